Background: an optimization exercise with open tools, aiming at small area. Do not read the settings as production practice.
Function was checked by simulation only, so behaviour that the tests miss may differ from the original.
Order is by start time. A run may have started before the one above it ended, and the first run may already hold edits.
The series may have gaps, and a smaller design here may also do less where the tests do not look.
Power figures rest on the tool's default switching activity, not on a simulated workload.

==> flow/design.v <==
localparam[3:0] AND_OP = 4'b0000;
localparam[3:0] OR_OP = 4'b0001;
localparam[3:0] ADD_OP = 4'b0010;
localparam[3:0] SUB_OP = 4'b0110;
localparam[3:0] LESS_OP = 4'b0111;
localparam[3:0] RIGHT_L_OP = 4'b1000;
localparam[3:0] LEFT_L_OP = 4'b1001;
localparam[3:0] RIGHT_AR_OP = 4'b1010;
localparam[3:0] XOR_OP = 4'b1101;
`timescale 1 ns / 1 ps 
module OneShot(clk, rst, in, os);
	input wire logic clk;        
	input wire logic rst;        
	input wire logic in;         
	output logic os;             
	logic [1:0] state, next_state;
	localparam ZERO = 2'b00;
	localparam INC = 2'b01;
	localparam ONE = 2'b10;
	always_ff@(posedge clk)
		if (rst)
			state <= ZERO;
		else
			state <= next_state;
	always_comb begin
		next_state = state;
		case(state)
			ZERO:
				if (in)
					next_state = INC;
			INC:
				if (in)
					next_state = ONE;
				else
					next_state = ZERO;
			ONE:
				if (!in)
					next_state = ZERO;			         
		endcase
	end
	assign os = (state == INC);
endmodule
`timescale 1 ns / 1 ps 
module alu(op1, op2, alu_op, zero, result);
	input wire logic [31:0] op1, op2;
	input wire logic [3:0] alu_op;
	output logic zero;
	output logic [31:0] result;
	always_comb 
	begin
	   case (alu_op)
	   	   default : result = op1 + op2;
	       ADD_OP :  result = op1 + op2;
	       SUB_OP :  result = op1 - op2;
	       AND_OP :  result = op1 & op2;
	       OR_OP : result = op1 | op2;
	       XOR_OP : result = op1 ^ op2;
	       LESS_OP : result = $signed(op1) < $signed(op2);
	       LEFT_L_OP : result = op1 << op2[4:0];
	       RIGHT_L_OP : result = op1 >> op2[4:0];
	       RIGHT_AR_OP : result = $unsigned($signed(op1) >>> op2[4:0]);
	   endcase
	   if(!result)
	       zero = 1;
	   else
	       zero = 0;
	end
endmodule
`timescale 1 ns / 1 ps 
module regfile(clk, readReg1, readReg2, writeReg, writeData, write, readData1, readData2);
	input wire logic clk, write;
	input wire logic [4:0] readReg1, readReg2, writeReg;
	input wire logic [31:0] writeData;
	output logic [31:0] readData1, readData2;
	logic [31:0] register[31:0];
	localparam registerSize = 32;
	 always_ff@ (posedge clk) begin
	   readData1 <= (readReg1 == 0) ? 32'd0 : register[readReg1];
	   readData2 <= (readReg2 == 0) ? 32'd0 : register[readReg2];
	   if (write && writeReg != 0) begin
	     register[writeReg] <= writeData;
	     if (readReg1 == writeReg)
	         readData1 <= writeData;
	     if (readReg2 == writeReg)
	         readData2 <= writeData;
	   end
	 end	
endmodule
`timescale 1 ns / 1 ps 
module regfile_top(clk, btnc, btnl, btnu, btnd, sw, led);
	input wire logic clk, btnc, btnl, btnu, btnd;
	input wire logic [15:0] sw;
	output logic [15:0] led;
	logic [14:0] Address_register;
	logic btnc_d, btnc_one;
	logic [31:0] regReadDataA, regReadDataB, writeData_in;
	logic zero_throw;
	logic [31:0] result;
    always_ff@ (posedge clk) begin
        btnc_d <= btnc;
        if(btnu) 
            Address_register <= 0;
        else if(btnl)
            Address_register <= sw[14:0];
        else
            Address_register <= Address_register;       
    end
    OneShot osc (.clk(clk), .rst(btnu), .in(btnc_d), .os(btnc_one));
    always_comb begin
        if(sw[15])
            writeData_in = {{17{sw[14]}}, sw[14:0]};
        else
            writeData_in = result;
    end
    regfile masterReg (.clk(clk), .readReg1(Address_register[4:0]), 
    .readReg2(Address_register[9:5]), .writeReg(Address_register[14:10]), 
    .writeData(writeData_in), .write(btnc_one), .readData1(regReadDataA), 
    .readData2(regReadDataB));
    alu ALU1 (.op1(regReadDataA), .op2(regReadDataB), .alu_op(sw[3:0]), 
    .zero(zero_throw), .result(result));
    always_comb begin
        if(!btnd)
            led = regReadDataA[15:0];
        else
            led = regReadDataA[31:16];
    end
endmodule
==> flow/run.sh <==
#!/bin/bash
# synth_recipe.tcl (not shown) runs the flow's synth.tcl, then flattens the netlist and writes it again
# the make line also repeats each setting of config.mk as NAME=value (left out here)
make -C /OpenROAD-flow-scripts/flow DESIGN_CONFIG=/design/flow/config.mk WORK_HOME=/design/flow/orfs CLKGATE_MAP_FILE= SYNTH_SCRIPT=/design/flow/synth_recipe.tcl finish
==> flow/config.mk <==
export PLATFORM = sky130hd
export DESIGN_NAME = regfile_top
export DESIGN_NICKNAME = regfile_top
export VERILOG_FILES = /design/flow/design.v
export SDC_FILE = /design/flow/constraint.sdc
export NUM_CORES = 4
export LEC_CHECK = 0
export CAP_MARGIN = 20
export CORE_MARGIN = 2
export CORE_UTILIZATION = 40
export SLEW_MARGIN = 20
==> flow/constraint.sdc <==
create_clock -name core_clock -period 5.0 [get_ports {clk}]
set_input_delay 1.0000 -clock core_clock [delete_from_list [all_inputs] [get_ports {clk}]]
set_output_delay 1.0000 -clock core_clock [all_outputs]
set_load 0.01 [all_outputs]
==> reports/metrics.cfg, run 1 <==
[status]
status = timing/DRC/antenna clean

[floorplanning]
die_width_um = 389
core-area_um2 = 147000
die_y_um = 389
row_count = 141
die_area_um2 = 151000
io_pins = 37
start_util = 0.402

[finish]
final_cell_mix = 1024 x edfxtp_1, 699 x mux4_2, 186 x buf_4
areaGrowthSynthToFinish_pct = 13.3
drive_gt1_frac = 0.315
nFillCells = 12686
final_nets = 3800
seq_area_um2 = 32600
layout.cells.most_common = edfxtp_1
multi_input_area_um2 = 25500

[place]
globalplace.congestion = 0.996
hpwl_mm = 125
io_buffers = 36

[synthesis]
synth_edf_count = 1024
synth_area_um2 = 59200
syn-mean-instance-area_um2 = 16.6
yosys_register_bits = 1116
yosysSeqAreaShare = 0.550
yosys.cell_types.count = 91
yosys_warnings = 4
ys_async_sr_fraction = 0
netlist_instances = 3568
synth_ff_type = edfxtp_1

[detailed_routing]
drtPass1Iterations = 9
drt_first_iter_violations = 4778
wl_mm = 195
via_count = 37245
via_per_inst = 6.54
detail_route.wl_per_cell_um = 34.2
drc = 0
postRouteAntennaNets = 0

[timing]
max_freq_mhz = 218
holdWs_ns = 0.521
finalSetupViolCount = 0
hold_violations = 0
fin_crit_ns = 4.58
slew_viol_final = 0
relSlewSlack = 0.252
finalCritPeriodShare = 0.916
setup_tns_ns = 0
rsz0062_at_grt = false
skew_ns = 0.0601
worst_pin_slew_ns = 1.09

[global_route]
antenna_found_initial = 4
grt.overflow.total = 0
first_global_vias = 37133
grt_max_degree = 84
grt_pass1_wl_mm = 278
track_usage = 0.257

[flow_run]
maxCapViolations = 0

[critical_path]
end_kind = register
worst_setup_path_start_kind = register
r2r-start = masterReg.readData1[0]
r2r_cells = 13
cp_cell_sequence = inv_1, ha_1, fa_1, or2_2, a221oi_1, o211ai_1, a21oi_1, o21ai_0, a31oi_1, mux2i_1, nor3_2, nor2_2, buf_4
cp_data_arrival_time_ns = 5.03
required_ns = 5.45
worst_path_max_delay_cell = nor3_2
cp_max_fo = 32
cp_slowest_stage_delay_ns = 0.48
r2r-end = masterReg.register[7][26]
ff2ff_setup_slack_ns = 0.42
critPathKind = register to register

[clock_network]
clkSinkCount = 1116
clkTransAtPathRegs_ns = 0.06
clk_path_buf_depth = 3
root_buffer = clkbuf_16
clk_latency_ns = 0.76
htree_levels = 3
cts_tree = built
cts_setup_buffers = 0
cts_made_buffers = 113

[hold_path]
min_path_cells = 2
min_to = osc.state[1]
hold_class = register to register
hold_start = btnc_d

[pwr]
power.switching_mw = 8.54
power_frac_comb = 0.264
power.density_nw_per_um2 = 404
power_switching_share = 0.315
p_seq_frac = 0.421
irDropWorstVdd_v = 0.000289
clockPowerShare = 0.315
p_leak_nw = 21.1
intPower_mw = 18.6

==> metrics by stage <==
stage	utilization	cells	total power [mW]	setup slack (ns)	instance area, um^2
floorplan	-	3599	15.8	0.339	59400
global placement	0.430	5491	18.7	0.0208	63400
detailed placement	0.430	5491	18.6	0.0306	63400
CTS	0.455	5696	27.1	0.331	67100
global route	0.455	5696	28.0	0.237	67100
finish	0.455	5697	27.1	0.422	67100
==> layout make-up <==
type	count	area share
Clock buffer	144	0.0452
Tap cell	1930	0.0360
Sequential cell	1116	0.486
Multi-Input combinational cell	2080	0.380
Timing Repair Buffer	252	0.0351
Clock inverter	61	0.0106
Inverter	113	0.00632
Antenna cell	1	0.0000373
==> registers in the layout, indices dropped and copies added (netlist names), named ones only <==
| signal | flops |
|---|---|
| masterReg.register | 1024 |
| masterReg.readData1 | 32 |
| masterReg.readData2 | 32 |
| Address_register | 15 |
| osc.state | 2 |
| btnc_d | 1 |
==> worst max-delay path: cells and delay by family, from the launching register on <==
kind	cells	cell delay [ns]
fa+ha+maj	2	0.62
simple gates	3	0.86
mux	1	0.14
buf+inv	2	0.36
compound gates	5	1.82
flops	1	0.44
==> repair_timing <==
item | in CTS | in global routing
resized for setup | 0 | 1
hold buffers | 0 | 0
setup endpoints to repair | 0 | 20
==> cell families (layout without fill, tap and decap cells) <==
| group | Yosys count | count (layout) | share of synthesized area |
|---|---|---|---|
| compound gates | 589 | 589 | 0.0669 |
| flops | 1116 | 1116 | 0.550 |
| simple gates | 492 | 492 | 0.0387 |
| buf+inv | 403 | 570 | 0.0267 |
| mux | 844 | 844 | 0.293 |
| fa+ha+maj | 103 | 103 | 0.0220 |
| xor+xnor | 20 | 20 | 0.00296 |
| other cells | 1 | 33 | 0.0000633 |
==> synth_stat cells, types with 17 or more instances <==
library cell | number | share of area
edfxtp_1 | 1024 | 0.52
mux4_2 | 699 | 0.27
clkbuf_1 | 197 | 0.012
nor2_1 | 182 | 0.012
a21oi_1 | 131 | 0.011
nand2_1 | 128 | 0.0081
mux2i_1 | 126 | 0.021
o21ai_0 | 111 | 0.0094
inv_1 | 108 | 0.0068
ha_1 | 101 | 0.021
dfxtp_1 | 92 | 0.031
buf_1 | 64 | 0.0041
o22ai_1 | 50 | 0.0053
nor3_1 | 44 | 0.0037
nand3_1 | 32 | 0.0027
o211ai_1 | 29 | 0.0037
a211oi_1 | 24 | 0.0030
a22oi_1 | 21 | 0.0027
buf_2 | 21 | 0.0018
a21o_1 | 17 | 0.0022
o2bb2ai_1 | 17 | 0.0025
==> layer usage <==
layer | part of all wire | global-route usage | up-vias
li1 | - | - | 15173
met1 | 0.39 | 0.353 | 19699
met2 | 0.48 | 0.416 | 2004
met3 | 0.088 | 0.0414 | 365
met4 | 0.038 | 0.0942 | 4
met5 | 0.00013 | 0 | -
==> power by group through the flow <==
stage	logic [mW]	clock network (mW)	registers (mW)
6_report	7.14	8.54	11.4
5_1_grt	7.56	9.05	11.4
4_1_cts	7.03	8.69	11.4
3_5_place_dp	7.00	0	11.6
3_3_place_gp	7.06	0	11.6
2_1_floorplan	4.45	0	11.4
==> how the worst max path moves through the flow <==
| stage | start | cells after the start | to | slack, ns |
|---|---|---|---|---|
| final | masterReg.readData1[0] | 13 | masterReg.register[7][26] | 0.42 |
| after global routing | masterReg.readData1[0] | 13 | masterReg.register[10][26] | 0.24 |
| after CTS | masterReg.readData1[0] | 12 | masterReg.register[4][20] | 0.33 |
| after detailed placement | sw[1] | 9 | masterReg.register[12][3] | 0.03 |
| after global placement | sw[1] | 9 | masterReg.register[14][3] | 0.02 |
| after floorplan | masterReg.readData2[2] | 16 | masterReg.register[0][27] | 0.34 |
==> run 2: changes to the inputs <==
==> flow/design.v (replaced) <==
localparam[3:0] AND_OP = 4'b0000;
localparam[3:0] OR_OP = 4'b0001;
localparam[3:0] ADD_OP = 4'b0010;
localparam[3:0] SUB_OP = 4'b0110;
localparam[3:0] LESS_OP = 4'b0111;
localparam[3:0] RIGHT_L_OP = 4'b1000;
localparam[3:0] LEFT_L_OP = 4'b1001;
localparam[3:0] RIGHT_AR_OP = 4'b1010;
localparam[3:0] XOR_OP = 4'b1101;
`timescale 1 ns / 1 ps
module OneShot(clk, rst, in, os);
	input wire logic clk;
	input wire logic rst;
	input wire logic in;
	output logic os;
	logic nz;
	always_ff @(posedge clk) begin
		nz <= !rst && in;
		os <= !rst && in && !nz;
	end
endmodule
`timescale 1 ns / 1 ps
module alu(op1, op2, alu_op, zero, result);
	input wire logic [31:0] op1, op2;
	input wire logic [3:0] alu_op;
	output logic zero;
	output logic [31:0] result;
	logic sub, left, arith;
	logic [31:0] bx, sum, ain, sh, shrev;
	logic slt;
	assign sub   = (alu_op == SUB_OP) || (alu_op == LESS_OP);
	assign left  = (alu_op == LEFT_L_OP);
	assign arith = (alu_op == RIGHT_AR_OP);
	assign bx  = op2 ^ {32{sub}};
	assign sum = op1 + bx + {31'd0, sub};
	assign slt = (op1[31] ^ op2[31]) ? op1[31] : sum[31];
	always_comb begin
		for (int i = 0; i < 32; i++) ain[i] = left ? op1[31-i] : op1[i];
	end
	assign sh = $unsigned($signed({arith & op1[31], ain}) >>> op2[4:0]);
	always_comb begin
		for (int i = 0; i < 32; i++) shrev[i] = sh[31-i];
	end
	always_comb begin
		case (alu_op)
			AND_OP:      result = op1 & op2;
			OR_OP:       result = op1 | op2;
			XOR_OP:      result = op1 ^ op2;
			LESS_OP:     result = {31'd0, slt};
			RIGHT_L_OP:  result = sh;
			RIGHT_AR_OP: result = sh;
			LEFT_L_OP:   result = shrev;
			default:     result = sum;
		endcase
		zero = (result == 32'd0);
	end
endmodule
`timescale 1 ns / 1 ps
module regfile(clk, readReg1, readReg2, writeReg, writeData, write, readData1, readData2);
	input wire logic clk, write;
	input wire logic [4:0] readReg1, readReg2, writeReg;
	input wire logic [31:0] writeData;
	output logic [31:0] readData1, readData2;
	function automatic logic [4:0] add31(input logic [4:0] a, input logic [4:0] b);
		logic [5:0] s;
		s = {1'b0, a} + {1'b0, b};
		add31 = s[4:0] + {4'd0, s[5]};
	endfunction
	logic [31:0] row[0:30];         
	logic [4:0] z;                  
	logic wr;                       
	logic pv;                       
	logic [4:0] pa;                 
	logic [31:0] pd;                
	logic [4:0] prow;               
	logic commit;                   
	logic [15:0] en;                
	logic [31:0] rd1, rd2;          
	logic fw1, fw2;                 
	assign wr = write && writeReg != 5'd0;
	assign prow = add31(pa, z);
	assign commit = pv && prow[0];
	always_comb
		for (int k = 0; k < 16; k++)
			en[k] = commit && prow[4:1] == k;
	always_ff @(posedge clk) begin
		z <= add31(z, 5'd30);
		pv <= wr || (pv && !prow[0]);
		if (wr) begin
			pa <= writeReg;
			pd <= ~writeData;
		end
		for (int k = 0; k < 31; k++) begin
			if (k % 2 == 0)
				row[k] <= en[k/2] ? pd : row[(k + 1) % 31];
			else
				row[k] <= row[k + 1];
		end
		rd1 <= rdport(readReg1);
		rd2 <= rdport(readReg2);
		fw1 <= wr && writeReg == readReg1;
		fw2 <= wr && writeReg == readReg2;
	end
	assign readData1 = fw1 ? ~pd : rd1;
	assign readData2 = fw2 ? ~pd : rd2;
	function automatic logic [31:0] rdport(input logic [4:0] r);
		logic [4:0] rr;
		logic hit;
		logic [31:0] acc;
		rr = add31(r, z);
		hit = pv && pa == r;
		acc = {32{hit}} & ~pd;
		for (int k = 0; k < 31; k++)
			acc = acc | ({32{r != 5'd0 && !hit && rr == (k == 0 ? 5'd31 : k)}} & ~row[k]);
		rdport = acc;
	endfunction
endmodule
`timescale 1 ns / 1 ps
module regfile_top(clk, btnc, btnl, btnu, btnd, sw, led);
	input wire logic clk, btnc, btnl, btnu, btnd;
	input wire logic [15:0] sw;
	output logic [15:0] led;
	logic [14:0] Address_register;
	logic btnc_d, btnc_one;
	logic [31:0] regReadDataA, regReadDataB, writeData_in;
	logic zero_throw;
	logic [31:0] result;
	always_ff @(posedge clk) begin
		btnc_d <= btnc;
		if (btnu)
			Address_register <= 0;
		else if (btnl)
			Address_register <= sw[14:0];
	end
	OneShot osc (.clk(clk), .rst(btnu), .in(btnc_d), .os(btnc_one));
	assign writeData_in = sw[15] ? {{17{sw[14]}}, sw[14:0]} : result;
	regfile masterReg (.clk(clk), .readReg1(Address_register[4:0]), .readReg2(Address_register[9:5]),
		.writeReg(Address_register[14:10]), .writeData(writeData_in),
		.write(btnc_one), .readData1(regReadDataA), .readData2(regReadDataB));
	alu ALU1 (.op1(regReadDataA), .op2(regReadDataB), .alu_op(sw[3:0]),
		.zero(zero_throw), .result(result));
	assign led = btnd ? regReadDataA[31:16] : regReadDataA[15:0];
endmodule
==> run 2 against run 1 <==
Sequential share of layout area decreased by 10 points. Via count increased by 33%. Sequential power decreased by 9%. Wire length increased by 39%. Global-route usage increased by 15 points. Cell area decreased by 12%. Critical path type unchanged.
==> reports/metrics.cfg, run 2 <==
[global_route]
first_global_vias = 46973
grt.overflow.total = 0
antenna_found_initial = 16
grt_max_degree = 49
track_usage = 0.411
grt_pass1_wl_mm = 370

[detailed_routing]
detail_route.wl_per_cell_um = 38.5
drtPass1Iterations = 8
via_count = 49709
drt_first_iter_violations = 8062
drc = 0
wl_mm = 270
postRouteAntennaNets = 0
via_per_inst = 7.09

[synthesis]
netlist_instances = 5096
synth.most_common_cell = dfxtp_1
synth_edf_count = 37
yosysSeqAreaShare = 0.457
yosys_register_bits = 1119
yosys_warnings = 5
synth_ff_type = dfxtp_1
yosys.cell_types.count = 89
synth_top_area_frac = 0.435
syn-mean-instance-area_um2 = 9.77
synth_area_um2 = 49800
ys_async_sr_fraction = 0
synth_top_area_cell = dfxtp_1
synth_area_leaders = dfxtp_1 43%, mux2_2 12%, o22ai_1 11%
yosys-top-cells-count = 1082 x dfxtp_1, 847 x o22ai_1, 533 x mux2_2

[clock_network]
htree_levels = 3
cts_tree = built
ctsHoldBuffers = 0
cts_made_buffers = 115
clk_latency_ns = 0.77
clk_path_buf_depth = 3
root_buffer = clkbuf_16
clkSinkCount = 1119
clkTransAtPathRegs_ns = 0.06

[finish]
seq_area_um2 = 22800
largest_reg_flops = 992
final_nets = 5412
layout.cells.most_common = dfxtp_1
drive_gt1_frac = 0.235
final_core_util = 0.480
nFillCells = 11551
final_cell_mix = 1080 x dfxtp_1, 847 x o22ai_1, 533 x mux2_2
largest_register = masterReg.row
areaGrowthSynthToFinish_pct = 19.2
multi_input_area_um2 = 25600

[critical_path]
required_ns = 5.65
cp_max_fo = 10
critPathKind = register to register
end_kind = register
worst_setup_path_start_kind = register
cp_data_arrival_time_ns = 5.46

[floorplanning]
row_count = 129
io_pins = 37
die_y_um = 357
die_area_um2 = 127000
core-area_um2 = 124000
die_width_um = 357
start_util = 0.403

[pwr]
p_leak_nw = 24.5
irDropWorstVdd_v = 0.000313
power.density_nw_per_um2 = 421

[timing]
setup_tns_ns = 0
slew_viol_final = 0
skew_ns = 0.0425
finalCritPeriodShare = 0.962
fin_crit_ns = 4.81
rsz0062_at_grt = false
worst_pin_slew_ns = 1.16
relSlewSlack = 0.218
max_freq_mhz = 208
hold_violations = 0
finalSetupViolCount = 0

[place]
io_buffers = 36
globalplace.congestion = 1.09
hpwl_mm = 179

[hold_path]
hold_class = register to register

[flow_run]
maxCapViolations = 0

[status]
status = timing/DRC/antenna clean

run 2: cell types whose count changed after synthesis, sizes merged, moves of 51 or more:
cell    delta
dfxtp    +990
edfxtp   -987
o22ai    +797
mux4     -703
mux2     +522
nor2     +156
clkbuf   +109
nor4     +109
nand3     +78
xnor2     +58
o221ai    +52
nand2b    +51
o22a      +51
run 2: worst max-delay path, stage by stage, from the launching register on:
cell and delay, ns:
dfxtp_1 0.40, ha_1 0.49, o21ai_0 0.18, nor2_1 0.30, o21ai_0 0.13, nand2b_1 0.09, ha_1 0.23, ha_1 0.29
nand4_1 0.19, o221ai_1 0.81, nand2_2 0.53, buf_4 0.35, buf_4 0.23, o22ai_1 0.17, nor4_1 0.07, nand3_1 0.24
run 2: repair_timing:
item	in CTS	in global routing
setup endpoints to repair	0	21
resized for setup	0	9
setup buffers	0	11
run 2: final cells by class:
class                   count  area share
diodes                      7    0.000295
clock buffers             168      0.0562
multi-input cells        3458       0.431
clock inverters            45     0.00992
flip-flops and latches   1119       0.384
inverters                 120     0.00759
repair buffers            454      0.0773
well taps                1637      0.0345
run 2: path summary, 6_finish.rpt:
path,startpoint,endpoint,slack [ns],depth (start not counted)
max,masterReg.z[3],masterReg.rd1[14],0.19,15
max reg2reg,masterReg.z[3],masterReg.rd1[14],0.19,15
min reg2reg,masterReg.row[26][12],masterReg.row[25][12],0.36,0
min,masterReg.row[26][12],masterReg.row[25][12],0.36,0
run 2: routing by layer:
metal | global-route usage | routed length, um | up-vias
met4 | 0.320 | 27000 | 16
li1 | - | - | 19771
met1 | 0.490 | 95000 | 23554
met3 | 0.179 | 41500 | 1611
met5 | 0 | 284 | -
met2 | 0.575 | 106000 | 4757
run 2: power breakdown:
group          leakage (nW)  internal, mW  switching, mW
Combinational          13.3          2.01           3.52
Clock                  1.92          5.16           3.93
Sequential             9.32          9.65          0.711
run 2: cell families after synthesis:
kind of cell    after synthesis  share of synthesized area
fa+ha+maj                   123                     0.0315
compound gates             1506                      0.201
mux                         654                      0.146
simple gates               1078                      0.107
flops                      1119                      0.457
buf+inv                     519                     0.0406
xor+xnor                     97                     0.0172
run 2: through the flow:
stage | std cells | setup slack [ns] | area (um^2) | power, mW | hold slack [ns]
finish | 7008 | 0.190 | 59400 | 25.0 | 0.356
global placement | 6777 | 0.153 | 55300 | 15.7 | 0.354
CTS | 6990 | 0.129 | 59200 | 24.5 | 0.357
global route | 7001 | 0.00172 | 59400 | 25.5 | 0.358
detailed placement | 6777 | 0.145 | 55300 | 15.6 | 0.356
floorplan | 5096 | 0.139 | 49800 | 13.1 | 0.344
==> run 3: changes to the inputs <==
--- a/flow/config.mk
+++ b/flow/config.mk
@@ -9,3 +9,5 @@
 export CORE_MARGIN = 2
 export CORE_UTILIZATION = 40
+export CTS_CLUSTER_DIAMETER = 100
+export CTS_CLUSTER_SIZE = 30
 export SLEW_MARGIN = 20
==> run 3 against run 2 <==
Critical endpoint is now masterReg.rd1[21]. Wire length down 0.92%. Die area unchanged. Combinational power about the same.
==> reports/metrics.cfg, run 3 <==
[status]
status = timing/DRC/antenna clean

[detailed_routing]
drc = 0
postRouteAntennaNets = 0
via_per_inst = 7.18
drt_first_iter_violations = 8025
drtPass1Iterations = 9
detail_route.wl_per_cell_um = 39.0
via_count = 49295
wl_mm = 268

[global_route]
first_global_vias = 46184
grt.overflow.total = 0
grt_max_degree = 49
track_usage = 0.406
grt_pass1_wl_mm = 366
antenna_found_initial = 15

[hold_path]
hold_class = register to register

[critical_path]
crit_top_cell = ha_1
end_kind = register
cp_cell_sequence = ha_1, o21ai_0, nor2_1, o21ai_0, nand2b_1, ha_1, ha_1, xnor2_1, nor3_2, buf_4, nand3_2, buf_4, o22ai_1, nor4_1, o211ai_1, or4_1
worst_setup_path_start_kind = register
required_ns = 5.52
worst_path_max_delay_cell = or4_1
critPathKind = register to register
critPathBufInv = 2
cp_data_arrival_time_ns = 5.37
cp_slowest_stage_delay_ns = 0.60
cp_max_fo = 14
crit_family = simple AND/OR/NAND/NOR gates

[clock_network]
clkSinkCount = 1119
htree_levels = 2
cts_tree = built
clk_path_buf_depth = 3
clkTransAtPathRegs_ns = 0.12
cts_made_buffers = 48
clk_latency_ns = 0.73
ctsHoldBuffers = 0
root_buffer = clkbuf_16

[place]
hpwl_mm = 179
io_buffers = 36
globalplace.congestion = 1.09

[pwr]
power.density_nw_per_um2 = 367
p_leak_nw = 23.3
irDropWorstVdd_v = 0.000291
power.total_mw = 20.9

[floorplanning]
row_count = 129
start_util = 0.403
core-area_um2 = 124000
die_width_um = 357
io_pins = 37
die_y_um = 357
die_area_um2 = 127000

[timing]
skew_ns = 0.0436
finalCritPeriodShare = 0.970
setup_tns_ns = 0
hold_violations = 0
finalSetupViolCount = 0
worst_pin_slew_ns = 1.20
relSlewSlack = 0.199
rsz0062_at_grt = false
max_freq_mhz = 206
slew_viol_final = 0
fin_crit_ns = 4.85

[finish]
nFillCells = 11777
seq_area_um2 = 22800
final_cell_mix = 1080 x dfxtp_1, 847 x o22ai_1, 533 x mux2_2
largest_reg_flops = 992
final_nets = 5347
drive_gt1_frac = 0.218
areaGrowthSynthToFinish_pct = 14.2
multi_input_area_um2 = 25600
largest_register = masterReg.row
layout.cells.most_common = dfxtp_1

[flow_run]
maxCapViolations = 0

[synthesis]
yosys_register_bits = 1119
yosys-top-cells-count = 1082 x dfxtp_1, 847 x o22ai_1, 533 x mux2_2
synth_top_area_frac = 0.435
synth_area_leaders = dfxtp_1 43%, mux2_2 12%, o22ai_1 11%
synth_area_um2 = 49800
yosysSeqAreaShare = 0.457
synth_edf_count = 37
yosys.cell_types.count = 89
ys_async_sr_fraction = 0
netlist_instances = 5096
syn-mean-instance-area_um2 = 9.77
synth.most_common_cell = dfxtp_1
yosys_warnings = 5
synth_top_area_cell = dfxtp_1
synth_ff_type = dfxtp_1

[run 3: cells by family after synthesis]
family / count (synthesis) / synth area share
AO/OA/AOI/OAI: 1506 / 0.201
flip-flops: 1119 / 0.457
AND/OR/NAND/NOR: 1078 / 0.107
multiplexers: 654 / 0.146
buffers and inverters: 519 / 0.0406
adder cells (fa/ha/maj): 123 / 0.0315
XOR/XNOR: 97 / 0.0172
[run 3: repair_timing]
item / 4_1_cts / 5_1_grt
endpoints found under the setup margin: 0 / 22
hold endpoints to repair: 0 / 0
buffers inserted: 0 / 13
gates resized for setup: 0 / 7
[run 3: layout make-up]
type                    count  share of cell area
flip-flops and latches   1119               0.400
clock inverters            12             0.00400
clock buffers              50              0.0216
multi-input cells        3458               0.449
diodes                      9            0.000396
repair buffers            456              0.0807
inverters                 120             0.00792
well taps                1637              0.0360
[run 3: layer usage]
layer | GRT usage | wire length, um | up-vias
met5 | 0 | 193 | -
met1 | 0.488 | 94900 | 23375
met4 | 0.314 | 27700 | 20
met3 | 0.171 | 40200 | 1602
li1 | - | - | 19574
met2 | 0.569 | 105000 | 4724
[run 3: report_power, final]
part / switching, mW / leakage, nW / internal, mW
clock network: 3.16 / 0.702 / 1.87
registers: 0.709 / 9.32 / 9.64
logic: 3.51 / 13.3 / 2.00
[run 3: final timing paths]
| check | from | endpoint | slack, ns | cells past startpoint |
|---|---|---|---|---|
| hold / removal | masterReg.row[28][26] | masterReg.row[27][26] | 0.36 | 0 |
| hold reg to reg | masterReg.row[28][26] | masterReg.row[27][26] | 0.36 | 0 |
| setup reg to reg | masterReg.z[3] | masterReg.rd1[21] | 0.15 | 16 |
| setup / recovery | masterReg.z[3] | masterReg.rd1[21] | 0.15 | 16 |
[run 3: stage by stage]
step	setup WS [ns]	hold WS [ns]	util	cells	cell area (um^2)
floorplan	0.139	0.344	-	5096	49800
global placement	0.153	0.354	0.447	6777	55300
detailed placement	0.145	0.356	0.447	6777	55300
CTS	0.131	0.355	0.459	6839	56700
global route	0.00162	0.362	0.460	6852	56900
finish	0.150	0.360	0.460	6861	56900
==> run 4: changes to the inputs <==
--- a/flow/config.mk
+++ b/flow/config.mk
@@ -8,6 +8,5 @@
 export CAP_MARGIN = 20
 export CORE_MARGIN = 2
-export CORE_UTILIZATION = 40
-export CTS_CLUSTER_DIAMETER = 100
-export CTS_CLUSTER_SIZE = 30
+export CORE_UTILIZATION = 60
+export GPL_TIMING_DRIVEN = 0
 export SLEW_MARGIN = 20
==> run 4 against run 3 <==
The flow now stops in global routing (5_1_grt). Synthesized area unchanged. Synthesized cell count unchanged.
==> reports/metrics.cfg, run 4 <==
[clock_network]
root_buffer = clkbuf_16
cts_made_buffers = 110
clkSinkCount = 1119
htree_levels = 3
clk_path_buf_depth = 3
ctsHoldBuffers = 0

[floorplanning]
start_util = 0.607
row_count = 105
io_pins = 37
die_y_um = 292
die_width_um = 292

[synthesis]
yosysSeqAreaShare = 0.457
synth_top_area_frac = 0.435
synth_top_area_cell = dfxtp_1
synth.most_common_cell = dfxtp_1
yosys_warnings = 5
synth_area_um2 = 49800
synth_mux_area_frac = 0.146
synth_simple_gate_area_share = 0.107
synth_ff_type = dfxtp_1
synth_edf_count = 37
ys_async_sr_fraction = 0
syn-mean-instance-area_um2 = 9.77
netlist_instances = 5096
synth_fa_ha_area_frac = 0.0315
yosys.area_share.xor_xnor = 0.0172
yosys-top-cells-count = 1082 x dfxtp_1, 847 x o22ai_1, 533 x mux2_2
yosys.cell_types.count = 89
yosys_register_bits = 1119
synth_top_family_by_area = compound AO/OA/AOI/OAI gates
synth_compound_area_frac = 0.201
synth_area_leaders = dfxtp_1 43%, mux2_2 12%, o22ai_1 11%

[place]
globalplace.congestion = 1.27
dp_slack_ns = -1.92
hpwl_mm = 216
dp_cells = 6227
io_buffers = 33

[status]
status = stopped before the end
stop_stage = global routing (5_1_grt)
error = [ERROR GRT-0116] Global routing finished with congestion. Check the congestion regions in the DRC Viewer.

[global_route]
grt_max_degree = 22
first_global_vias = 54420
grt_pass1_wl_mm = 465
grt.overflow.total = 4
track_usage = 0.784

-- run 4: cell counts after synthesis --
No cell type changed its count.
-- run 4: metal layers --
metal,GRT usage,GRT overflow
met2,0.916,2
met1,0.793,0
met3,0.657,0
met4,0.754,2
met5,0.466,0
-- run 4: how the worst max path moves through the flow --
stage / from / end / slack, ns / cells after the start
after floorplan: sw[3] / masterReg.pd[29] / 0.14 / 15
after global placement: masterReg.z[1] / masterReg.rd1[13] / -3.11 / 16
after detailed placement: masterReg.z[1] / masterReg.rd2[17] / -1.92 / 17
after CTS: Address_register[7] / masterReg.rd2[17] / -0.03 / 18
-- run 4: timing repair --
action	4_1_cts
resized for setup	398
setup endpoints to repair	99
pin swaps	16
buffers inserted	22
-- run 4: cell families after synthesis --
| logic type | after synthesis |
|---|---|
| buffers and inverters | 519 |
| DFF | 1119 |
| AOI/OAI and AO/OA | 1506 |
| and+or+nand+nor | 1078 |
| xor gates and xnor gates | 97 |
| muxes | 654 |
| adders and majority gates | 123 |
-- run 4: power by group through the flow --
stage / logic [mW] / registers, mW / clock network, mW
after global placement: 4.96 / 10.4 / 0
after detailed placement: 5.02 / 10.4 / 0
after CTS: 5.18 / 10.2 / 8.86
after floorplan: 3.01 / 10.1 / 0
-- run 4: through the flow --
step                area (um^2)   util  setup TNS [ns]  hold slack (ns)
CTS                       57700  0.703         -0.0335            0.355
detailed placement        52200  0.636         -119.54            0.357
global placement          51500  0.627         -190.77            0.354
floorplan                 49800      -               0            0.344
==> run 5: changes to the inputs <==
--- a/flow/config.mk
+++ b/flow/config.mk
@@ -8,5 +8,6 @@
 export CAP_MARGIN = 20
 export CORE_MARGIN = 2
-export CORE_UTILIZATION = 60
-export GPL_TIMING_DRIVEN = 0
+export CORE_UTILIZATION = 40
+export CTS_CLUSTER_DIAMETER = 80
+export CTS_CLUSTER_SIZE = 24
 export SLEW_MARGIN = 20
==> run 5 against run 4 <==
The run now finishes clean. Synthesized cell count unchanged. Synthesized area unchanged.
==> reports/metrics.cfg, run 5 <==
[status]
status = timing/DRC/antenna clean

[critical_path]
cp_max_fo = 12
worst_path_max_delay_cell = o21ai_4
crit_path_end = masterReg.rd2[9]
critPathBufInv = 1
cp_data_arrival_time_ns = 5.35
end_kind = register
r2r-start = Address_register[7]
critPathKind = register to register
critPathLaunch = Address_register[7]
r2r-end = masterReg.rd2[9]
worst_setup_path_start_kind = register
crit_family = compound AO/OA/AOI/OAI gates
required_ns = 5.52
ff2ff_setup_slack_ns = 0.17
r2r_cells = 15
cp_slowest_stage_delay_ns = 0.80
worstSetupPathDepth = 15
cp_cell_sequence = ha_1, o21ai_0, nor2_1, o21ai_0, nand2b_1, ha_1, and2_1, nand2_1, a311oi_1, nor3_2, o21ai_4, buf_4, o22ai_1, nor4_1, nand2_1

[floorplanning]
core-area_um2 = 124000
start_util = 0.403
die_width_um = 357
die_y_um = 357
row_count = 129
die_area_um2 = 127000
io_pins = 37

[clock_network]
clkSinkCount = 1119
cts_made_buffers = 59
cts_tree = built
clk_path_buf_depth = 3
clkTransAtPathRegs_ns = 0.10
clk_latency_ns = 0.75
htree_levels = 2
ctsHoldBuffers = 0
root_buffer = clkbuf_16

[global_route]
grt_max_degree = 49
grt_pass1_wl_mm = 367
grt.overflow.total = 0
antenna_found_initial = 22
track_usage = 0.407
first_global_vias = 46272

[pwr]
intPower_mw = 13.9
power_switching_share = 0.350
power.switching_mw = 7.52
p_leak_nw = 23.5
clockPowerShare = 0.260
irDropWorstVdd_v = 0.000304
power.density_nw_per_um2 = 375
p_seq_frac = 0.482
power_frac_comb = 0.257

[timing]
slew_viol_final = 0
hold_violations = 0
fin_crit_ns = 4.83
finalCritPeriodShare = 0.967
finalSetupViolCount = 0
max_freq_mhz = 207
setup_tns_ns = 0
skew_ns = 0.0541
worst_pin_slew_ns = 1.16
relSlewSlack = 0.222

[synthesis]
synth_top_area_frac = 0.435
synth.most_common_cell = dfxtp_1
synth_top_area_cell = dfxtp_1
synth_area_leaders = dfxtp_1 43%, mux2_2 12%, o22ai_1 11%
yosys_warnings = 5
syn-mean-instance-area_um2 = 9.77
synth_area_um2 = 49800
ys_async_sr_fraction = 0
yosys-top-cells-count = 1082 x dfxtp_1, 847 x o22ai_1, 533 x mux2_2
synth_ff_type = dfxtp_1
yosysSeqAreaShare = 0.457
netlist_instances = 5096
yosys_register_bits = 1119
synth_edf_count = 37
yosys.cell_types.count = 89

[detailed_routing]
postRouteAntennaNets = 0
via_count = 49521
drtPass1Iterations = 10
via_per_inst = 7.20
wl_mm = 269
drc = 0
drt_first_iter_violations = 8445
detail_route.wl_per_cell_um = 39.1

[flow_run]
maxCapViolations = 0

[hold_path]
hold_class = register to register
min_path_cells = 0

[finish]
largest_register = masterReg.row
final_core_util = 0.463
areaGrowthSynthToFinish_pct = 14.9
drive_gt1_frac = 0.220
final_nets = 5356
final_cell_mix = 1080 x dfxtp_1, 847 x o22ai_1, 533 x mux2_2
layout.cells.most_common = dfxtp_1
final_cells = 6882
largest_reg_flops = 992

[place]
globalplace.congestion = 1.09
dp_cells = 6777
hpwl_mm = 179
io_buffers = 36

[run 5: cell counts after synthesis]
No cell type changed its count.
[run 5: cell type report]
| type | instances | area [um^2] |
|---|---|---|
| tap | 1637 | 2050 |
| clock inverter | 14 | 248 |
| multi-input combinational | 3458 | 25600 |
| clock buffer | 66 | 1510 |
| timing repair buffer | 454 | 4580 |
| inverter | 120 | 450 |
| antenna | 14 | 35.0 |
| sequential | 1119 | 22800 |
| fill | 11721 | 66400 |
[run 5: power groups by stage]
stage,Clock [mW],Combinational (mW),Sequential (mW)
floorplan,0,3.01,10.1
global placement,0,5.19,10.5
detailed placement,0,5.17,10.5
CTS,5.56,5.21,10.3
global route,5.86,5.73,10.4
finish,5.58,5.52,10.3
[run 5: what timing repair did]
action / in CTS / in global routing
gates resized for setup: 0 / 8
buffers inserted: 0 / 11
setup endpoints to repair: 0 / 20
hold endpoints to repair: 0 / 0
[run 5: worst min path at each step]
| stage | to | from |
|---|---|---|
| after floorplan | masterReg.row[13][3] | masterReg.row[14][3] |
| after CTS | masterReg.row[23][2] | masterReg.row[24][2] |
| final | masterReg.row[23][2] | masterReg.row[24][2] |
| after global placement | masterReg.row[1][24] | masterReg.row[2][24] |
| after detailed placement | masterReg.row[5][14] | masterReg.row[6][14] |
| after global routing | masterReg.row[23][2] | masterReg.row[24][2] |
[run 5: kinds of logic after synthesis]
group,share of synthesized area
XOR/XNOR,0.0172
flip-flops,0.457
multiplexers,0.146
AO/OA/AOI/OAI,0.201
AND/OR/NAND/NOR,0.107
adder cells (fa/ha/maj),0.0315
buffers and inverters,0.0406
[run 5: metal layers]
metal  global-route usage  share of wire  vias up
met2                0.571           0.39     4769
li1                     -              -    19602
met3                0.168           0.15     1625
met4                0.316           0.10       18
met5                    0        0.00062        -
met1                0.493           0.35    23507
[run 5: per-stage QoR]
stage                     area (um^2)  hold slack (ns)  worst slack, ns  power, mW
after detailed placement        55300            0.356            0.145       15.6
after global routing            57200            0.358          -0.0150       22.0
after global placement          55300            0.354            0.153       15.7
after floorplan                 49800            0.344            0.139       13.1
after CTS                       57000            0.354            0.149       21.0
final                           57200            0.356            0.165       21.5
==> run 6: changes to the inputs <==
--- a/flow/design.v
+++ b/flow/design.v
@@ -57,8 +57,11 @@
 endmodule
 `timescale 1 ns / 1 ps
-module regfile(clk, readReg1, readReg2, writeReg, writeData, write, readData1, readData2);
+module regfile(clk, readReg1, readReg2, writeReg, writeData, write, readData1, readData2,
+	loadReg, newReg1, newReg2);
 	input wire logic clk, write;
 	input wire logic [4:0] readReg1, readReg2, writeReg;
 	input wire logic [31:0] writeData;
+	input wire logic loadReg;               
+	input wire logic [4:0] newReg1, newReg2;
 	output logic [31:0] readData1, readData2;
 	function automatic logic [4:0] add31(input logic [4:0] a, input logic [4:0] b);
@@ -77,4 +80,5 @@
 	logic [15:0] en;                
 	logic [31:0] rd1, rd2;          
+	logic [4:0] rrow1, rrow2;       
 	logic fw1, fw2;                 
 	assign wr = write && writeReg != 5'd0;
@@ -97,6 +101,8 @@
 				row[k] <= row[k + 1];
 		end
-		rd1 <= rdport(readReg1);
-		rd2 <= rdport(readReg2);
+		rd1 <= rdport(readReg1, rrow1);
+		rd2 <= rdport(readReg2, rrow2);
+		rrow1 <= loadReg ? add31(newReg1, add31(z, 5'd30)) : add31(rrow1, 5'd30);
+		rrow2 <= loadReg ? add31(newReg2, add31(z, 5'd30)) : add31(rrow2, 5'd30);
 		fw1 <= wr && writeReg == readReg1;
 		fw2 <= wr && writeReg == readReg2;
@@ -104,9 +110,7 @@
 	assign readData1 = fw1 ? ~pd : rd1;
 	assign readData2 = fw2 ? ~pd : rd2;
-	function automatic logic [31:0] rdport(input logic [4:0] r);
-		logic [4:0] rr;
+	function automatic logic [31:0] rdport(input logic [4:0] r, input logic [4:0] rr);
 		logic hit;
 		logic [31:0] acc;
-		rr = add31(r, z);
 		hit = pv && pa == r;
 		acc = {32{hit}} & ~pd;
@@ -137,5 +141,6 @@
 	regfile masterReg (.clk(clk), .readReg1(Address_register[4:0]), .readReg2(Address_register[9:5]),
 		.writeReg(Address_register[14:10]), .writeData(writeData_in),
-		.write(btnc_one), .readData1(regReadDataA), .readData2(regReadDataB));
+		.write(btnc_one), .readData1(regReadDataA), .readData2(regReadDataB),
+		.loadReg(btnl && !btnu), .newReg1(sw[4:0]), .newReg2(sw[9:5]));
 	alu ALU1 (.op1(regReadDataA), .op2(regReadDataB), .alu_op(sw[3:0]),
 		.zero(zero_throw), .result(result));
==> run 6 against run 5 <==
Maximum frequency increased by 4.2%. Core utilization down 1.4 points. Via count fell by 5.7%. Register-to-register slack better by 0.39 ns. Cell area is 4.8% lower. Total power increased by 37%. Global-route usage decreased by 2.9 points. Wire length shrank 7.9%. Non-clock buffer count decreased by 110. Flip-flop and latch count is 10 higher. Critical endpoint is now led[11]. Largest cell class unchanged.
==> reports/metrics.cfg, run 6 <==
[status]
status = timing/DRC/antenna clean

[critical_path]
critPathKind = register to primary output
worst_setup_path_start_kind = register
r2r-start = masterReg.pa[1]
cp_data_arrival_time_ns = 3.64
r2r-end = masterReg.row[24][29]
end_kind = primary output
ff2ff_setup_slack_ns = 0.56
r2r_cells = 14
cp_slowest_stage_delay_ns = 0.65
worst_path_max_delay_cell = clkdlybuf4s50_1
cp_cell_sequence = buf_4, mux2_2, inv_1, nor2_1, a21oi_1, clkdlybuf4s50_1
cp_max_fo = 21
required_ns = 4.00

[finish]
largest_register = masterReg.row
multi_input_area_um2 = 24000
areaGrowthSynthToFinish_pct = 11.7
final_nets = 5029
stdcell_area_um2 = 54500
nFillCells = 11494
seq_area_um2 = 23000
largest_reg_flops = 992
layout.cells.most_common = dfxtp_1
final_cell_mix = 1090 x dfxtp_1, 773 x o22ai_1, 515 x mux2_2
drive_gt1_frac = 0.208

[timing]
setup_tns_ns = 0
finalCritPeriodShare = 0.928
rsz0062_at_grt = false
relSlewSlack = 0.186
fin_crit_ns = 4.64
max_freq_mhz = 216
hold_violations = 0
finalSetupViolCount = 0
worst_pin_slew_ns = 1.22
slew_viol_final = 0
worst_slack_ns = 0.362
skew_ns = 0.0549

[synthesis]
synth_area_leaders = dfxtp_1 45%, mux2_2 12%, o22ai_1 9.9%
synth_ff_type = dfxtp_1
syn-mean-instance-area_um2 = 10.0
synth_edf_count = 37
synth_area_um2 = 48800
yosys.cell_types.count = 76
synth_top_area_frac = 0.448
yosys_warnings = 5
netlist_instances = 4865
synth_top_area_cell = dfxtp_1
ys_async_sr_fraction = 0
yosys-top-cells-count = 1092 x dfxtp_1, 773 x o22ai_1, 515 x mux2_2
synth.most_common_cell = dfxtp_1
yosysSeqAreaShare = 0.471
yosys_register_bits = 1129

[place]
globalplace.congestion = 1.01
hpwl_mm = 163
place_area_um2 = 52700
dp_slack_ns = 0.106
io_buffers = 36

[clock_network]
clk_path_buf_depth = 3
root_buffer = clkbuf_16
cts_tree = built
htree_levels = 2
cts_made_buffers = 58
clkSinkCount = 1129
ctsResizeCount = 0
clk_latency_ns = 0.76
cts_setup_buffers = 0
clkTransAtPathRegs_ns = 0.10
ctsHoldBuffers = 0

[pwr]
power.total_mw = 29.4
clockPowerShare = 0.189
power_switching_share = 0.425
p_leak_nw = 22.3
intPower_mw = 16.9
irDropWorstVdd_v = 0.000299
p_seq_frac = 0.368
power.switching_mw = 12.5
power_frac_comb = 0.443
power.density_nw_per_um2 = 539

[detailed_routing]
detail_route.wl_per_cell_um = 37.9
drtPass1Iterations = 9
wl_mm = 248
via_per_inst = 7.14
drt_first_iter_violations = 8826
drc = 0
postRouteAntennaNets = 0
via_count = 46683

[hold_path]
hold_class = register to register
min_to = masterReg.row[9][14]
min_path_cells = 0
hold_start = masterReg.row[10][14]

[global_route]
grt.overflow.total = 0
grt_max_degree = 39
track_usage = 0.379
first_global_vias = 43943
antenna_found_initial = 16
grt_pass1_wl_mm = 341

[floorplanning]
die_y_um = 353
io_pins = 37
die_area_um2 = 125000
core-area_um2 = 121000
start_util = 0.402
die_width_um = 353
row_count = 128

[flow_run]
maxCapViolations = 0

run 6: cell count changes in the layout (fill, tap and decap cells not counted), moves of 26 or more:
cell      delta
nor2_1     -108
mux2i_1     +29
nand2b_1    -45
o22ai_1     -74
o221ai_1    +75
nand2_2     +39
nor3_1      +44
o22a_1      +38
nand3_2     -26
nand3_1     -35
buf_12      -49
buf_4       -60
run 6: final cells by class:
cell class                      count  area share
Antenna cell                       11    0.000505
Sequential cell                  1129       0.422
Tap cell                         1625      0.0373
Timing Repair Buffer              344      0.0575
Multi-Input combinational cell   3193       0.440
Clock inverter                     16     0.00422
Inverter                          153      0.0106
Clock buffer                       63      0.0279
run 6: how the worst max path moves through the flow:
| stage | start | endpoint | slack, ns | depth (start not counted) |
|---|---|---|---|---|
| detailed placement | sw[1] | masterReg.pd[28] | 0.11 | 17 |
| CTS | masterReg.fw1 | led[11] | 0.39 | 6 |
| global route | masterReg.fw2 | masterReg.pd[20] | 0.38 | 16 |
| global placement | sw[1] | masterReg.pd[28] | 0.11 | 17 |
| floorplan | sw[3] | masterReg.pd[28] | 0.51 | 16 |
| finish | masterReg.fw1 | led[11] | 0.36 | 6 |
run 6: layer usage:
layer / GRT usage / vias to the layer above / share of wire
li1: - / 18467 / -
met1: 0.475 / 22228 / 0.36
met2: 0.528 / 4484 / 0.39
met3: 0.158 / 1484 / 0.16
met4: 0.250 / 20 / 0.086
met5: 0.00264 / - / 0.00062
run 6: power by group through the flow:
stage | sequential [mW] | combinational (mW) | clock (mW)
2_1_floorplan | 10.6 | 7.44 | 0
3_3_place_gp | 10.9 | 12.3 | 0
3_5_place_dp | 10.9 | 12.2 | 0
4_1_cts | 10.7 | 12.3 | 5.52
5_1_grt | 10.9 | 13.5 | 5.80
6_report | 10.8 | 13.0 | 5.54
run 6: through the flow:
step	utilization	cells	hold slack [ns]
6_report	0.449	6534	0.345
5_1_grt	0.449	6523	0.361
2_1_floorplan	-	4865	0.351
3_3_place_gp	0.434	6444	0.357
4_1_cts	0.449	6523	0.347
3_5_place_dp	0.434	6444	0.359
run 6: worst max-delay path, delay by kind of cell, from the launching register on:
| kind | cells | cell delay, ns |
|---|---|---|
| DFF | 1 | 0.50 |
| muxes | 1 | 0.49 |
| buffers and inverters | 3 | 1.35 |
| and+or+nand+nor | 1 | 0.09 |
| AOI/OAI and AO/OA | 1 | 0.49 |
run 6: cells by family (layout without fill, tap and decap cells):
kind of cell    Yosys count  in the layout  synth area share
compound gates         1384           1384             0.190
xor+xnor                107            107            0.0192
fa+ha+maj               129            129            0.0337
buf+inv                 543            576            0.0439
flops                  1129           1129             0.471
mux                     674            674             0.153
other cells               0             11                 0
simple gates            899            899            0.0893
==> run 7: changes to the inputs <==
--- a/flow/config.mk
+++ b/flow/config.mk
@@ -6,8 +6,8 @@
 export NUM_CORES = 4
 export LEC_CHECK = 0
-export CAP_MARGIN = 20
+export CAP_MARGIN = 0
 export CORE_MARGIN = 2
 export CORE_UTILIZATION = 40
 export CTS_CLUSTER_DIAMETER = 80
 export CTS_CLUSTER_SIZE = 24
-export SLEW_MARGIN = 20
+export SLEW_MARGIN = 0
==> run 7 against run 6 <==
Clock-buffer cell count unchanged. Still clean on timing, DRC and antenna. Clock power about the same. Via count about the same.
==> reports/metrics.cfg, run 7 <==
[status]
status = timing/DRC/antenna clean

[synthesis]
synth_top_area_cell = dfxtp_1
yosys.cell_types.count = 76
ys_async_sr_fraction = 0
netlist_instances = 4865
synth_edf_count = 37
yosysSeqAreaShare = 0.471
synth_area_um2 = 48800
synth_ff_type = dfxtp_1
yosys_register_bits = 1129
yosys_warnings = 5
synth_top_area_frac = 0.448
synth.most_common_cell = dfxtp_1
syn-mean-instance-area_um2 = 10.0
yosys-top-cells-count = 1092 x dfxtp_1, 773 x o22ai_1, 515 x mux2_2
synth_area_leaders = dfxtp_1 45%, mux2_2 12%, o22ai_1 9.9%

[detailed_routing]
detail_route.wl_per_cell_um = 37.9
via_count = 46654
drt_first_iter_violations = 8372
drtPass1Iterations = 9
via_per_inst = 7.14
postRouteAntennaNets = 0
drc = 0
wl_mm = 247

[timing]
slew_viol_final = 0
hold_violations = 0
skew_ns = 0.0571
setup_tns_ns = 0
relSlewSlack = 0.194
rsz0062_at_grt = false
fin_crit_ns = 4.64
worst_pin_slew_ns = 1.21
max_freq_mhz = 216
finalSetupViolCount = 0
finalCritPeriodShare = 0.927

[global_route]
track_usage = 0.379
grt.overflow.total = 0
antenna_found_initial = 16
grt_pass1_wl_mm = 341
first_global_vias = 43943
grt_max_degree = 39

[finish]
largest_register = masterReg.row
areaGrowthSynthToFinish_pct = 11.7
layout.cells.most_common = dfxtp_1
final_cell_mix = 1090 x dfxtp_1, 773 x o22ai_1, 515 x mux2_2
largest_reg_flops = 992
nFillCells = 11495
stdcell_area_um2 = 54500
final_nets = 5029
drive_gt1_frac = 0.208

[critical_path]
worst_setup_path_start_kind = register
required_ns = 4.00
end_kind = primary output
cp_data_arrival_time_ns = 3.64
crit_family = buffers and inverters
cp_slowest_stage_delay_ns = 0.65
cp_cell_sequence = buf_4, mux2_2, inv_1, nor2_1, a21oi_1, clkdlybuf4s50_1
critPathBufInv = 3
worst_path_max_delay_cell = clkdlybuf4s50_1
critPathKind = register to primary output
cp_max_fo = 21

[place]
hpwl_mm = 163
io_buffers = 36
place_area_um2 = 52700
globalplace.congestion = 1.01

[clock_network]
ctsResizeCount = 0
ctsHoldBuffers = 0
clk_latency_ns = 0.76
root_buffer = clkbuf_16
clkSinkCount = 1129
htree_levels = 2
cts_tree = built
cts_made_buffers = 58
cts_setup_buffers = 0
clkTransAtPathRegs_ns = 0.10
clk_path_buf_depth = 3

[floorplanning]
die_y_um = 353
die_width_um = 353
start_util = 0.402
row_count = 128
die_area_um2 = 125000
io_pins = 37
core-area_um2 = 121000

[pwr]
p_leak_nw = 22.3
power.density_nw_per_um2 = 539
irDropWorstVdd_v = 0.000299
power.total_mw = 29.4

[flow_run]
maxCapViolations = 0

[hold_path]
hold_class = register to register

-- run 7: cell counts after synthesis --
Identical to the previous run, type by type.
-- run 7: cell type report --
class	instances	area [um^2]	share of cell area
Sequential cell	1129	23000	0.422
Clock buffer	63	1520	0.0279
Multi-Input combinational cell	3193	24000	0.440
Antenna cell	10	25.0	0.000459
Tap cell	1625	2030	0.0373
Timing Repair Buffer	344	3140	0.0575
Clock inverter	16	230	0.00423
Inverter	153	577	0.0106
-- run 7: layer usage --
layer	part of all wire	up-vias	wire, um	global-route usage
li1	-	18481	-	-
met1	0.37	22238	90700	0.475
met2	0.39	4423	96400	0.528
met3	0.16	1490	38400	0.158
met4	0.088	22	21700	0.250
met5	0.00070	-	172	0.00264
-- run 7: worst paths after layout --
kind | to | start | slack [ns] | cells past startpoint
worst max register to register | masterReg.row[24][29] | masterReg.pa[1] | 0.57 | 14
worst min register to register | masterReg.row[9][14] | masterReg.row[10][14] | 0.34 | 0
worst min-delay path | masterReg.row[9][14] | masterReg.row[10][14] | 0.34 | 0
worst max-delay path | led[11] | masterReg.fw1 | 0.36 | 6
-- run 7: cell families (layout without fill, tap and decap cells) --
family,count (synthesis),in the layout,synth area share
compound gates,1384,1384,0.190
xor+xnor,107,107,0.0192
fa+ha+maj,129,129,0.0337
buf+inv,543,576,0.0439
flops,1129,1129,0.471
mux,674,674,0.153
other cells,0,10,0
simple gates,899,899,0.0893
-- run 7: report_power, final --
group / internal, mW / leakage, nW / switching, mW
combinational: 4.58 / 12.0 / 8.44
sequential: 10.0 / 9.42 / 0.785
clock: 2.30 / 0.859 / 3.25
-- run 7: metrics by stage --
stage | utilization | hold slack, ns | std cells | setup slack [ns]
6_report | 0.449 | 0.335 | 6533 | 0.365
5_1_grt | 0.449 | 0.361 | 6523 | 0.380
4_1_cts | 0.449 | 0.347 | 6523 | 0.394
3_5_place_dp | 0.434 | 0.359 | 6444 | 0.106
3_3_place_gp | 0.434 | 0.357 | 6444 | 0.110
2_1_floorplan | - | 0.351 | 4865 | 0.505
==> run 8: changes to the inputs <==
--- a/flow/config.mk
+++ b/flow/config.mk
@@ -6,8 +6,8 @@
 export NUM_CORES = 4
 export LEC_CHECK = 0
-export CAP_MARGIN = 0
+export CAP_MARGIN = 20
 export CORE_MARGIN = 2
-export CORE_UTILIZATION = 40
+export CORE_UTILIZATION = 35
 export CTS_CLUSTER_DIAMETER = 80
 export CTS_CLUSTER_SIZE = 24
-export SLEW_MARGIN = 0
+export SLEW_MARGIN = 20
==> run 8 against run 7 <==
Clock skew about the same. Largest power group unchanged. Via count decreased by 0.71%. Critical path type is now register to register. Die area increased by 14%.
==> reports/metrics.cfg, run 8 <==
[hold_path]
min_path_cells = 0
hold_class = register to register
hold_start = masterReg.row[20][21]
min_to = masterReg.row[19][21]

[detailed_routing]
detail_route.wl_per_cell_um = 36.7
via_per_inst = 6.94
via_count = 46321
drc = 0
postRouteAntennaNets = 0
drt_first_iter_violations = 8571
drtPass1Iterations = 8
wl_mm = 245

[clock_network]
clkTransAtPathRegs_ns = 0.10
cts_setup_buffers = 0
root_buffer = clkbuf_16
cts_tree = built
htree_levels = 2
ctsResizeCount = 0
ctsHoldBuffers = 0
clk_path_buf_depth = 3
cts_made_buffers = 58
clk_latency_ns = 0.78
clkSinkCount = 1129

[critical_path]
cp_max_fo = 19
worst_setup_path_start_kind = register
end_kind = register
cp_data_arrival_time_ns = 4.96
critPathKind = register to register
r2r_cells = 11
r2r-start = masterReg.pa[1]
r2r-end = masterReg.rd1[7]
required_ns = 5.52
ff2ff_setup_slack_ns = 0.56

[finish]
areaGrowthSynthToFinish_pct = 11.9
drive_gt1_frac = 0.205
largest_reg_flops = 992
final_cell_mix = 1090 x dfxtp_1, 773 x o22ai_1, 515 x mux2_2
largest_register = masterReg.row
nFillCells = 13444
layout.cells.most_common = dfxtp_1
final_nets = 5007
final_cells = 6678

[place]
dp_cells = 6591
io_buffers = 36
hpwl_mm = 155
globalplace.congestion = 1.01

[synthesis]
yosys_register_bits = 1129
ys_async_sr_fraction = 0
yosys-top-cells-count = 1092 x dfxtp_1, 773 x o22ai_1, 515 x mux2_2
yosys_warnings = 5
synth_area_um2 = 48800
yosys.cell_types.count = 76
synth.most_common_cell = dfxtp_1
synth_ff_type = dfxtp_1
synth_area_leaders = dfxtp_1 45%, mux2_2 12%, o22ai_1 9.9%
syn-mean-instance-area_um2 = 10.0
yosysSeqAreaShare = 0.471
netlist_instances = 4865
synth_top_area_frac = 0.448
synth_edf_count = 37
synth_top_area_cell = dfxtp_1

[global_route]
track_usage = 0.331
grt_pass1_wl_mm = 339
first_global_vias = 43548
antenna_found_initial = 12
grt_max_degree = 39
grt.overflow.total = 0

[timing]
slew_viol_final = 0
setup_tns_ns = 0
skew_ns = 0.0573
finalSetupViolCount = 0
finalCritPeriodShare = 0.887
rsz0062_at_grt = false
hold_violations = 0
fin_crit_ns = 4.44
relSlewSlack = 0.234
max_freq_mhz = 225
worst_pin_slew_ns = 1.15

[floorplanning]
die_y_um = 377
start_util = 0.354
die_width_um = 377
die_area_um2 = 142000
row_count = 136
core-area_um2 = 138000
io_pins = 37

[pwr]
p_leak_nw = 22.2
irDropWorstVdd_v = 0.000361
power.density_nw_per_um2 = 543

[status]
status = timing/DRC/antenna clean

[flow_run]
maxCapViolations = 0

## run 8: cell types whose count changed in the layout (fill, tap and decap cells not counted), sizes merged
cell / before / now
buf: 308 / 286
clkinv: 12 / 7
clkinvlp: 0 / 1
diode: 10 / 9
inv: 156 / 159
## run 8: metal layers
metal | up-vias | global-route usage | wire, um
met2 | 4325 | 0.472 | 97600
met5 | - | 0.00103 | 155
met1 | 22173 | 0.416 | 90200
met4 | 16 | 0.195 | 19400
li1 | 18464 | - | -
met3 | 1343 | 0.136 | 37900
## run 8: worst max path at each step
stage                          from          endpoint  slack, ns  cells past startpoint
global placement              sw[2]  masterReg.pd[28]       0.01                     16
global route          masterReg.fw2  masterReg.pd[30]       0.39                     16
detailed placement            sw[2]  masterReg.pd[28]       0.07                     16
CTS                   masterReg.fw1           led[11]       0.63                      6
floorplan                     sw[3]  masterReg.pd[28]       0.51                     16
finish              masterReg.pa[1]  masterReg.rd1[7]       0.56                     11
## run 8: stage by stage
step	power, mW	cell area [um^2]	setup WS, ns	util	hold WS (ns)
CTS	28.7	54600	0.635	0.396	0.332
finish	29.6	54600	0.563	0.396	0.328
global placement	23.4	52800	0.0149	0.383	0.355
detailed placement	23.4	52800	0.0661	0.383	0.357
global route	30.4	54600	0.389	0.396	0.352
floorplan	18.0	48800	0.505	-	0.351
## run 8: worst max-delay path, cell delays in order, from the launching register on
cell      delay [ns]
edfxtp_1        0.53
xnor2_1         0.18
nand4_1         0.16
o21ai_0         0.63
nor4_1          0.28
nand2_2         0.88
buf_4           0.32
nor2_1          0.06
nor4_1          0.28
o221ai_1        0.25
nor3_1          0.28
nand4_1         0.34
## run 8: area by class of cell
cell class,count,area [um^2],share of cell area
diodes,9,22.5,0.000413
clock buffers,63,1500,0.0275
clock inverters,15,240,0.00440
inverters,153,577,0.0106
multi-input cells,3193,24000,0.439
flip-flops and latches,1129,23000,0.421
well taps,1794,2240,0.0411
repair buffers,322,3050,0.0558
## run 8: where the power goes
| part | switching [mW] | internal, mW |
|---|---|---|
| Sequential | 0.855 | 10.0 |
| Combinational | 8.49 | 4.69 |
| Clock | 3.28 | 2.27 |
## run 8: cell families after synthesis
logic type | count (synthesis) | synth area share
AOI/OAI and AO/OA | 1384 | 0.190
DFF | 1129 | 0.471
and+or+nand+nor | 899 | 0.0893
muxes | 674 | 0.153
buffers and inverters | 543 | 0.0439
adders and majority gates | 129 | 0.0337
xor gates and xnor gates | 107 | 0.0192
==> run 9: changes to the inputs <==
--- a/flow/config.mk
+++ b/flow/config.mk
@@ -8,5 +8,5 @@
 export CAP_MARGIN = 20
 export CORE_MARGIN = 2
-export CORE_UTILIZATION = 35
+export CORE_UTILIZATION = 50
 export CTS_CLUSTER_DIAMETER = 80
 export CTS_CLUSTER_SIZE = 24
==> run 9 against run 8 <==
Still clean on timing, DRC and antenna. Synthesized area is the same. Sequential power is essentially flat. Non-clock buffer count shrank 1. Critical path depth grew 2. Via count grew 0.40%. Combinational power is essentially flat. Global-route usage grew 14 points. Wire length shrank 0.39%. First-iteration DRC count grew 6.6%. Flip-flop and latch count is the same. Setup slack lost 0.13 ns. Total power shrank 0.51%. Critical path type unchanged. Largest cell class unchanged.
==> reports/metrics.cfg, run 9 <==
[critical_path]
critPathKind = register to register
critPathBufInv = 2
cp_cell_sequence = inv_1, mux2_2, ha_1, nand4_1, a211oi_1, o311ai_1, a21oi_1, o21ai_1, buf_4, nor2_1, a31oi_1, xor2_1, a22o_1
end_kind = register
critPathLaunch = masterReg.pd[4]
crit_path_end = masterReg.pd[29]
r2r_cells = 13
worst_setup_path_start_kind = register
r2r-start = masterReg.pd[4]
cp_max_fo = 11
worst_path_max_delay_cell = edfxtp_1
required_ns = 5.48
r2r-end = masterReg.pd[29]
ff2ff_setup_slack_ns = 0.43
crit_family = compound AO/OA/AOI/OAI gates
cp_data_arrival_time_ns = 5.05
cp_slowest_stage_delay_ns = 0.73
worstSetupPathDepth = 13

[synthesis]
synth_edf_count = 37
synth_area_leaders = dfxtp_1 45%, mux2_2 12%, o22ai_1 9.9%
synth_area_um2 = 48800
synth_top_area_frac = 0.448
synth.most_common_cell = dfxtp_1
synth_top_area_cell = dfxtp_1
yosysSeqAreaShare = 0.471
yosys_warnings = 5
synth_ff_type = dfxtp_1
yosys.cell_types.count = 76
syn-mean-instance-area_um2 = 10.0
ys_async_sr_fraction = 0
netlist_instances = 4865
yosys-top-cells-count = 1092 x dfxtp_1, 773 x o22ai_1, 515 x mux2_2
yosys_register_bits = 1129

[pwr]
power_frac_comb = 0.447
p_leak_nw = 22.1
power.density_nw_per_um2 = 548
p_seq_frac = 0.369
power_switching_share = 0.423
intPower_mw = 17.0
irDropWorstVdd_v = 0.000301
power.switching_mw = 12.5
clockPowerShare = 0.185

[floorplanning]
core-area_um2 = 96700
die_y_um = 316
io_pins = 37
die_width_um = 316
row_count = 114
start_util = 0.504
die_area_um2 = 100000

[detailed_routing]
drt_first_iter_violations = 9137
wl_mm = 244
drc = 0
postRouteAntennaNets = 0
drtPass1Iterations = 12
detail_route.wl_per_cell_um = 39.7
via_count = 46508
via_per_inst = 7.55

[timing]
slew_viol_final = 0
fin_crit_ns = 4.57
finalCritPeriodShare = 0.914
skew_ns = 0.0228
relSlewSlack = 0.146
hold_violations = 0
rsz0062_at_grt = false
finalSetupViolCount = 0
worst_pin_slew_ns = 1.28
max_freq_mhz = 219

[finish]
multi_input_area_um2 = 24000
nFillCells = 8618
drive_gt1_frac = 0.203
final_cell_mix = 1090 x dfxtp_1, 773 x o22ai_1, 515 x mux2_2
areaGrowthSynthToFinish_pct = 10.2
largest_register = masterReg.row
seq_area_um2 = 23000
layout.cells.most_common = dfxtp_1
stdcell_area_um2 = 53800
final_nets = 5005
final_core_util = 0.556
largest_reg_flops = 992

[place]
place_area_um2 = 52000
globalplace.congestion = 1.08
hpwl_mm = 153
io_buffers = 36

[clock_network]
cts_setup_buffers = 0
clkSinkCount = 1129
clk_latency_ns = 0.74
ctsResizeCount = 0
root_buffer = clkbuf_16
cts_tree = built
htree_levels = 2
ctsHoldBuffers = 0
clk_path_buf_depth = 3
cts_made_buffers = 57
clkTransAtPathRegs_ns = 0.09

[hold_path]
hold_class = register to register

[flow_run]
maxCapViolations = 0

[status]
status = timing/DRC/antenna clean

[global_route]
grt_max_degree = 39
first_global_vias = 43478
grt_pass1_wl_mm = 337
antenna_found_initial = 16
grt.overflow.total = 0
track_usage = 0.474

-- run 9: changes by cell type in the layout (fill, tap and decap cells not counted), sizes merged --
cell | previous run | this run
clkbuf | 63 | 64
diode | 9 | 14
inv | 159 | 155
buf | 286 | 285
clkinvlp | 1 | 0
clkinv | 7 | 9
-- run 9: logic make-up (layout without fill, tap and decap cells) --
logic type / count (synthesis) / after routing / share of synthesized area
multiplexers: 674 / 674 / 0.153
XOR/XNOR: 107 / 107 / 0.0192
buffers and inverters: 543 / 550 / 0.0439
adder cells (fa/ha/maj): 129 / 129 / 0.0337
AO/OA/AOI/OAI: 1384 / 1384 / 0.190
AND/OR/NAND/NOR: 899 / 899 / 0.0893
other: 0 / 14 / 0
flip-flops: 1129 / 1129 / 0.471
-- run 9: worst min-delay path by stage --
stage | start | to | depth (start not counted)
after floorplan | masterReg.row[26][2] | masterReg.row[25][2] | 0
final | masterReg.row[16][8] | masterReg.row[15][8] | 0
after global placement | masterReg.row[28][14] | masterReg.row[27][14] | 0
after global routing | masterReg.row[18][3] | masterReg.row[17][3] | 0
after detailed placement | masterReg.row[2][4] | masterReg.row[1][4] | 0
after CTS | masterReg.row[16][8] | masterReg.row[15][8] | 0
-- run 9: final cells by class --
cell class | count | area share
multi-input combinational | 3193 | 0.446
clock buffer | 64 | 0.0282
sequential | 1129 | 0.427
antenna | 14 | 0.000652
clock inverter | 12 | 0.00333
timing repair buffer | 321 | 0.0537
tap | 1276 | 0.0297
inverter | 153 | 0.0107
-- run 9: layer usage --
layer,global-route usage,vias up,wire length (um)
li1,-,18439,-
met1,0.587,21988,86800
met4,0.327,12,22500
met5,0.0194,-,287
met2,0.656,4575,95700
met3,0.211,1494,39100
-- run 9: power by group through the flow --
| stage | logic (mW) | clock network, mW | registers [mW] |
|---|---|---|---|
| 2_1_floorplan | 7.44 | 0 | 10.6 |
| 3_3_place_gp | 12.4 | 0 | 11.0 |
| 3_5_place_dp | 12.4 | 0 | 11.0 |
| 4_1_cts | 12.4 | 5.39 | 10.8 |
| 5_1_grt | 13.6 | 5.69 | 10.9 |
| 6_report | 13.2 | 5.44 | 10.9 |
-- run 9: per-stage QoR --
stage | setup slack (ns) | TNS (ns) | hold slack (ns) | total power, mW | cells
floorplan | 0.505 | 0 | 0.351 | 18.0 | 4865
global placement | -0.0188 | -0.0188 | 0.354 | 23.4 | 6072
detailed placement | 0.00340 | 0 | 0.358 | 23.4 | 6072
CTS | 0.568 | 0 | 0.353 | 28.6 | 6148
global route | 0.343 | 0 | 0.363 | 30.2 | 6148
finish | 0.428 | 0 | 0.359 | 29.5 | 6162
-- run 9: worst reg2reg max path, delay by kind of cell (launching register included) --
family	cells	cell delay (ns)
xor+xnor	1	0.16
flops	1	0.73
fa+ha+maj	1	0.44
compound gates	6	1.43
buf+inv	2	0.60
mux	1	0.59
simple gates	2	0.37
==> run 10: changes to the inputs <==
--- a/flow/config.mk
+++ b/flow/config.mk
@@ -11,3 +11,4 @@
 export CTS_CLUSTER_DIAMETER = 80
 export CTS_CLUSTER_SIZE = 24
+export PLACE_DENSITY = 0.7
 export SLEW_MARGIN = 20
==> run 10 against run 9 <==
Still clean. Setup slack got worse by 0.028 ns. First-iteration DRC count increased by 2.2%. Maximum frequency decreased by 0.60%. Combinational power about the same. Die area unchanged. Global-route usage decreased by 2.0 points. Critical path depth increased by 3. Final cell count decreased by 0.49%. Wire length decreased by 3.8%. Clock-buffer cell count decreased by 2. Synthesized cell count unchanged. Clock power decreased by 0.9%. Largest cell class unchanged.
==> reports/metrics.cfg, run 10 <==
[status]
status = timing/DRC/antenna clean

[critical_path]
required_ns = 5.54
cp_max_fo = 11
end_kind = register
r2r_cells = 16
worst_setup_path_start_kind = register
cp_data_arrival_time_ns = 5.14
critPathKind = register to register

[place]
globalplace.congestion = 1.07
io_buffers = 36
hpwl_mm = 147
dp_cells = 6053
place_area_um2 = 52000

[finish]
final_cells = 6132
areaGrowthSynthToFinish_pct = 10.2
final_cell_mix = 1090 x dfxtp_1, 773 x o22ai_1, 515 x mux2_2
largest_register = masterReg.row
largest_reg_flops = 992
drive_gt1_frac = 0.200
stdcell_area_um2 = 53700
layout.cells.most_common = dfxtp_1
final_nets = 4986
nFillCells = 8548

[detailed_routing]
drtPass1Iterations = 15
via_count = 46774
via_per_inst = 7.63
detail_route.wl_per_cell_um = 38.3
wl_mm = 235
drc = 0
postRouteAntennaNets = 0
drt_first_iter_violations = 9341

[synthesis]
yosys_register_bits = 1129
ys_async_sr_fraction = 0
synth_top_area_frac = 0.448
syn-mean-instance-area_um2 = 10.0
yosys_warnings = 5
netlist_instances = 4865
yosys-top-cells-count = 1092 x dfxtp_1, 773 x o22ai_1, 515 x mux2_2
yosys.cell_types.count = 76
yosysSeqAreaShare = 0.471
synth_area_leaders = dfxtp_1 45%, mux2_2 12%, o22ai_1 9.9%
synth_top_area_cell = dfxtp_1
synth_area_um2 = 48800
synth_edf_count = 37
synth_ff_type = dfxtp_1
synth.most_common_cell = dfxtp_1

[clock_network]
clk_latency_ns = 0.73
root_buffer = clkbuf_16
clkTransAtPathRegs_ns = 0.10
ctsHoldBuffers = 0
cts_made_buffers = 57
htree_levels = 2
cts_tree = built
ctsResizeCount = 0
cts_setup_buffers = 0
clk_path_buf_depth = 3
clkSinkCount = 1129

[floorplanning]
io_pins = 37
core-area_um2 = 96700
start_util = 0.504
die_area_um2 = 100000
die_y_um = 316
row_count = 114
die_width_um = 316

[pwr]
power.switching_mw = 12.4
p_leak_nw = 22.1
clockPowerShare = 0.184
irDropWorstVdd_v = 0.000346
power_frac_comb = 0.446
intPower_mw = 16.9
power_switching_share = 0.423
power.density_nw_per_um2 = 545
p_seq_frac = 0.370

[timing]
holdWs_ns = 0.355
rsz0062_at_grt = false
skew_ns = 0.0359
fin_crit_ns = 4.60
max_freq_mhz = 217
hold_violations = 0
relSlewSlack = 0.130
finalSetupViolCount = 0
slew_viol_final = 0
worst_pin_slew_ns = 1.30
finalCritPeriodShare = 0.920

[global_route]
grt_max_degree = 39
track_usage = 0.454
grt.overflow.total = 0
antenna_found_initial = 9
first_global_vias = 43552
grt_pass1_wl_mm = 326

[hold_path]
hold_class = register to register
min_path_cells = 0

[flow_run]
maxCapViolations = 0

-- run 10: cell counts after synthesis --
No cell type changed its count.
-- run 10: final cells by class --
class                   instances  area [um^2]  share of cell area
clock buffers                  62         1500              0.0278
well taps                    1276         1600              0.0297
diodes                          7         17.5            0.000326
multi-input cells            3193        24000               0.446
flip-flops and latches       1129        23000               0.428
repair buffers                302         2930              0.0546
clock inverters                10          185             0.00345
inverters                     153          577              0.0107
-- run 10: through the flow --
| step | setup TNS (ns) | worst slack, ns | util | power (mW) |
|---|---|---|---|---|
| finish | 0 | 0.400 | 0.556 | 29.3 |
| global placement | -0.973 | -0.266 | 0.538 | 23.1 |
| global route | 0 | 0.106 | 0.555 | 30.0 |
| floorplan | 0 | 0.505 | - | 18.0 |
| detailed placement | -0.956 | -0.277 | 0.538 | 23.1 |
| CTS | 0 | 0.410 | 0.555 | 28.3 |
-- run 10: metal layers --
| layer | vias to the layer above | part of all wire | track usage |
|---|---|---|---|
| met5 | - | 0.0012 | 0.00758 |
| met4 | 18 | 0.099 | 0.318 |
| met3 | 1681 | 0.17 | 0.212 |
| met2 | 4781 | 0.38 | 0.621 |
| met1 | 21908 | 0.35 | 0.560 |
| li1 | 18386 | - | - |
-- run 10: power groups by stage --
stage          Combinational, mW  Sequential, mW  Clock (mW)
6_report                    13.1            10.8        5.39
5_1_grt                     13.4            10.9        5.63
4_1_cts                     12.2            10.8        5.32
3_5_place_dp                12.1            11.0           0
3_3_place_gp                12.1            10.9           0
2_1_floorplan               7.44            10.6           0
-- run 10: cell families after synthesis --
| kind of cell | synth area share |
|---|---|
| compound gates | 0.190 |
| xor+xnor | 0.0192 |
| fa+ha+maj | 0.0337 |
| buf+inv | 0.0439 |
| flops | 0.471 |
| mux | 0.153 |
| simple gates | 0.0893 |
-- run 10: worst paths after layout --
kind	endpoint	slack, ns	startpoint
worst max register to register	masterReg.pd[28]	0.40	masterReg.fw2
worst max-delay path	masterReg.pd[28]	0.40	masterReg.fw2
worst min register to register	masterReg.row[9][31]	0.35	masterReg.row[10][31]
worst min-delay path	masterReg.row[9][31]	0.35	masterReg.row[10][31]
-- run 10: critical path, stage by stage, from the launching register on --
cell and delay (ns):
dfxtp_2 0.62, buf_4 0.28, mux2i_1 0.52, xnor2_1 0.16
ha_1 0.37, nand2_1 0.11, nor2_1 0.18, a221oi_1 0.10
buf_4 0.16, o21ai_1 0.20, a31oi_1 0.13, buf_4 0.16
o31ai_1 0.68, a31oi_1 0.20, nor2b_1 0.18, xnor2_1 0.13
o311ai_1 0.25
==> run 11: changes to the inputs <==
--- a/flow/design.v
+++ b/flow/design.v
@@ -58,8 +58,9 @@
 `timescale 1 ns / 1 ps
 module regfile(clk, readReg1, readReg2, writeReg, writeData, write, readData1, readData2,
-	loadReg, newReg1, newReg2);
+	clearReg, loadReg, newReg1, newReg2);
 	input wire logic clk, write;
 	input wire logic [4:0] readReg1, readReg2, writeReg;
 	input wire logic [31:0] writeData;
+	input wire logic clearReg;              
 	input wire logic loadReg;               
 	input wire logic [4:0] newReg1, newReg2;
@@ -82,4 +83,9 @@
 	logic [4:0] rrow1, rrow2;       
 	logic fw1, fw2;                 
+	logic [4:0] nr1, nr2;           
+	logic pvn;                      
+	logic [4:0] pan;                
+	logic hit1, hit2;               
+	logic zr1, zr2;                 
 	assign wr = write && writeReg != 5'd0;
 	assign prow = add31(pa, z);
@@ -88,11 +94,19 @@
 		for (int k = 0; k < 16; k++)
 			en[k] = commit && prow[4:1] == k;
+	assign nr1 = clearReg ? 5'd0 : loadReg ? newReg1 : readReg1;
+	assign nr2 = clearReg ? 5'd0 : loadReg ? newReg2 : readReg2;
+	assign pvn = wr || (pv && !prow[0]);
+	assign pan = wr ? writeReg : pa;
 	always_ff @(posedge clk) begin
 		z <= add31(z, 5'd30);
-		pv <= wr || (pv && !prow[0]);
+		pv <= pvn;
 		if (wr) begin
 			pa <= writeReg;
 			pd <= ~writeData;
 		end
+		hit1 <= pvn && pan == nr1;
+		hit2 <= pvn && pan == nr2;
+		zr1 <= nr1 == 5'd0;
+		zr2 <= nr2 == 5'd0;
 		for (int k = 0; k < 31; k++) begin
 			if (k % 2 == 0)
@@ -101,6 +115,6 @@
 				row[k] <= row[k + 1];
 		end
-		rd1 <= rdport(readReg1, rrow1);
-		rd2 <= rdport(readReg2, rrow2);
+		rd1 <= rdport(rrow1, zr1, hit1);
+		rd2 <= rdport(rrow2, zr2, hit2);
 		rrow1 <= loadReg ? add31(newReg1, add31(z, 5'd30)) : add31(rrow1, 5'd30);
 		rrow2 <= loadReg ? add31(newReg2, add31(z, 5'd30)) : add31(rrow2, 5'd30);
@@ -110,11 +124,9 @@
 	assign readData1 = fw1 ? ~pd : rd1;
 	assign readData2 = fw2 ? ~pd : rd2;
-	function automatic logic [31:0] rdport(input logic [4:0] r, input logic [4:0] rr);
-		logic hit;
+	function automatic logic [31:0] rdport(input logic [4:0] rr, input logic zr, input logic hit);
 		logic [31:0] acc;
-		hit = pv && pa == r;
 		acc = {32{hit}} & ~pd;
 		for (int k = 0; k < 31; k++)
-			acc = acc | ({32{r != 5'd0 && !hit && rr == (k == 0 ? 5'd31 : k)}} & ~row[k]);
+			acc = acc | ({32{!zr && !hit && rr == (k == 0 ? 5'd31 : k)}} & ~row[k]);
 		rdport = acc;
 	endfunction
@@ -142,5 +154,5 @@
 		.writeReg(Address_register[14:10]), .writeData(writeData_in),
 		.write(btnc_one), .readData1(regReadDataA), .readData2(regReadDataB),
-		.loadReg(btnl && !btnu), .newReg1(sw[4:0]), .newReg2(sw[9:5]));
+		.clearReg(btnu), .loadReg(btnl), .newReg1(sw[4:0]), .newReg2(sw[9:5]));
 	alu ALU1 (.op1(regReadDataA), .op2(regReadDataB), .alu_op(sw[3:0]),
 		.zero(zero_throw), .result(result));
--- a/flow/config.mk
+++ b/flow/config.mk
@@ -11,4 +11,3 @@
 export CTS_CLUSTER_DIAMETER = 80
 export CTS_CLUSTER_SIZE = 24
-export PLACE_DENSITY = 0.7
 export SLEW_MARGIN = 20
==> run 11 against run 10 <==
Global-route usage grew 3.4 points. Critical path depth shrank 11. Clock skew grew 0.0084 ns. Setup slack gained 0.022 ns. Total power grew 1.7%. Largest power group is now registers.
==> reports/metrics.cfg, run 11 <==
[timing]
skew_ns = 0.0443
hold_violations = 0
worst_slack_ns = 0.422
max_freq_mhz = 218
finalSetupViolCount = 0
holdWs_ns = 0.356
rsz0062_at_grt = false
worst_pin_slew_ns = 1.34
setup_tns_ns = 0
relSlewSlack = 0.107
fin_crit_ns = 4.58
finalCritPeriodShare = 0.916
slew_viol_final = 0

[hold_path]
hold_class = register to register
min_path_cells = 0
min_to = masterReg.row[27][5]
hold_start = masterReg.row[28][5]

[critical_path]
r2r-start = masterReg.pd[2]
end_kind = primary output
cp_data_arrival_time_ns = 3.58
critPathBufInv = 2
critPathKind = register to primary output
r2r-end = masterReg.pd[30]
crit_family = buffers and inverters
cp_max_fo = 29
crit_top_cell = a21oi_1
worst_setup_path_start_kind = register
ff2ff_setup_slack_ns = 0.43
cp_cell_sequence = buf_12, nor2b_1, a21oi_1, a21oi_1, clkdlybuf4s50_1
required_ns = 4.00
cp_slowest_stage_delay_ns = 0.89
worst_path_max_delay_cell = dfxtp_2
r2r_cells = 15

[flow_run]
maxCapViolations = 0

[finish]
largest_reg_flops = 992
drive_gt1_frac = 0.165
final_cells = 6219
nFillCells = 8867
final_cell_mix = 1099 x dfxtp_1, 554 x o22ai_1, 370 x mux2_2
seq_area_um2 = 23000
areaGrowthSynthToFinish_pct = 9.21
largest_register = masterReg.row
layout.cells.most_common = dfxtp_1
multi_input_area_um2 = 24500
final_nets = 5060

[synthesis]
yosys_register_bits = 1133
yosys-top-cells-count = 1101 x dfxtp_1, 554 x o22ai_1, 370 x mux2_2
netlist_instances = 4986
synth_edf_count = 32
synth_area_leaders = dfxtp_1 45%, mux2_2 8.5%, o22ai_1 7.0%
syn-mean-instance-area_um2 = 9.86
synth_top_area_frac = 0.448
synth_area_um2 = 49200
yosys.cell_types.count = 86
synth.most_common_cell = dfxtp_1
synth_top_area_cell = dfxtp_1
synth_ff_type = dfxtp_1
ys_async_sr_fraction = 0
yosys_warnings = 5
yosysSeqAreaShare = 0.468

[clock_network]
clk_path_buf_depth = 3
clkTransAtPathRegs_ns = 0.11
clkSinkCount = 1133
root_buffer = clkbuf_16
cts_made_buffers = 58
clk_latency_ns = 0.76
htree_levels = 2
cts_tree = built
cts_setup_buffers = 0
ctsResizeCount = 0
ctsHoldBuffers = 0

[detailed_routing]
drt_first_iter_violations = 9453
via_per_inst = 7.67
postRouteAntennaNets = 0
drc = 0
detail_route.wl_per_cell_um = 41.3
wl_mm = 257
via_count = 47679
drtPass1Iterations = 12

[global_route]
track_usage = 0.488
grt_pass1_wl_mm = 352
grt_util_met2 = 0.656
met3_usage = 0.219
grt_max_degree = 54
antenna_found_initial = 12
gr-usage-met1 = 0.625
grt_busiest_layer = met2
first_global_vias = 44477
grt.overflow.total = 0

[pwr]
irDropWorstVdd_v = 0.000355
power.total_mw = 29.8
p_leak_nw = 21.6
power.density_nw_per_um2 = 555

[floorplanning]
io_pins = 37
die_width_um = 318
core-area_um2 = 98000
die_area_um2 = 101000
start_util = 0.502
row_count = 115
die_y_um = 318

[place]
dp_cells = 6137
globalplace.congestion = 1.04
dp_slack_ns = 0.150
hpwl_mm = 158
io_buffers = 36

[status]
status = timing/DRC/antenna clean

## run 11: cell types whose count changed after synthesis, moves of 37 or more
cell / change
nor4_1: -113
o221ai_1: +103
mux2_2: -145
o21ai_0: +125
nand2_1: +124
nor2_1: -61
o22a_1: +132
nor3_1: +106
mux2i_1: -37
o22ai_1: -219
## run 11: cells by family after synthesis
| logic type | Yosys count | share of synthesized area |
|---|---|---|
| AND/OR/NAND/NOR | 1038 | 0.0998 |
| flip-flops | 1133 | 0.468 |
| buffers and inverters | 529 | 0.0427 |
| adder cells (fa/ha/maj) | 129 | 0.0334 |
| multiplexers | 508 | 0.118 |
| XOR/XNOR | 107 | 0.0193 |
| AO/OA/AOI/OAI | 1542 | 0.219 |
## run 11: per-stage QoR
stage | util | area (um^2)
floorplan | - | 49200
global placement | 0.530 | 52000
detailed placement | 0.530 | 52000
CTS | 0.548 | 53700
global route | 0.548 | 53700
finish | 0.548 | 53700
## run 11: worst max-delay path by stage
stage | start | to | slack [ns] | cells after the start
2_1_floorplan | sw[1] | masterReg.pd[0] | 0.49 | 15
3_3_place_gp | sw[2] | masterReg.pd[0] | 0.16 | 14
4_1_cts | masterReg.fw1 | led[12] | 0.51 | 5
3_5_place_dp | sw[2] | masterReg.pd[0] | 0.15 | 14
5_1_grt | masterReg.pd[2] | masterReg.pd[30] | 0.17 | 15
6_report | masterReg.fw1 | led[12] | 0.42 | 5
## run 11: worst reg2reg max path: cells and delay by family (launching register included)
family / cells / cell delay, ns
AOI/OAI and AO/OA: 8 / 1.78
buffers and inverters: 3 / 0.80
DFF: 1 / 0.76
adders and majority gates: 1 / 0.34
muxes: 1 / 0.30
and+or+nand+nor: 1 / 0.17
xor gates and xnor gates: 1 / 0.15
## run 11: layer usage
metal | wire length [um] | vias to the layer above
li1 | - | 18710
met1 | 93800 | 22547
met2 | 96800 | 4844
met3 | 43200 | 1568
met4 | 22700 | 10
met5 | 63 | -
## run 11: final cells by class
type | instances | area share
antenna | 5 | 0.000233
tap | 1287 | 0.0300
clock inverter | 12 | 0.00370
timing repair buffer | 262 | 0.0441
multi-input combinational | 3324 | 0.456
sequential | 1133 | 0.428
clock buffer | 65 | 0.0287
inverter | 131 | 0.00920
## run 11: report_power, final
| group | switching [mW] | leakage (nW) | internal, mW |
|---|---|---|---|
| Sequential | 1.82 | 9.52 | 10.9 |
| Combinational | 7.23 | 11.3 | 4.26 |
| Clock | 3.30 | 0.846 | 2.26 |
| Total | 12.4 | 21.6 | 17.4 |
==> run 12: changes to the inputs <==
--- a/flow/config.mk
+++ b/flow/config.mk
@@ -9,5 +9,5 @@
 export CORE_MARGIN = 2
 export CORE_UTILIZATION = 50
-export CTS_CLUSTER_DIAMETER = 80
-export CTS_CLUSTER_SIZE = 24
+export CTS_CLUSTER_DIAMETER = 90
+export CTS_CLUSTER_SIZE = 28
 export SLEW_MARGIN = 20
==> run 12 against run 11 <==
Still clean on timing, DRC and antenna. Total power down 2.0%. Die area unchanged. Register-to-register slack improved by 0.03 ns.
==> reports/metrics.cfg, run 12 <==
[clock_network]
clk_latency_ns = 0.73
cts_made_buffers = 49
clk_path_buf_depth = 3
cts_setup_buffers = 0
htree_levels = 2
root_buffer = clkbuf_16
clkSinkCount = 1133
ctsResizeCount = 0
ctsHoldBuffers = 0
cts_tree = built
clkTransAtPathRegs_ns = 0.11

[synthesis]
yosys-top-cells-count = 1101 x dfxtp_1, 554 x o22ai_1, 370 x mux2_2
synth.most_common_cell = dfxtp_1
yosysSeqAreaShare = 0.468
synth_edf_count = 32
synth_area_leaders = dfxtp_1 45%, mux2_2 8.5%, o22ai_1 7.0%
yosys.cell_types.count = 86
synth_ff_type = dfxtp_1
ys_async_sr_fraction = 0
yosys_warnings = 5
yosys_register_bits = 1133
synth_top_area_frac = 0.448
synth_top_area_cell = dfxtp_1
synth_area_um2 = 49200
syn-mean-instance-area_um2 = 9.86
netlist_instances = 4986

[place]
dp_slack_ns = 0.150
io_buffers = 36
globalplace.congestion = 1.04
hpwl_mm = 158
dp_cells = 6137

[finish]
final_cells = 6207
final_cell_mix = 1099 x dfxtp_1, 554 x o22ai_1, 370 x mux2_2
layout.cells.most_common = dfxtp_1
areaGrowthSynthToFinish_pct = 8.54
drive_gt1_frac = 0.162
final_nets = 5051
largest_reg_flops = 992
largest_register = masterReg.row

[global_route]
antenna_found_initial = 13
grt_max_degree = 54
grt_busiest_layer = met2
grt_util_met2 = 0.655
met3_usage = 0.217
first_global_vias = 44288
grt_pass1_wl_mm = 350
gr-usage-met1 = 0.625
grt.overflow.total = 0
track_usage = 0.486

[hold_path]
hold_class = register to register

[floorplanning]
die_width_um = 318
core-area_um2 = 98000
start_util = 0.502
io_pins = 37
row_count = 115
die_area_um2 = 101000
die_y_um = 318

[detailed_routing]
wl_mm = 255
via_count = 47642
drt_first_iter_violations = 9477
via_per_inst = 7.68
drtPass1Iterations = 11
detail_route.wl_per_cell_um = 41.1
drc = 0
postRouteAntennaNets = 0

[critical_path]
critPathKind = register to register
end_kind = register
cp_max_fo = 11
worst_setup_path_start_kind = register
required_ns = 5.45
cp_data_arrival_time_ns = 4.99

[timing]
relSlewSlack = 0.172
finalCritPeriodShare = 0.908
skew_ns = 0.0504
max_freq_mhz = 220
slew_viol_final = 0
finalSetupViolCount = 0
worst_pin_slew_ns = 1.24
rsz0062_at_grt = false
hold_violations = 0
worst_slack_ns = 0.461
setup_tns_ns = 0
holdWs_ns = 0.356
fin_crit_ns = 4.54

[status]
status = timing/DRC/antenna clean

[pwr]
irDropWorstVdd_v = 0.000371
p_leak_nw = 21.5
power.density_nw_per_um2 = 547

[flow_run]
maxCapViolations = 0

==> run 12: cell counts after synthesis <==
Identical to the previous run, type by type.
==> run 12: area by class of cell <==
type	count	area [um^2]
antenna	7	17.5
multi-input combinational	3324	24500
fill	8891	44600
clock inverter	11	155
timing repair buffer	262	2370
inverter	131	494
tap	1287	1610
clock buffer	52	1250
sequential	1133	23000
==> run 12: final timing paths <==
| path | to | start | slack [ns] | cells after the start |
|---|---|---|---|---|
| worst max-delay path | masterReg.pd[30] | masterReg.pd[2] | 0.46 | 15 |
| worst min-delay path | masterReg.row[15][23] | masterReg.row[16][23] | 0.36 | 0 |
| worst max register to register | masterReg.pd[30] | masterReg.pd[2] | 0.46 | 15 |
| worst min register to register | masterReg.row[15][23] | masterReg.row[16][23] | 0.36 | 0 |
==> run 12: metrics by stage <==
stage | area (um^2) | util | total power, mW
6_report | 53400 | 0.545 | 29.2
5_1_grt | 53400 | 0.545 | 30.0
4_1_cts | 53400 | 0.545 | 28.4
3_5_place_dp | 52000 | 0.530 | 23.6
3_3_place_gp | 52000 | 0.530 | 23.6
2_1_floorplan | 49200 | - | 18.8
==> run 12: kinds of logic after synthesis <==
family,after synthesis,share of synthesized area
xor+xnor,107,0.0193
mux,508,0.118
simple gates,1038,0.0998
flops,1133,0.468
compound gates,1542,0.219
fa+ha+maj,129,0.0334
buf+inv,529,0.0427
==> run 12: worst max-delay path, cell delays in order, from the launching register on <==
cell,delay (ns)
edfxtp_1,0.76
inv_1,0.42
mux2i_4,0.29
inv_1,0.14
xnor2_1,0.15
ha_1,0.34
nor2b_1,0.17
o31a_1,0.30
a221oi_1,0.32
buf_4,0.21
a21oi_1,0.09
o21ba_2,0.24
o211ai_1,0.34
a21oi_1,0.16
a211oi_1,0.24
o41ai_1,0.12
==> run 12: where the power goes <==
group	switching (mW)	internal (mW)
clock	3.13	1.86
combinational	7.22	4.26
sequential	1.82	10.9
==> run 12: routing by layer <==
metal / part of all wire / vias up
li1: - / 18685
met5: 0.00040 / -
met3: 0.17 / 1549
met4: 0.085 / 14
met1: 0.37 / 22556
met2: 0.38 / 4838
==> run 13: changes to the inputs <==
==> flow/design.v (replaced) <==
localparam[3:0] AND_OP = 4'b0000;
localparam[3:0] OR_OP = 4'b0001;
localparam[3:0] ADD_OP = 4'b0010;
localparam[3:0] SUB_OP = 4'b0110;
localparam[3:0] LESS_OP = 4'b0111;
localparam[3:0] RIGHT_L_OP = 4'b1000;
localparam[3:0] LEFT_L_OP = 4'b1001;
localparam[3:0] RIGHT_AR_OP = 4'b1010;
localparam[3:0] XOR_OP = 4'b1101;
`timescale 1 ns / 1 ps
module OneShot(clk, rst, in, os);
	input wire logic clk;
	input wire logic rst;
	input wire logic in;
	output logic os;
	logic nz;
	always_ff @(posedge clk) begin
		nz <= !rst && in;
		os <= !rst && in && !nz;
	end
endmodule
`timescale 1 ns / 1 ps 
module alu(op1, op2, alu_op, zero, result);
	input wire logic [31:0] op1, op2;
	input wire logic [3:0] alu_op;
	output logic zero;
	output logic [31:0] result;
	always_comb 
	begin
	   case (alu_op)
	   	   default : result = op1 + op2;
	       ADD_OP :  result = op1 + op2;
	       SUB_OP :  result = op1 - op2;
	       AND_OP :  result = op1 & op2;
	       OR_OP : result = op1 | op2;
	       XOR_OP : result = op1 ^ op2;
	       LESS_OP : result = $signed(op1) < $signed(op2);
	       LEFT_L_OP : result = op1 << op2[4:0];
	       RIGHT_L_OP : result = op1 >> op2[4:0];
	       RIGHT_AR_OP : result = $unsigned($signed(op1) >>> op2[4:0]);
	   endcase
	   if(!result)
	       zero = 1;
	   else
	       zero = 0;
	end
endmodule
`timescale 1 ns / 1 ps
module regfile(clk, readReg1, readReg2, writeReg, writeData, write, readData1, readData2);
	input wire logic clk, write;
	input wire logic [4:0] readReg1, readReg2, writeReg;
	input wire logic [31:0] writeData;
	output logic [31:0] readData1, readData2;
	logic [31:0] register[31:1];    
	always_ff @(posedge clk) begin
		for (int i = 1; i < 32; i++)
			if (write && writeReg == i)
				register[i] <= ~writeData;
		readData1 <= rdport(readReg1);
		readData2 <= rdport(readReg2);
	end
	function automatic logic [31:0] rdport(input logic [4:0] r);
		logic [31:0] acc;
		acc = 32'd0;
		for (int i = 1; i < 32; i++)
			acc = acc | ({32{r == i}} & ~register[i]);
		rdport = (write && writeReg != 5'd0 && writeReg == r) ? writeData : acc;
	endfunction
endmodule
`timescale 1 ns / 1 ps 
module regfile_top(clk, btnc, btnl, btnu, btnd, sw, led);
	input wire logic clk, btnc, btnl, btnu, btnd;
	input wire logic [15:0] sw;
	output logic [15:0] led;
	logic [14:0] Address_register;
	logic btnc_d, btnc_one;
	logic [31:0] regReadDataA, regReadDataB, writeData_in;
	logic zero_throw;
	logic [31:0] result;
    always_ff@ (posedge clk) begin
        btnc_d <= btnc;
        if(btnu) 
            Address_register <= 0;
        else if(btnl)
            Address_register <= sw[14:0];
        else
            Address_register <= Address_register;       
    end
    OneShot osc (.clk(clk), .rst(btnu), .in(btnc_d), .os(btnc_one));
    always_comb begin
        if(sw[15])
            writeData_in = {{17{sw[14]}}, sw[14:0]};
        else
            writeData_in = result;
    end
    regfile masterReg (.clk(clk), .readReg1(Address_register[4:0]), 
    .readReg2(Address_register[9:5]), .writeReg(Address_register[14:10]), 
    .writeData(writeData_in), .write(btnc_one), .readData1(regReadDataA), 
    .readData2(regReadDataB));
    alu ALU1 (.op1(regReadDataA), .op2(regReadDataB), .alu_op(sw[3:0]), 
    .zero(zero_throw), .result(result));
    always_comb begin
        if(!btnd)
            led = regReadDataA[15:0];
        else
            led = regReadDataA[31:16];
    end
endmodule
--- a/flow/config.mk
+++ b/flow/config.mk
@@ -9,5 +9,5 @@
 export CORE_MARGIN = 2
 export CORE_UTILIZATION = 50
-export CTS_CLUSTER_DIAMETER = 90
-export CTS_CLUSTER_SIZE = 28
+export CTS_CLUSTER_DIAMETER = 80
+export CTS_CLUSTER_SIZE = 24
 export SLEW_MARGIN = 20
==> run 13 against run 12 <==
Core utilization increased by 1.7 points. Clock-buffer cell count increased by 31. Non-clock buffer count increased by 129. Setup slack got worse by 0.13 ns. Cell area increased by 8.8%. Critical path type unchanged. Largest power group unchanged.
==> reports/metrics.cfg, run 13 <==
[critical_path]
cp_max_fo = 12
r2r_cells = 9
cp_slowest_stage_delay_ns = 0.90
ff2ff_setup_slack_ns = 0.34
end_kind = register
critPathKind = register to register
r2r-start = Address_register[1]
cp_cell_sequence = nor2b_1, nand2_2, buf_4, o22ai_1, nor4_1, nand2_1, nor3_1, buf_4, a21oi_1
worst_path_max_delay_cell = a21oi_1
r2r-end = masterReg.readData1[2]
required_ns = 5.51
cp_data_arrival_time_ns = 5.18
worst_setup_path_start_kind = register
crit_top_cell = buf_4

[clock_network]
cts_made_buffers = 54
root_buffer = clkbuf_16
clk_latency_ns = 0.75
htree_levels = 2
cts_setup_buffers = 0
cts_tree = built
ctsHoldBuffers = 0
clkTransAtPathRegs_ns = 0.10
ctsResizeCount = 0
clk_path_buf_depth = 3
clkSinkCount = 1074

[timing]
hold_violations = 0
skew_ns = 0.0329
worst_pin_slew_ns = 1.34
fin_crit_ns = 4.66
setup_tns_ns = 0
relSlewSlack = 0.105
finalSetupViolCount = 0
max_freq_mhz = 214
finalCritPeriodShare = 0.933
rsz0062_at_grt = false
slew_viol_final = 0

[detailed_routing]
wl_mm = 272
postRouteAntennaNets = 0
detail_route.wl_per_cell_um = 45.5
drc = 0
via_per_inst = 8.17
drtPass1Iterations = 10
via_count = 48796
drt_first_iter_violations = 10847

[finish]
layout.cells.most_common = edfxtp_1
final_core_util = 0.562
final_nets = 4659
drive_gt1_frac = 0.142
largest_register = masterReg.register
top_regs = masterReg.register (992), masterReg.readData1 (32), masterReg.readData2 (32)
largest_reg_flops = 992
areaGrowthSynthToFinish_pct = 11.6
final_cell_mix = 992 x edfxtp_1, 959 x o22ai_1, 421 x nor2_1

[floorplanning]
die_y_um = 327
start_util = 0.503
core-area_um2 = 103000
die_width_um = 327
die_area_um2 = 107000
io_pins = 37
row_count = 118

[synthesis]
synth_area_leaders = edfxtp_1 57%, o22ai_1 12%, nor2_1 3.2%
ys_async_sr_fraction = 0
synth_ff_type = edfxtp_1
synth_area_um2 = 52000
yosys.cell_types.count = 96
synth_top_area_frac = 0.573
synth_edf_count = 992
synth.most_common_cell = edfxtp_1
synth_top_area_cell = edfxtp_1
yosys_register_bits = 1074
yosys-top-cells-count = 992 x edfxtp_1, 961 x o22ai_1, 450 x nor2_1
yosysSeqAreaShare = 0.604
syn-mean-instance-area_um2 = 11.8
netlist_instances = 4426
yosys_warnings = 5

[status]
status = timing/DRC/antenna clean

[pwr]
power.total_mw = 21.1
power.density_nw_per_um2 = 363
p_leak_nw = 19.2
irDropWorstVdd_v = 0.000375

[global_route]
track_usage = 0.493
grt_max_degree = 58
grt_pass1_wl_mm = 361
first_global_vias = 43776
grt.overflow.total = 0
antenna_found_initial = 23

[hold_path]
min_path_cells = 1
min_to = osc.os
hold_class = register to register
hold_start = osc.nz

[place]
io_buffers = 36
globalplace.congestion = 1.08
hpwl_mm = 168

[flow_run]
maxCapViolations = 0

-- run 13: cell type report --
cell class                 count  area (um^2)
antenna                       13         32.5
clock buffer                  83         1490
clock inverter                11          131
fill                        8645        45300
inverter                      95          357
multi-input combinational   2923        19400
sequential                  1074        31400
tap                         1380         1730
timing repair buffer         391         3510
-- run 13: how the worst max path moves through the flow --
stage                           start                         end  slack [ns]  cells past startpoint
6_report          Address_register[1]      masterReg.readData1[2]        0.34                      9
5_1_grt        masterReg.readData1[3]  masterReg.register[13][16]        0.21                     12
4_1_cts                          btnd                      led[6]        0.56                      3
3_5_place_dp                    sw[3]      masterReg.readData1[1]        0.04                     11
3_3_place_gp                    sw[1]      masterReg.readData1[1]        0.09                     10
2_1_floorplan  masterReg.readData2[2]  masterReg.register[10][12]        0.26                     14
-- run 13: power breakdown --
| part | internal, mW | switching [mW] |
|---|---|---|
| logic | 1.75 | 3.60 |
| registers | 10.4 | 0.229 |
| clock network | 2.11 | 3.03 |
| total | 14.2 | 6.86 |
-- run 13: through the flow --
stage | setup slack, ns | hold WS, ns | cell area (um^2) | cells
after floorplan | 0.261 | 0.367 | 52000 | 4426
after CTS | 0.562 | 0.461 | 58000 | 5956
after detailed placement | 0.0425 | 0.457 | 56400 | 5862
final | 0.335 | 0.462 | 58100 | 5970
after global routing | 0.205 | 0.473 | 58000 | 5957
after global placement | 0.0944 | 0.445 | 56200 | 5857
-- run 13: metal layers --
layer | vias up | routed length, um | global-route usage
met5 | - | 358 | 0.00710
met2 | 5811 | 105000 | 0.673
met3 | 1820 | 51500 | 0.237
li1 | 17962 | - | -
met4 | 36 | 26400 | 0.329
met1 | 23167 | 88400 | 0.619
-- run 13: kinds of logic (layout without fill, tap and decap cells) --
family	Yosys count	after routing	share of synthesized area
muxes	140	140	0.0436
AOI/OAI and AO/OA	1496	1496	0.185
xor gates and xnor gates	39	39	0.00657
and+or+nand+nor	1149	1149	0.104
other	0	13	0
buffers and inverters	429	580	0.0331
DFF	1074	1074	0.604
adders and majority gates	99	99	0.0241
-- run 13: worst max-delay path, delay by kind of cell, from the launching register on --
kind                   cells  cell delay, ns
flip-flops                 1            0.58
AO/OA/AOI/OAI              2            1.15
AND/OR/NAND/NOR            5            1.99
buffers and inverters      2            0.70

port drivers added, routing unchanged:
The flow's constraints put no driver on any port. The routed layouts listed below were extracted and timed again, unchanged, in two steps. Step 1 (the two cells are an assumption about what drives the block):
set clk [get_ports {clk}]
set_driving_cell -lib_cell sky130_fd_sc_hd__clkbuf_16 $clk
set_driving_cell -lib_cell sky130_fd_sc_hd__buf_2 [delete_from_list [all_inputs] $clk]
Step 2 adds t to the input delays and takes it off the output delays; t is the mean of the earliest and latest rising clock arrival at the registers after step 1. Input paths then give back, and output paths get back, about the clock's delay inside the block. Three values: ideal ports, drivers, drivers and shift; two values: the first two.
run | shift t [ns] | slack for setup (ns) | worst hold slack (ns) | worst register clock-pin slew, ns | worst slew at a driven data input, ns
run 1 | 0.810 | 0.422 / 0.422 / 0.012 | 0.521 / 0.521 / 0.521 | 0.07 / 0.07 | 0.15
run 2 | 0.832 | 0.190 / 0.190 / -0.211 | 0.356 / 0.356 / 0.356 | 0.07 / 0.07 | 0.04
run 3 | 0.784 | 0.150 / 0.150 / -0.013 | 0.360 / 0.360 / 0.360 | 0.12 / 0.12 | 0.04
run 5 | 0.808 | 0.165 / 0.165 / -0.108 | 0.356 / 0.356 / 0.356 | 0.11 / 0.11 | 0.04
run 6 | 0.802 | 0.362 / 0.290 / 0.066 | 0.345 / 0.345 / 0.345 | 0.11 / 0.11 | 0.06
run 7 | 0.804 | 0.365 / 0.295 / 0.074 | 0.335 / 0.335 / 0.335 | 0.10 / 0.10 | 0.06
run 8 | 0.825 | 0.563 / 0.563 / 0.008 | 0.328 / 0.328 / 0.328 | 0.10 / 0.10 | 0.07
run 9 | 0.796 | 0.428 / 0.428 / -0.055 | 0.359 / 0.359 / 0.359 | 0.10 / 0.10 | 0.04
run 10 | 0.778 | 0.400 / 0.332 / -0.290 | 0.355 / 0.355 / 0.355 | 0.10 / 0.10 | 0.08
run 11 | 0.803 | 0.422 / 0.354 / 0.053 | 0.356 / 0.356 / 0.356 | 0.11 / 0.11 | 0.04
run 12 | 0.776 | 0.461 / 0.418 / 0.055 | 0.356 / 0.356 / 0.356 | 0.12 / 0.12 | 0.04
run 13 | 0.802 | 0.335 / 0.335 / -0.266 | 0.462 / 0.462 / 0.462 | 0.11 / 0.11 | 0.08
With both steps, setup timing fails in 6 of these runs, where it was met with ideal ports. The setup slack of run 10, which loses most, moves by -0.068 ns with the drivers and by -0.690 ns with both steps.
